From an optimization exercise on the open Yosys and OpenROAD flow, aimed at small area, a short achievable clock period and few clock cycles; shortcuts taken in it are not production practice. The RTL was checked by simulation tests, not by an equivalence proof against the original design. The runs stand in the order in which they began. Some may have run side by side, so a run need not build on the results above it, and the first need not be the original design. Not every run is shown, and edits may drop behaviour that the tests do not exercise. Power is estimated from default activity; no workload was simulated.

**flow/run.sh**
```bash
#!/bin/bash
# synth_recipe.tcl (not shown) runs the flow's synth.tcl, then flattens the netlist and writes it again
# the make line also repeats each setting of config.mk as NAME=value (left out here)
make -C /OpenROAD-flow-scripts/flow DESIGN_CONFIG=/design/flow/config.mk WORK_HOME=/design/flow/orfs CLKGATE_MAP_FILE= SYNTH_SCRIPT=/design/flow/synth_recipe.tcl finish
```
**flow/constraint.sdc**
```tcl
create_clock -name core_clock -period 12.0 [get_ports {clk}]
set_input_delay 2.4000 -clock core_clock [delete_from_list [all_inputs] [get_ports {clk}]]
set_output_delay 2.4000 -clock core_clock [all_outputs]
set_load 0.01 [all_outputs]
```
**flow/design.v**
```verilog
module reg_file(
    input  logic        clk, reset,
    input  logic        we,
    input  logic [4:0]  waddr,
    input  logic [31:0] wdata,
    input  logic [4:0]  raddr1, raddr2,
    output logic [31:0] rdata1, rdata2
);
logic [31:0] regs [1:31];
logic [31:1] vld;
always_ff @(posedge clk) begin
    for (int k = 1; k < 32; k++)
        if (we && waddr == k) regs[k] <= wdata;
end
always_ff @(posedge clk or posedge reset) begin
    if (reset) vld <= '0;
    else for (int k = 1; k < 32; k++)
        if (we && waddr == k) vld[k] <= 1'b1;
end
always_comb begin
    rdata1 = '0;
    rdata2 = '0;
    for (int k = 1; k < 32; k++) begin
        rdata1 = rdata1 | ({32{vld[k] && raddr1 == k}} & regs[k]);
        rdata2 = rdata2 | ({32{vld[k] && raddr2 == k}} & regs[k]);
    end
end
endmodule
module Top_module(
    input  logic        clk, reset,
    output logic [31:0] imem_addr,
    input  logic [31:0] imem_rdata,
    output logic [31:0] dmem_addr,
    output logic [31:0] dmem_wdata,
    output logic        dmem_we,
    input  logic [31:0] dmem_rdata
);
localparam logic [4:0] OP_LOAD = 5'b00000, OP_IMM = 5'b00100, OP_AUIPC = 5'b00101,
                       OP_STORE = 5'b01000, OP_REG = 5'b01100, OP_LUI = 5'b01101,
                       OP_BRANCH = 5'b11000, OP_JALR = 5'b11001, OP_JAL = 5'b11011;
logic [31:2] pc_f;                   
logic        x_valid;
logic [31:2] x_inst;                 
logic [31:2] x_pc;
logic [31:0] x_rs1v, x_rs2v;         
logic        x_fwd1, x_fwd2;         
logic        m_regwe, m_load, m_store;
logic [4:0]  m_rd;
logic [31:0] m_res, m_wdata;
logic [31:0] wb_data;
assign wb_data    = m_load ? dmem_rdata : m_res;
assign dmem_addr  = m_res;
assign dmem_wdata = m_wdata;
assign dmem_we    = m_store;
logic [31:0] inst_f;
logic [4:0]  rs1_f, rs2_f, op_f;
logic        use1_f, use2_f;
logic [31:0] rf_rd1, rf_rd2, rd1_f, rd2_f;
assign imem_addr = {pc_f, 2'b00};
assign inst_f    = imem_rdata;
assign rs1_f     = inst_f[19:15];
assign rs2_f     = inst_f[24:20];
assign op_f      = inst_f[6:2];
assign use1_f    = !(op_f == OP_LUI || op_f == OP_AUIPC || op_f == OP_JAL);
assign use2_f    = (op_f == OP_REG || op_f == OP_STORE || op_f == OP_BRANCH);
reg_file u_reg_file(
    .clk(clk), .reset(reset),
    .we(m_regwe), .waddr(m_rd), .wdata(wb_data),
    .raddr1(rs1_f), .raddr2(rs2_f),
    .rdata1(rf_rd1), .rdata2(rf_rd2)
);
assign rd1_f = (m_regwe && m_rd == rs1_f) ? wb_data : rf_rd1;
assign rd2_f = (m_regwe && m_rd == rs2_f) ? wb_data : rf_rd2;
logic [4:0]  x_op, x_rd;
logic [2:0]  x_f3;
logic        is_load, is_store, is_reg, is_imm, is_lui, is_auipc, is_br, is_jal, is_jalr;
logic        x_regwe;
logic [31:0] imm_i, imm_s, imm_b, imm_u, imm_j;
assign x_op  = x_inst[6:2];
assign x_rd  = x_inst[11:7];
assign x_f3  = x_inst[14:12];
assign is_load  = x_op == OP_LOAD;
assign is_store = x_op == OP_STORE;
assign is_reg   = x_op == OP_REG;
assign is_imm   = x_op == OP_IMM;
assign is_lui   = x_op == OP_LUI;
assign is_auipc = x_op == OP_AUIPC;
assign is_br    = x_op == OP_BRANCH;
assign is_jal   = x_op == OP_JAL;
assign is_jalr  = x_op == OP_JALR;
assign x_regwe  = (x_rd != 5'd0) && (is_load || is_reg || is_imm || is_lui || is_auipc || is_jal || is_jalr);
assign imm_i = {{20{x_inst[31]}}, x_inst[31:20]};
assign imm_s = {{20{x_inst[31]}}, x_inst[31:25], x_inst[11:7]};
assign imm_b = {{19{x_inst[31]}}, x_inst[31], x_inst[7], x_inst[30:25], x_inst[11:8], 1'b0};
assign imm_u = {x_inst[31:12], 12'b0};
assign imm_j = {{11{x_inst[31]}}, x_inst[31], x_inst[19:12], x_inst[20], x_inst[30:21], 1'b0};
logic [31:0] a, b, op2, op2x, sum, sh_in, sh_out, alu_res, tgt, result;
logic [32:0] sum33;
logic [32:0] sh_ext;
logic        sub, eq, lt, ltu, cond, taken, redirect, left, fill;
logic [31:2] redirect_pc;
assign a   = x_fwd1 ? m_res : x_rs1v;
assign b   = x_fwd2 ? m_res : x_rs2v;
assign op2 = (is_reg || is_br) ? b : (is_store ? imm_s : imm_i);
assign sub   = is_br || ((is_reg || is_imm) && (x_f3 == 3'b010 || x_f3 == 3'b011))
                     || (is_reg && x_f3 == 3'b000 && x_inst[30]);
assign op2x  = sub ? ~op2 : op2;
assign sum33 = {1'b0, a} + {1'b0, op2x} + {32'b0, sub};
assign sum   = sum33[31:0];
assign ltu   = !sum33[32];
assign lt    = (a[31] != op2[31]) ? a[31] : sum[31];
assign eq    = (a == b);
function automatic logic [31:0] rev32(input logic [31:0] v);
    for (int k = 0; k < 32; k++) rev32[k] = v[31 - k];
endfunction
assign left   = (x_f3 == 3'b001);
assign fill   = x_inst[30] && a[31] && !left;
assign sh_in  = left ? rev32(a) : a;
assign sh_ext = $signed({fill, sh_in}) >>> op2[4:0];
assign sh_out = left ? rev32(sh_ext[31:0]) : sh_ext[31:0];
always_comb begin
    case (x_f3)
        3'b000: alu_res = sum;
        3'b001: alu_res = sh_out;
        3'b010: alu_res = {31'b0, lt};
        3'b011: alu_res = {31'b0, ltu};
        3'b100: alu_res = a ^ op2;
        3'b101: alu_res = sh_out;
        3'b110: alu_res = a | op2;
        default: alu_res = a & op2;
    endcase
end
assign tgt = {x_pc, 2'b00} + (is_br ? imm_b : (is_jal ? imm_j : imm_u));
always_comb begin
    case (x_f3)
        3'b000: cond = eq;
        3'b001: cond = !eq;
        3'b100: cond = lt;
        3'b101: cond = !lt;
        3'b110: cond = ltu;
        3'b111: cond = !ltu;
        default: cond = 1'b0;
    endcase
end
assign taken       = is_jal || is_jalr || (is_br && cond);
assign redirect    = x_valid && taken;
assign redirect_pc = is_jalr ? sum[31:2] : tgt[31:2];
always_comb begin
    if (is_lui)                 result = imm_u;
    else if (is_auipc)          result = tgt;
    else if (is_jal || is_jalr) result = {pc_f, 2'b00};
    else if (is_reg || is_imm)  result = alu_res;
    else                        result = sum;
end
logic stall, fwd1_n, fwd2_n;
assign fwd1_n = x_valid && x_regwe && x_rd == rs1_f;
assign fwd2_n = x_valid && x_regwe && x_rd == rs2_f;
assign stall  = is_load && ((fwd1_n && use1_f) || (fwd2_n && use2_f));
always_ff @(posedge clk or posedge reset) begin
    if (reset) begin
        pc_f    <= '0;
        x_valid <= 1'b0;
        m_regwe <= 1'b0;
        m_load  <= 1'b0;
        m_store <= 1'b0;
    end else begin
        pc_f    <= redirect ? redirect_pc : (stall ? pc_f : pc_f + 30'd1);
        x_valid <= !redirect && !stall;
        m_regwe <= x_valid && x_regwe;
        m_load  <= x_valid && is_load;
        m_store <= x_valid && is_store;
    end
end
always_ff @(posedge clk) begin
    x_inst  <= inst_f[31:2];
    x_pc    <= pc_f;
    x_rs1v  <= rd1_f;
    x_rs2v  <= rd2_f;
    x_fwd1  <= fwd1_n;
    x_fwd2  <= fwd2_n;
    m_rd    <= x_rd;
    m_res   <= result;
    m_wdata <= b;
end
endmodule
```
**flow/config.mk**
```make
export PLATFORM = sky130hd
export DESIGN_NAME = Top_module
export DESIGN_NICKNAME = Top_module
export VERILOG_FILES = /design/flow/design.v
export SDC_FILE = /design/flow/constraint.sdc
export NUM_CORES = 4
export LEC_CHECK = 0
export CAP_MARGIN = 20
export CORE_MARGIN = 2
export CORE_UTILIZATION = 35
export PLACE_DENSITY = 0.55
export SETUP_SLACK_MARGIN = 0.4
export SLEW_MARGIN = 20
```
==> results.yml, run 1 <==
floorplan:
  die_y_microns: 420
  core_sq_um: 172000
  die_area_sq_um: 176000
  rows: 152
  initial_utilization_pct: 35.3
  ios: 163
  die_width_microns: 420
final_layout:
  finalCoreUtilization_pct: 40.5
  synthToLayoutAreaGrowth_pct: 15.0
  num-nets-final: 5183
  final_area_sq_um: 69600
  fillers: 16100
  drive_gt1_share_pct: 11.9
yosys:
  synthTopCellsByCount: "992 x edfxtp_1, 460 x a221oi_1, 452 x a22o_1"
  synth-warning-count: 3
  post-synth-top-area-fraction_pct: 49.2
  post-synth-top-count-cell: "edfxtp_1"
  synth_area_leader_cell: "edfxtp_1"
  avgSynthCellArea_sq_um: 12.3
  synthCells: 4931
  yosys_register_bits: 1252
  synth_area_leaders: "edfxtp_1 49%, a221oi_1 6.7%, a22o_1 6.5%"
  yosysUniqueCellTypes: 89
  async_reset_ff_share_pct: 5.19
  synthFlopType: "edfxtp_1"
  netlist_area_sq_um: 60600
  synth_edf_count: 992
  ys_seq_area_share_pct: 58.3
sta:
  max-slew-margin-rel_pct: 10.2
  clock_skew_ns: 0.0368
  slew_violations: 0
  min_period_over_period_pct: 66.6
  worst_pin_slew_ns: 1.34
  rsz0062_at_grt: "no"
  hold_ws_ns: 0.487
  max_freq_mhz: 125
  final_hold_viol_count: 0
  fin_setup_tns_ns: 0
  finalSetupViolations: 0
  layout_min_cycle_time_ns: 8.00
detailed_routing:
  route.met2.wl_mm: 133
  wl_mm: 313
  drc: 0
  wl_per_cell_microns: 42.1
  antenna_left: 0
  dr.pass1.iters: 13
  met1_length_mm: 108
  vias: 52500
  routed_via_density: 7.08
  drt-initial-drc-count: 10800
  wl_met3_mm: 46.2
  top_layer: "met5"
hold_path:
  hold_start: "u_reg_file.vld[8]"
  hold_path.class: "register to register"
cts:
  ctsHoldBuffers: 0
  clk_path_buf_depth: 3
  clkTransAtPathRegs_ns: 0.06
  cts_resized: 0
  post_cts_buffers: 0
  cts_buffers: 136
  cts_tree: "yes"
  cts_max_level: 4
  clk_latency_ns: 0.80
  cts.sinks: 1252
  root_buffer: "clkbuf_16"
placed_design:
  hpwl_mm: 186
  port_buffers: 158
  gp_congestion: 0.998
  postPlaceCellArea_sq_um: 65100
grt:
  antenna_found_initial: 22
  grt_pass1_wl_mm: 416
  grt_max_degree: 66
  grt_pass1_vias: 49300
  gr-total-overflow: 0
  grt_use_total_pct: 34.4
critical_path:
  cp_max_fo: 50
  slowest_delay_ns: 0.79
  crit_chain: "nor3_1 > nand2_1 > o31ai_4 > buf_4 > o21ai_0 > fa_1 > nor2b_1 > o31a_1 > o31a_1 > a22oi_1 > o221a_2 > o31ai_1 > mux2i_1 > a31oi_2 > nor2_4 > buf_4 > mux2_2 > a221oi_2"
  startpoint_type: "register"
  worstSetupStartpoint: "x_inst[3]"
  r2r_start: "x_inst[3]"
  required_ns: 12.69
  slowest_stage: "nor3_1"
  crit_arrival_ns: 8.69
  critPathKind: "register to register"
  critPathCaptureType: "register"
run_status:
  status: "no timing/DRC/antenna violations"
power:
  power_density_nw_per_um2: 182
  p_leak_nw: 24.0
  ir_drop_mv: 0.106
  power_mw: 12.6
flow_run:
  cap_violations: 0
[flip-flops by register name (all words and copies together), names as in the netlist, 5 cells and up]
| signal | flops |
|---|---|
| m_rd | 5 |
| x_rs2v | 32 |
| pc_f | 30 |
| x_rs1v | 32 |
| m_wdata | 32 |
| u_reg_file.regs | 992 |
| x_inst | 30 |
| m_res | 32 |
| u_reg_file.vld | 31 |
| x_pc | 30 |
[layout make-up]
type	count	area, sq um	area share (%)
Antenna cell	9	22.5	0.0323
Clock buffer	171	3700	5.32
Clock inverter	74	752	1.08
Inverter	130	489	0.703
Multi-Input combinational cell	3146	23600	33.9
Sequential cell	1252	35300	50.7
Tap cell	2310	2890	4.15
Timing Repair Buffer	324	2830	4.06
[cell usage in the layout (no fill, tap or decap), types with 126 or more instances in the layout]
cell and count:
a21oi_1 283, a221oi_1 460, a22o_1 452, buf_4 164, clkbuf_16 141, clkdlybuf4s50_1 158, dfxtp_1 192, edfxtp_1 992
mux2i_1 128, nand2_1 151, nand4_1 155, nor2_1 189, o21ai_0 167, xnor2_1 126
[path summary, 6_finish.rpt]
check | to | slack, ns | depth (start not counted)
setup / recovery | pc_f[16] | 4.00 | 18
hold / removal | u_reg_file.vld[8] | 0.49 | 1
setup reg to reg | pc_f[16] | 4.00 | 18
hold reg to reg | u_reg_file.vld[8] | 0.49 | 1
max in group asynchronous | m_load | 9.03 | 3
min in group asynchronous | m_store | 2.23 | 3
[through the flow]
| stage | worst slack (ns) | cells |
|---|---|---|
| 6_report | 4.00 | 7416 |
| 5_1_grt | 3.64 | 7408 |
| 4_1_cts | 4.27 | 7405 |
| 3_5_place_dp | 4.30 | 7160 |
| 3_3_place_gp | 4.33 | 7160 |
| 2_1_floorplan | 6.31 | 4932 |
[critical path: cells and delay by family (launching register included)]
kind                     cells  cell delay (ns)
AND/OR/NAND/NOR              4             1.94
buffers and inverters        2             1.08
AO/OA/AOI/OAI                9             3.11
adder cells (fa/ha/maj)      1             0.51
flip-flops                   1             0.43
multiplexers                 2             0.75
[cells by family after synthesis]
kind of cell	Yosys count	synth area share, %
compound gates	1716	21.8
flops	1252	58.3
simple gates	916	7.67
buf+inv	534	3.41
mux	193	3.40
xor+xnor	192	2.78
fa+ha+maj	127	2.65
other cells	1	0.00619
[power by group]
group / switching [mW] / total [mW] / internal [mW]
logic: 1.81 / 2.68 / 0.877
registers: 0.424 / 5.72 / 5.29
clock network: 1.89 / 4.25 / 2.35
[per-layer routing]
layer  vias up  GRT usage (%)
met5         -          0.222
met4        20           22.2
met3      1391           13.5
met2      5187           51.2
met1     25800           41.1
li1      20100              -
Testbench counts, summed over its fixed seeds: cycles 113,148.
==> run 2, diff against run 1 <==
==> flow/design.v (replaced) <==
module reg_file(
    input  logic        clk, reset,
    input  logic        we,
    input  logic [4:0]  waddr,
    input  logic [31:0] wdata,
    input  logic [4:0]  raddr1, raddr2,
    output logic [31:0] rdata1, rdata2
);
logic [31:0] regs [1:31];
logic [31:1] vld;
always_ff @(posedge clk) begin
    for (int k = 1; k < 32; k++)
        if (we && waddr == k) regs[k] <= wdata;
end
always_ff @(posedge clk or posedge reset) begin
    if (reset) vld <= '0;
    else for (int k = 1; k < 32; k++)
        if (we && waddr == k) vld[k] <= 1'b1;
end
always_comb begin
    rdata1 = '0;
    rdata2 = '0;
    for (int k = 1; k < 32; k++) begin
        rdata1 = rdata1 | ({32{vld[k] && raddr1 == k}} & regs[k]);
        rdata2 = rdata2 | ({32{vld[k] && raddr2 == k}} & regs[k]);
    end
end
endmodule
module Top_module(
    input  logic        clk, reset,
    output logic [31:0] imem_addr,
    input  logic [31:0] imem_rdata,
    output logic [31:0] dmem_addr,
    output logic [31:0] dmem_wdata,
    output logic        dmem_we,
    input  logic [31:0] dmem_rdata
);
localparam logic [4:0] OP_LOAD = 5'b00000, OP_IMM = 5'b00100, OP_AUIPC = 5'b00101,
                       OP_STORE = 5'b01000, OP_REG = 5'b01100, OP_LUI = 5'b01101,
                       OP_BRANCH = 5'b11000, OP_JALR = 5'b11001, OP_JAL = 5'b11011;
logic [31:2] pc_f;                   
logic        x_valid;
logic [31:2] x_pc;
logic [31:0] x_rs1v, x_rs2v;         
logic [31:0] x_imm;                  
logic [4:0]  x_rd;
logic [2:0]  x_f3;
logic        x_i30, x_useimm, x_sub, x_regwe;
logic        x_load, x_store, x_br, x_jal, x_jalr, x_lui, x_auipc, x_alu;
logic        m_regwe, m_load, m_store;
logic [4:0]  m_rd;
logic [31:0] m_res, m_wdata;
logic [31:0] wb_data;
assign wb_data    = m_load ? dmem_rdata : m_res;
assign dmem_addr  = m_res;
assign dmem_wdata = m_wdata;
assign dmem_we    = m_store;
logic [31:0] inst_f, imm_f;
logic [4:0]  rs1_f, rs2_f, rd_f, op_f;
logic [2:0]  f3_f;
logic        use1_f, use2_f;
logic        load_f, store_f, br_f, jal_f, jalr_f, lui_f, auipc_f, reg_f, opimm_f;
logic [31:0] rf_rd1, rf_rd2, rd1_f, rd2_f;
assign imem_addr = {pc_f, 2'b00};
assign inst_f    = imem_rdata;
assign rs1_f     = inst_f[19:15];
assign rs2_f     = inst_f[24:20];
assign rd_f      = inst_f[11:7];
assign op_f      = inst_f[6:2];
assign f3_f      = inst_f[14:12];
assign load_f    = op_f == OP_LOAD;
assign store_f   = op_f == OP_STORE;
assign br_f      = op_f == OP_BRANCH;
assign jal_f     = op_f == OP_JAL;
assign jalr_f    = op_f == OP_JALR;
assign lui_f     = op_f == OP_LUI;
assign auipc_f   = op_f == OP_AUIPC;
assign reg_f     = op_f == OP_REG;
assign opimm_f   = op_f == OP_IMM;
assign use1_f    = !(lui_f || auipc_f || jal_f);
assign use2_f    = reg_f || store_f || br_f;
always_comb begin
    if (store_f)               imm_f = {{20{inst_f[31]}}, inst_f[31:25], inst_f[11:7]};
    else if (br_f)             imm_f = {{19{inst_f[31]}}, inst_f[31], inst_f[7], inst_f[30:25], inst_f[11:8], 1'b0};
    else if (lui_f || auipc_f) imm_f = {inst_f[31:12], 12'b0};
    else if (jal_f)            imm_f = {{11{inst_f[31]}}, inst_f[31], inst_f[19:12], inst_f[20], inst_f[30:21], 1'b0};
    else                       imm_f = {{20{inst_f[31]}}, inst_f[31:20]};
end
reg_file u_reg_file(
    .clk(clk), .reset(reset),
    .we(m_regwe), .waddr(m_rd), .wdata(wb_data),
    .raddr1(rs1_f), .raddr2(rs2_f),
    .rdata1(rf_rd1), .rdata2(rf_rd2)
);
assign rd1_f = (m_regwe && m_rd == rs1_f) ? wb_data : rf_rd1;
assign rd2_f = (m_regwe && m_rd == rs2_f) ? wb_data : rf_rd2;
logic [31:0] a, b, op2, op2x, sum, sh_in, sh_out, alu_res, tgt, result;
logic [32:0] sum33, diff33;
logic [32:0] sh_ext;
logic        eq, lt, ltu, blt, bltu, cond, taken, redirect, left, fill;
logic [31:2] redirect_pc;
assign a   = x_rs1v;
assign b   = x_rs2v;
assign op2 = x_useimm ? x_imm : b;
assign op2x  = x_sub ? ~op2 : op2;
assign sum33 = {1'b0, a} + {1'b0, op2x} + {32'b0, x_sub};
assign sum   = sum33[31:0];
assign ltu   = !sum33[32];
assign lt    = (a[31] != op2[31]) ? a[31] : sum[31];
assign diff33 = {1'b0, a} + {1'b0, ~b} + 33'd1;
assign bltu   = !diff33[32];
assign blt    = (a[31] != b[31]) ? a[31] : diff33[31];
assign eq     = (a == b);
function automatic logic [31:0] rev32(input logic [31:0] v);
    for (int k = 0; k < 32; k++) rev32[k] = v[31 - k];
endfunction
assign left   = !x_f3[2];
assign fill   = x_i30 && a[31] && !left;
assign sh_in  = left ? rev32(a) : a;
assign sh_ext = $signed({fill, sh_in}) >>> op2[4:0];
assign sh_out = left ? rev32(sh_ext[31:0]) : sh_ext[31:0];
always_comb begin
    case (x_f3)
        3'b000: alu_res = sum;
        3'b001: alu_res = sh_out;
        3'b010: alu_res = {31'b0, lt};
        3'b011: alu_res = {31'b0, ltu};
        3'b100: alu_res = a ^ op2;
        3'b101: alu_res = sh_out;
        3'b110: alu_res = a | op2;
        default: alu_res = a & op2;
    endcase
end
assign tgt = {x_pc, 2'b00} + x_imm;
always_comb begin
    case (x_f3)
        3'b000: cond = eq;
        3'b001: cond = !eq;
        3'b100: cond = blt;
        3'b101: cond = !blt;
        3'b110: cond = bltu;
        3'b111: cond = !bltu;
        default: cond = 1'b0;
    endcase
end
assign taken       = x_jal || x_jalr || (x_br && cond);
assign redirect    = x_valid && taken;
assign redirect_pc = x_jalr ? sum[31:2] : tgt[31:2];
always_comb begin
    if (x_lui)                result = x_imm;
    else if (x_auipc)         result = tgt;
    else if (x_jal || x_jalr) result = {pc_f, 2'b00};
    else if (x_alu)           result = alu_res;
    else                      result = sum;
end
logic stall, fwd1_n, fwd2_n;
assign fwd1_n = x_valid && x_regwe && x_rd == rs1_f;
assign fwd2_n = x_valid && x_regwe && x_rd == rs2_f;
assign stall  = x_load && ((fwd1_n && use1_f) || (fwd2_n && use2_f));
always_ff @(posedge clk or posedge reset) begin
    if (reset) begin
        pc_f    <= '0;
        x_valid <= 1'b0;
        m_regwe <= 1'b0;
        m_load  <= 1'b0;
        m_store <= 1'b0;
    end else begin
        pc_f    <= redirect ? redirect_pc : (stall ? pc_f : pc_f + 30'd1);
        x_valid <= !redirect && !stall;
        m_regwe <= x_valid && x_regwe;
        m_load  <= x_valid && x_load;
        m_store <= x_valid && x_store;
    end
end
always_ff @(posedge clk) begin
    x_pc    <= pc_f;
    x_rs1v  <= fwd1_n ? result : rd1_f;
    x_rs2v  <= fwd2_n ? result : rd2_f;
    x_imm   <= imm_f;
    x_rd    <= rd_f;
    x_f3    <= f3_f;
    x_i30   <= inst_f[30];
    x_useimm <= !(reg_f || br_f);
    x_sub   <= (reg_f && f3_f == 3'b000 && inst_f[30]) ||
               ((reg_f || opimm_f) && (f3_f == 3'b010 || f3_f == 3'b011));
    x_regwe <= (rd_f != 5'd0) && (load_f || reg_f || opimm_f || lui_f || auipc_f || jal_f || jalr_f);
    x_load  <= load_f;
    x_store <= store_f;
    x_br    <= br_f;
    x_jal   <= jal_f;
    x_jalr  <= jalr_f;
    x_lui   <= lui_f;
    x_auipc <= auipc_f;
    x_alu   <= reg_f || opimm_f;
    m_rd    <= x_rd;
    m_res   <= result;
    m_wdata <= b;
end
endmodule
==> flow/flow/run.sh (new file) <==
#!/bin/bash
set -euo pipefail
MARGIN=$(cat flow/margin.txt)
bash standard.sh SETUP_SLACK_MARGIN=$MARGIN finish > standard_finish.log 2>&1 || { tail -50 standard_finish.log; exit 1; }
tail -5 standard_finish.log
==> flow/flow/margin.txt (new file) <==
8
==> flow/standard.sh (new file) <==
#!/bin/bash
# synth_recipe.tcl (not shown) runs the flow's synth.tcl, then flattens the netlist and writes it again
# the make line also repeats each setting of config.mk as NAME=value (left out here)
make -C /OpenROAD-flow-scripts/flow DESIGN_CONFIG=/design/flow/config.mk WORK_HOME=/design/flow/orfs CLKGATE_MAP_FILE= SYNTH_SCRIPT=/design/flow/synth_recipe.tcl "${@:-finish}"
removed: flow/run.sh
==> results.yml, run 2 <==
run_status:
  status: "no timing/DRC/antenna violations"
sta:
  max-slew-margin-rel_pct: 21.9
  final_hold_viol_count: 0
  min_period_over_period_pct: 34.1
  slew_violations: 0
  worst_pin_slew_ns: 1.17
  max_freq_mhz: 245
  fin_setup_tns_ns: 0
  layout_min_cycle_time_ns: 4.09
  clock_skew_ns: 0.0659
  finalSetupViolations: 0
  rsz0062_at_grt: "yes"
detailed_routing:
  drc: 0
  wl_per_cell_microns: 43.2
  dr.pass1.iters: 10
  vias: 56700
  routed_via_density: 7.14
  wl_mm: 343
  drt-initial-drc-count: 11400
  antenna_left: 0
yosys:
  synth-warning-count: 3
  netlist_area_sq_um: 62300
  avgSynthCellArea_sq_um: 12.0
  post-synth-top-area-fraction_pct: 47.8
  yosysUniqueCellTypes: 103
  synth_area_leaders: "edfxtp_1 48%, dfxtp_1 6.9%, a22oi_1 5.2%"
  async_reset_ff_share_pct: 5.11
  ys_seq_area_share_pct: 57.3
  synthTopCellsByCount: "992 x edfxtp_1, 429 x a22oi_1, 324 x clkbuf_1"
  synth_edf_count: 992
  post-synth-top-count-cell: "edfxtp_1"
  yosys_register_bits: 1272
  synthFlopType: "edfxtp_1"
  synth_area_leader_cell: "edfxtp_1"
  synthCells: 5192
critical_path:
  startpoint_type: "input port"
  required_ns: 12.72
  critPathKind: "input port to register"
  r2r_start: "x_useimm"
  cp_max_fo: 25
  critPathCaptureType: "register"
  crit_arrival_ns: 4.81
  worstSetupStartpoint: "imem_rdata[17]"
final_layout:
  synthToLayoutAreaGrowth_pct: 25.6
  drive_gt1_share_pct: 24.8
  layout_common_cells: "992 x edfxtp_1, 394 x a22oi_1, 274 x buf_4, 244 x a22o_1, 224 x nor2_1"
  num-nets-final: 5719
  regMostFlops: "u_reg_file.regs"
  finalNonFillerCells: 7952
  final_common_cell: "edfxtp_1"
  largest_reg_flops: 992
power:
  p_sw_mw: 4.46
  sequentialPowerShare_pct: 42.0
  power_density_nw_per_um2: 173
  p_leak_nw: 27.5
  pwr-share-clk_pct: 33.6
  cell_internal_pwr_mw: 9.11
  ir_drop_mv: 0.137
  swShare_pct: 32.9
  power_frac_comb_pct: 24.4
grt:
  antenna_found_initial: 21
  gr-total-overflow: 0
  grt_use_total_pct: 36.3
  grt_pass1_wl_mm: 452
  grt_pass1_vias: 52900
  grt_max_degree: 66
floorplan:
  die_width_microns: 426
  die_y_microns: 426
  die_area_sq_um: 181000
  core_sq_um: 176000
  rows: 154
  initial_utilization_pct: 35.3
  ios: 163
cts:
  ctsHoldBuffers: 0
  clk_path_buf_depth: 3
  cts_tree: "yes"
  root_buffer: "clkbuf_16"
  cts_buffers: 140
  clkTransAtPathRegs_ns: 0.07
  cts_max_level: 4
  clk_latency_ns: 0.82
  cts.sinks: 1272
placed_design:
  gp_congestion: 0.980
  hpwl_mm: 195
  place_inst: 7435
  port_buffers: 158
hold_path:
  hold_path.class: "register to register"
  hold_start: "x_rd[2]"
flow_run:
  cap_violations: 0
## run 2: cell types whose count changed in the layout (fill, tap and decap cells not counted), moves of 65 or more
cell | previous run | this run
a22o_1 | 452 | 244
buf_4 | 164 | 274
buf_12 | 0 | 71
dlygate4sd2_1 | 0 | 93
clkdlybuf4s50_1 | 158 | 48
a22oi_1 | 5 | 394
nand3_1 | 48 | 113
a221oi_2 | 1 | 149
nand2_1 | 151 | 220
a21oi_1 | 283 | 169
a221oi_1 | 460 | 104
## run 2: repair_timing
| action | 4_1_cts | 5_1_grt |
|---|---|---|
| gates resized for setup | 648 | 245 |
| hold endpoints to repair | 0 | 0 |
| cloned | 11 | 6 |
| pin swaps | 69 | 96 |
| buffers inserted | 171 | 68 |
| endpoints found under the setup margin | 220 | 115 |
## run 2: area by class of cell
type / instances / area [sq um]
clock inverters: 83 / 1080
repair inverters: 1 / 5.00
inverters: 160 / 631
repair buffers: 561 / 6100
flip-flops and latches: 1272 / 35800
clock buffers: 172 / 3750
fillers: 16100 / 98200
diodes: 6 / 15.0
multi-input cells: 3357 / 27900
well taps: 2340 / 2930
## run 2: stage by stage
stage	worst slack (ns)	hold slack [ns]	area [sq um]	utilization [%]	total power, mW
after global placement	5.46	0.396	67800	38.4	8.60
after floorplan	7.72	0.350	64900	-	7.23
after CTS	7.99	0.409	76400	43.3	13.3
final	7.91	0.409	78300	44.3	13.6
after detailed placement	5.49	0.390	67800	38.4	8.62
after global routing	7.87	0.411	78300	44.3	13.9
## run 2: power by group through the flow
stage / combinational [mW] / sequential [mW] / clock [mW]
after global routing: 3.45 / 5.70 / 4.74
after global placement: 2.76 / 5.85 / 0
after floorplan: 1.60 / 5.63 / 0
after CTS: 3.07 / 5.68 / 4.55
after detailed placement: 2.77 / 5.85 / 0
final: 3.30 / 5.70 / 4.56
## run 2: critical path, stage by stage
cell and delay [ns]:
buf_4 0.20, nor3b_4 0.32, and3_4 0.45, buf_16 0.32, a22o_1 0.19, a221oi_1 0.05
nand4_1 0.12, nor3_1 0.06, a21oi_2 0.37, nor2_1 0.11, a21oi_1 0.15
## run 2: cell families (layout without fill, tap and decap cells)
group / Yosys count / in the layout / synth area share, %
fa+ha+maj: 160 / 160 / 3.25
xor+xnor: 128 / 128 / 1.80
other cells: 1 / 8 / 0.00602
buf+inv: 565 / 977 / 3.58
compound gates: 1683 / 1683 / 20.4
mux: 255 / 255 / 4.67
simple gates: 1128 / 1129 / 9.01
flops: 1272 / 1272 / 57.3
## run 2: layer usage
layer | vias up | global-route usage (%) | share of wire (%)
met1 | 27800 | 42.7 | 33
li1 | 21400 | - | -
met2 | 5764 | 53.3 | 42
met4 | 14 | 28.7 | 10
met5 | - | 0 | 0.068
met3 | 1761 | 13.5 | 15
## run 2: path summary, 6_finish.rpt
path,end,slack (ns),cells after the start
max reg2reg,m_res[25],7.93,16
max in group asynchronous,m_load,8.94,3
min in group asynchronous,pc_f[14],2.24,3
min reg2reg,m_rd[2],0.41,0
min,m_rd[2],0.41,0
max,x_rs1v[4],7.91,11
Testbench counts for the RTL of run 2, summed over its fixed seeds: cycles 113,148.
==> run 3, diff against run 2 <==
--- a/flow/config.mk
+++ b/flow/config.mk
@@ -8,6 +8,7 @@
 export CAP_MARGIN = 20
 export CORE_MARGIN = 2
 export CORE_UTILIZATION = 35
+export CTS_BUF_LIST = sky130_fd_sc_hd__clkbuf_8
 export PLACE_DENSITY = 0.55
 export SETUP_SLACK_MARGIN = 0.4
 export SLEW_MARGIN = 20
==> results.yml, run 3 <==
grt:
  gr-total-overflow: 0
  grt.busiest_layer: "met2"
  antenna_found_initial: 21
  grtUsageMet3_pct: 14.4
  grt_max_degree: 66
  gr-usage-met1_pct: 42.4
  grt_use_total_pct: 36.1
  grt_pass1_vias: 53200
  grt_pass1_wl_mm: 451
  met2_usage_pct: 53.0
yosys:
  post-synth-top-count-cell: "edfxtp_1"
  avgSynthCellArea_sq_um: 12.0
  netlist_area_sq_um: 62300
  yosysUniqueCellTypes: 103
  synthTopCellsByCount: "992 x edfxtp_1, 429 x a22oi_1, 324 x clkbuf_1"
  yosys_register_bits: 1272
  async_reset_ff_share_pct: 5.11
  synthFlopType: "edfxtp_1"
  synthCells: 5192
  synth-warning-count: 3
  synth_edf_count: 992
  synth_area_leaders: "edfxtp_1 48%, dfxtp_1 6.9%, a22oi_1 5.2%"
  ys_seq_area_share_pct: 57.3
  post-synth-top-area-fraction_pct: 47.8
  synth_area_leader_cell: "edfxtp_1"
power:
  power_mw: 12.9
  cell_internal_pwr_mw: 8.41
  p_sw_mw: 4.45
  ir_drop_mv: 0.102
  power_density_nw_per_um2: 168
  sequentialPowerShare_pct: 44.4
  p_leak_nw: 27.0
  swShare_pct: 34.6
  pwr-share-clk_pct: 30.0
  power_frac_comb_pct: 25.6
cts:
  clkTransAtPathRegs_ns: 0.06
  cts_buffers: 206
  cts.sinks: 1272
  clk_latency_ns: 1.03
  cts_tree: "yes"
  cts_max_level: 4
  root_buffer: "clkbuf_8"
  ctsHoldBuffers: 0
  clk_path_buf_depth: 3
placed_design:
  post-place-ws_ns: 5.49
  postPlaceCellArea_sq_um: 67800
  gp_congestion: 0.980
  place_inst: 7435
  hpwl_mm: 195
  port_buffers: 158
sta:
  fin_setup_tns_ns: 0
  worst_pin_slew_ns: 1.16
  finalSetupViolations: 0
  min_period_over_period_pct: 35.0
  clock_skew_ns: 0.114
  hold_ws_ns: 0.412
  final_hold_viol_count: 0
  slew_violations: 0
  max-slew-margin-rel_pct: 22.6
  fin_ws_ns: 7.80
  rsz0062_at_grt: "yes"
  max_freq_mhz: 238
  layout_min_cycle_time_ns: 4.20
final_layout:
  regMostFlops: "u_reg_file.regs"
  num-nets-final: 5737
  final_area_sq_um: 76500
  finalCoreUtilization_pct: 43.3
  drive_gt1_share_pct: 25.0
  synthToLayoutAreaGrowth_pct: 22.7
  finalNonFillerCells: 8034
  largest_reg_flops: 992
  final_common_cell: "edfxtp_1"
  layout_common_cells: "992 x edfxtp_1, 395 x a22oi_1, 244 x a22o_1, 240 x buf_4, 228 x nor2_1"
detailed_routing:
  dr.pass1.iters: 10
  wl_per_cell_microns: 42.2
  routed_via_density: 7.03
  drt-initial-drc-count: 11700
  vias: 56500
  drc: 0
  antenna_left: 0
  wl_mm: 339
critical_path:
  cp_max_fo: 7
  required_ns: 12.88
  crit_arrival_ns: 5.08
  critPathKind: "register to register"
  startpoint_type: "register"
  critPathCaptureType: "register"
floorplan:
  ios: 163
  rows: 154
  die_y_microns: 426
  initial_utilization_pct: 35.3
  die_width_microns: 426
  die_area_sq_um: 181000
  core_sq_um: 176000
hold_path:
  hold_path.class: "register to register"
flow_run:
  cap_violations: 0
run_status:
  status: "no timing/DRC/antenna violations"
[run 3: cell families (layout without fill, tap and decap cells)]
| kind of cell | after synthesis | count (layout) | share of synthesized area, % |
|---|---|---|---|
| flops | 1272 | 1272 | 57.3 |
| simple gates | 1128 | 1129 | 9.01 |
| buf+inv | 565 | 1056 | 3.58 |
| fa+ha+maj | 160 | 160 | 3.25 |
| mux | 255 | 255 | 4.67 |
| xor+xnor | 128 | 128 | 1.80 |
| compound gates | 1683 | 1683 | 20.4 |
| other cells | 1 | 11 | 0.00602 |
[run 3: metal layers]
metal / up-vias / part of all wire (%)
li1: 21500 / -
met1: 27600 / 33
met2: 5627 / 42
met3: 1664 / 15
met4: 24 / 9.7
met5: - / 0.10
[run 3: path summary, 6_finish.rpt]
| check | to | depth (start not counted) | slack (ns) | from |
|---|---|---|---|---|
| min | m_rd[2] | 0 | 0.41 | x_rd[2] |
| max in group asynchronous | pc_f[31] | 3 | 9.12 | reset |
| min in group asynchronous | pc_f[4] | 3 | 2.12 | reset |
| max | m_res[25] | 16 | 7.80 | x_useimm |
| max reg2reg | m_res[25] | 16 | 7.80 | x_useimm |
| min reg2reg | m_rd[2] | 0 | 0.41 | x_rd[2] |
[run 3: what timing repair did]
action | in CTS | in global routing
pin swaps | 62 | 59
setup endpoints to repair | 216 | 102
setup buffers | 142 | 55
resized for setup | 776 | 179
gates cloned | 9 | 2
[run 3: worst max-delay path: stages, from the launching register on]
cell	delay, ns
dfxtp_4	0.40
buf_6	0.15
buf_16	0.16
mux2i_4	0.40
xnor2_1	0.14
ha_2	0.41
nand4_1	0.19
nor3_2	0.35
nand3_4	0.16
a211oi_4	0.31
o211ai_1	0.18
mux2_2	0.31
o211ai_1	0.35
o211ai_1	0.16
buf_4	0.21
buf_4	0.14
inv_1	0.04
[run 3: layout make-up]
cell class	count	area [sq um]
fillers	16500	100000
flip-flops and latches	1272	35800
multi-input cells	3357	27500
repair buffers	513	5370
clock buffers	221	3040
well taps	2340	2930
clock inverters	161	1130
inverters	160	633
diodes	9	22.5
repair inverters	1	5.00
[run 3: power groups by stage]
stage / combinational, mW / clock [mW] / sequential [mW]
floorplan: 1.60 / 0 / 5.63
global placement: 2.76 / 0 / 5.85
detailed placement: 2.77 / 0 / 5.85
CTS: 3.09 / 3.87 / 5.69
global route: 3.44 / 4.06 / 5.71
finish: 3.29 / 3.87 / 5.71
==> run 4, diff against run 3 <==
--- a/flow/design.v
+++ b/flow/design.v
@@ -41,6 +41,7 @@
 logic [31:2] pc_f;                   
 logic        x_valid;
 logic [31:2] x_pc;
+logic        x_seq;                  
 logic [31:0] x_rs1v, x_rs2v;         
 logic [31:0] x_imm;                  
 logic [4:0]  x_rd;
@@ -143,7 +144,7 @@
         default: cond = 1'b0;
     endcase
 end
-assign taken       = x_jal || x_jalr || (x_br && cond);
+assign taken       = x_jalr || ((x_jal || (x_br && cond)) && !x_seq);
 assign redirect    = x_valid && taken;
 assign redirect_pc = x_jalr ? sum[31:2] : tgt[31:2];
 always_comb begin
@@ -174,6 +175,8 @@
 end
 always_ff @(posedge clk) begin
     x_pc    <= pc_f;
+    x_seq   <= (br_f  && imm_f[12:2] == 11'd1) ||
+               (jal_f && imm_f[20:2] == 19'd1);
     x_rs1v  <= fwd1_n ? result : rd1_f;
     x_rs2v  <= fwd2_n ? result : rd2_f;
     x_imm   <= imm_f;
==> results.yml, run 4 <==
yosys:
  synth_area_leader_cell: "edfxtp_1"
  async_reset_ff_share_pct: 5.11
  synth_edf_count: 992
  yosys_register_bits: 1273
  ys_seq_area_share_pct: 57.4
  synthCells: 5265
  netlist_area_sq_um: 62300
  synthFlopType: "edfxtp_1"
  synth_area_leaders: "edfxtp_1 48%, dfxtp_1 6.9%, a22oi_1 5.2%"
  yosysUniqueCellTypes: 89
  synth-warning-count: 3
  avgSynthCellArea_sq_um: 11.8
  post-synth-top-area-fraction_pct: 47.8
  synthTopCellsByCount: "992 x edfxtp_1, 435 x a22oi_1, 348 x clkbuf_1"
  post-synth-top-count-cell: "edfxtp_1"
final_layout:
  fillers: 16400
  layout_common_cells: "992 x edfxtp_1, 419 x a22oi_1, 278 x nand2_1, 239 x a22o_1, 233 x inv_1"
  largest_reg_flops: 992
  num-nets-final: 5782
  final_area_sq_um: 75900
  regMostFlops: "u_reg_file.regs"
  final_common_cell: "edfxtp_1"
  drive_gt1_share_pct: 23.6
  synthToLayoutAreaGrowth_pct: 21.8
  finalCoreUtilization_pct: 43.0
cts:
  clk_latency_ns: 1.02
  clkTransAtPathRegs_ns: 0.06
  cts_tree: "yes"
  root_buffer: "clkbuf_8"
  cts_buffers: 211
  cts.sinks: 1273
  ctsHoldBuffers: 0
  cts_max_level: 4
  clk_path_buf_depth: 3
flow_run:
  cap_violations: 0
sta:
  slew_violations: 0
  clock_skew_ns: 0.0858
  fin_ws_ns: 7.82
  fin_setup_tns_ns: 0
  layout_min_cycle_time_ns: 4.18
  min_period_over_period_pct: 34.8
  finalSetupViolations: 0
  max_freq_mhz: 239
  max-slew-margin-rel_pct: 14.9
  worst_pin_slew_ns: 1.27
  hold_ws_ns: 0.404
  final_hold_viol_count: 0
  rsz0062_at_grt: "yes"
critical_path:
  cp_top_family: "simple AND/OR/NAND/NOR gates"
  critPathBufInv: 3
  cp_max_fo: 18
  startpoint_type: "input port"
  crit_chain: "clkbuf_4 > and2_4 > and3_2 > buf_6 > buf_12 > a22o_1 > a221oi_2 > nand4_1 > nor3_1 > o22ai_1"
  critPathCaptureType: "register"
  critPathKind: "input port to register"
  slowest_stage: "nor3_1"
  crit_arrival_ns: 4.98
  required_ns: 12.80
  slowest_delay_ns: 0.71
  r2r_slack_ns: 7.99
floorplan:
  die_area_sq_um: 181000
  core_sq_um: 176000
  die_y_microns: 426
  die_width_microns: 426
  rows: 154
  initial_utilization_pct: 35.3
  ios: 163
power:
  swShare_pct: 35.1
  ir_drop_mv: 0.111
  p_leak_nw: 27.1
  cell_internal_pwr_mw: 8.41
  sequentialPowerShare_pct: 44.2
  pwr-share-clk_pct: 29.8
  power_density_nw_per_um2: 171
  p_sw_mw: 4.56
  power_frac_comb_pct: 26.1
detailed_routing:
  drc: 0
  wl_per_cell_microns: 41.8
  wl_mm: 338
  antenna_left: 0
  routed_via_density: 7.05
  vias: 57000
  drt-initial-drc-count: 11800
  dr.pass1.iters: 10
grt:
  grt_pass1_vias: 52700
  grt_max_degree: 66
  grt_use_total_pct: 35.7
  gr-total-overflow: 0
  antenna_found_initial: 16
  grt_pass1_wl_mm: 446
hold_path:
  hold_path.class: "register to register"
placed_design:
  port_buffers: 158
  post-place-ws_ns: 5.44
  postPlaceCellArea_sq_um: 67800
  gp_congestion: 1.02
  hpwl_mm: 198
run_status:
  status: "no timing/DRC/antenna violations"
==> run 4: changes by cell type in the layout (fill, tap and decap cells not counted), sizes merged, moves of 39 or more <==
cell	delta
o21ai	+48
nor2	-41
nand3	+39
nand2	+74
o211ai	+42
a21oi	-40
==> run 4: metal layers <==
| layer | wire length, microns | share of wire, % | GRT usage [%] |
|---|---|---|---|
| met1 | 113000 | 34 | 42.8 |
| met2 | 144000 | 43 | 53.1 |
| met3 | 50900 | 15 | 13.1 |
| met4 | 29700 | 8.8 | 24.7 |
| met5 | 329 | 0.097 | 0.370 |
==> run 4: metrics by stage <==
stage / total power [mW] / cells
5_1_grt: 13.3 / 8078
3_5_place_dp: 8.75 / 7493
4_1_cts: 12.7 / 7981
3_3_place_gp: 8.74 / 7492
6_report: 13.0 / 8085
2_1_floorplan: 7.30 / 5266
==> run 4: repair_timing <==
item	4_1_cts	5_1_grt
endpoints found under the setup margin	223	116
buffers inserted	86	83
gates cloned	10	11
gates resized for setup	763	193
pin swaps	45	52
==> run 4: area by class of cell <==
cell class | count | area, sq um | share of cell area [%]
Timing Repair inverter | 1 | 5.00 | 0.00659
Timing Repair Buffer | 489 | 4990 | 6.57
Clock inverter | 164 | 1030 | 1.35
Multi-Input combinational cell | 3412 | 27200 | 35.9
Clock buffer | 228 | 3140 | 4.13
Sequential cell | 1273 | 35900 | 47.3
Inverter | 168 | 652 | 0.859
Antenna cell | 10 | 25.0 | 0.0330
Tap cell | 2340 | 2930 | 3.86
==> run 4: kinds of logic (layout without fill, tap and decap cells) <==
group	after synthesis	after routing	share of synthesized area [%]
compound gates	1705	1705	20.5
flops	1273	1273	57.4
simple gates	1191	1194	9.42
buf+inv	584	1050	3.63
mux	220	220	3.99
fa+ha+maj	160	160	3.25
xor+xnor	131	131	1.84
other cells	1	12	0.00602
==> run 4: worst paths after layout <==
path	cells past startpoint	end	start
setup / recovery	10	x_rs2v[7]	imem_rdata[21]
hold / removal	0	m_rd[1]	x_rd[1]
setup reg to reg	10	x_rs1v[18]	x_rs1v[31]
hold reg to reg	0	m_rd[1]	x_rd[1]
max in group asynchronous	3	m_load	reset
min in group asynchronous	3	pc_f[22]	reset
==> run 4: worst reg2reg max path: stages (launching register included) <==
cell       delay (ns)
dfxtp_1          0.71
and3_1           0.62
mux2i_1          0.20
a2111oi_0        0.70
o21ai_0          0.19
a221oi_2         0.59
nand2_1          0.16
a21oi_1          0.35
a211oi_4         0.09
buf_12           0.19
o21ai_1          0.13
==> run 4: power groups by stage <==
stage                     Combinational (mW)  Sequential, mW  Clock, mW
after floorplan                         1.64            5.66          0
after global placement                  2.87            5.87          0
after detailed placement                2.88            5.87          0
after CTS                               3.17            5.71       3.86
after global routing                    3.52            5.72       4.05
final                                   3.38            5.72       3.86
Testbench counts for the RTL of run 4, summed over its fixed seeds: cycles 110,643.
==> run 5, diff against run 4 <==
==> flow/flow/margin.txt (replaced) <==
7.75
==> results.yml, run 5 <==
yosys:
  synth_area_leader_cell: "edfxtp_1"
  netlist_area_sq_um: 62300
  synth_area_leaders: "edfxtp_1 48%, dfxtp_1 6.9%, a22oi_1 5.2%"
  post-synth-top-area-fraction_pct: 47.8
  synth_edf_count: 992
  yosys_register_bits: 1273
  post-synth-top-count-cell: "edfxtp_1"
  synth-warning-count: 3
  ys_seq_area_share_pct: 57.4
  synthCells: 5265
  synthTopCellsByCount: "992 x edfxtp_1, 435 x a22oi_1, 348 x clkbuf_1"
  synthFlopType: "edfxtp_1"
  avgSynthCellArea_sq_um: 11.8
  async_reset_ff_share_pct: 5.11
  yosysUniqueCellTypes: 89
critical_path:
  rr_endpoint: "x_rs2v[18]"
  critPathKind: "input port to register"
  r2r_start: "x_f3[2]"
  r2r_cells: 11
  required_ns: 12.82
  cp_max_fo: 25
  r2r_slack_ns: 7.73
  crit_arrival_ns: 5.13
  startpoint_type: "input port"
  critPathCaptureType: "register"
run_status:
  status: "no timing/DRC/antenna violations"
grt:
  grt_pass1_wl_mm: 442
  grt_pass1_vias: 52800
  antenna_found_initial: 18
  gr-total-overflow: 0
  grt_max_degree: 65
  grt_use_total_pct: 35.3
placed_design:
  port_buffers: 158
  hpwl_mm: 196
  post-place-ws_ns: 5.49
  postPlaceCellArea_sq_um: 66800
  place_inst: 7498
  gp_congestion: 1.02
detailed_routing:
  dr.pass1.iters: 9
  routed_via_density: 7.06
  drt-initial-drc-count: 12300
  vias: 56500
  antenna_left: 0
  drc: 0
  wl_mm: 331
  wl_per_cell_microns: 41.4
cts:
  ctsHoldBuffers: 0
  root_buffer: "clkbuf_8"
  clk_path_buf_depth: 3
  clkTransAtPathRegs_ns: 0.07
  cts_max_level: 4
  cts_buffers: 211
  cts.sinks: 1273
  clk_latency_ns: 1.02
  cts_tree: "yes"
sta:
  max_freq_mhz: 232
  fin_ws_ns: 7.69
  fin_setup_tns_ns: 0
  layout_min_cycle_time_ns: 4.31
  slew_violations: 0
  finalSetupViolations: 0
  hold_ws_ns: 0.410
  clock_skew_ns: 0.0716
  worst_pin_slew_ns: 1.23
  min_period_over_period_pct: 35.9
  rsz0062_at_grt: "yes"
  final_hold_viol_count: 0
  max-slew-margin-rel_pct: 17.4
hold_path:
  hold_start: "x_rd[2]"
  hold_path.class: "register to register"
  min_path_cells: 0
  hold_end: "m_rd[2]"
floorplan:
  core_sq_um: 176000
  initial_utilization_pct: 35.3
  rows: 154
  die_area_sq_um: 181000
  die_y_microns: 426
  ios: 163
  die_width_microns: 426
power:
  power_density_nw_per_um2: 176
  p_leak_nw: 26.1
  power_mw: 12.9
  ir_drop_mv: 0.116
final_layout:
  finalCoreUtilization_pct: 41.6
  largest_reg_flops: 992
  num-nets-final: 5687
  synthToLayoutAreaGrowth_pct: 17.9
  fillers: 16800
  drive_gt1_share_pct: 17.6
  regMostFlops: "u_reg_file.regs"
  final_area_sq_um: 73400
  layout_common_cells: "992 x edfxtp_1, 435 x a22oi_1, 287 x nand2_1, 247 x a221oi_1, 239 x a22o_1"
  final_common_cell: "edfxtp_1"
  finalNonFillerCells: 7997
flow_run:
  cap_violations: 0
==> run 5: cell types whose count changed in the layout (fill, tap and decap cells not counted), sizes merged <==
cell	before	now
and3	86	85
buf	382	240
bufbuf	3	1
bufinv	6	11
clkbuf	241	232
clkdlybuf4s15	21	0
clkdlybuf4s18	0	2
clkdlybuf4s50	48	58
clkinv	69	96
clkinvlp	7	0
diode	10	12
dlygate4sd2	20	88
inv	251	232
nand3	160	159
==> run 5: report_power, final <==
group / switching, mW / internal (mW) / total [mW]
clock: 1.94 / 2.00 / 3.95
combinational: 2.20 / 1.02 / 3.23
sequential: 0.361 / 5.38 / 5.74
==> run 5: area by class of cell <==
cell class | instances | area, sq um | share of cell area [%]
Clock buffer | 226 | 3110 | 4.24
Tap cell | 2340 | 2930 | 3.99
Clock inverter | 171 | 1160 | 1.57
Multi-Input combinational cell | 3410 | 25900 | 35.3
Sequential cell | 1273 | 35800 | 48.8
Antenna cell | 12 | 30.0 | 0.0409
Timing Repair Buffer | 397 | 3830 | 5.21
Inverter | 168 | 637 | 0.867
==> run 5: worst max-delay path by stage <==
| stage | startpoint | to | cells past startpoint | slack, ns |
|---|---|---|---|---|
| global route | x_useimm | x_rs1v[15] | 14 | 7.69 |
| finish | imem_rdata[16] | x_rs1v[2] | 10 | 7.69 |
| floorplan | imem_rdata[16] | pc_f[10] | 11 | 7.74 |
| detailed placement | imem_rdata[15] | x_rs1v[23] | 11 | 5.49 |
| global placement | imem_rdata[15] | x_rs1v[23] | 11 | 5.50 |
| CTS | m_store | dmem_we | 1 | 7.75 |
==> run 5: timing repair <==
item                       CTS  global route
setup endpoints to repair  212           110
buffers inserted            54            30
gates cloned                 3             2
resized for setup          406           153
pin swaps                   19            30
==> run 5: cell families (layout without fill, tap and decap cells) <==
logic type	Yosys count	count (layout)	synth area share [%]
other cells	1	14	0.00602
buf+inv	584	962	3.63
flops	1273	1273	57.4
mux	220	220	3.99
fa+ha+maj	160	160	3.25
simple gates	1191	1192	9.42
compound gates	1705	1705	20.5
xor+xnor	131	131	1.84
==> run 5: routing by layer <==
| layer | vias to the layer above | track usage, % | part of all wire, % |
|---|---|---|---|
| met5 | - | 0.794 | 0.077 |
| met4 | 21 | 26.3 | 9.3 |
| li1 | 21500 | - | - |
| met1 | 27400 | 41.5 | 33 |
| met2 | 5795 | 52.7 | 43 |
| met3 | 1737 | 12.9 | 15 |
==> run 5: critical path: stages <==
cell and delay, ns:
buf_2 0.27, nor2_4 0.15, and3_2 0.41, buf_6 0.35, a222oi_1 0.47, nand3_1 0.20, nor3_4 0.46, nand2_1 0.11
o211ai_1 0.15, o21ai_1 0.09
==> run 6, diff against run 5 <==
--- a/flow/design.v
+++ b/flow/design.v
@@ -41,12 +41,12 @@
 logic [31:2] pc_f;                   
 logic        x_valid;
 logic [31:2] x_pc;
-logic        x_seq;                  
-logic [31:0] x_rs1v, x_rs2v;         
+logic [31:0] x_rs1v;                 
+logic [31:0] x_op2v;                 
 logic [31:0] x_imm;                  
 logic [4:0]  x_rd;
 logic [2:0]  x_f3;
-logic        x_i30, x_useimm, x_sub, x_regwe;
+logic        x_i30, x_sub, x_regwe, x_seq;
 logic        x_load, x_store, x_br, x_jal, x_jalr, x_lui, x_auipc, x_alu;
 logic        m_regwe, m_load, m_store;
 logic [4:0]  m_rd;
@@ -59,9 +59,10 @@
 logic [31:0] inst_f, imm_f;
 logic [4:0]  rs1_f, rs2_f, rd_f, op_f;
 logic [2:0]  f3_f;
-logic        use1_f, use2_f;
+logic        use1_f, use2_f, useimm_f, sub_f;
 logic        load_f, store_f, br_f, jal_f, jalr_f, lui_f, auipc_f, reg_f, opimm_f;
-logic [31:0] rf_rd1, rf_rd2, rd1_f, rd2_f;
+logic [31:0] rf_rd1, rf_rd2, rd1_f, rd2_f, result;
+logic        fwd1_n, fwd2_n, stall;
 assign imem_addr = {pc_f, 2'b00};
 assign inst_f    = imem_rdata;
 assign rs1_f     = inst_f[19:15];
@@ -80,6 +81,9 @@
 assign opimm_f   = op_f == OP_IMM;
 assign use1_f    = !(lui_f || auipc_f || jal_f);
 assign use2_f    = reg_f || store_f || br_f;
+assign useimm_f  = !(reg_f || br_f);
+assign sub_f     = br_f || (reg_f && f3_f == 3'b000 && inst_f[30]) ||
+                   ((reg_f || opimm_f) && (f3_f == 3'b010 || f3_f == 3'b011));
 always_comb begin
     if (store_f)               imm_f = {{20{inst_f[31]}}, inst_f[31:25], inst_f[11:7]};
     else if (br_f)             imm_f = {{19{inst_f[31]}}, inst_f[31], inst_f[7], inst_f[30:25], inst_f[11:8], 1'b0};
@@ -87,6 +91,9 @@
     else if (jal_f)            imm_f = {{11{inst_f[31]}}, inst_f[31], inst_f[19:12], inst_f[20], inst_f[30:21], 1'b0};
     else                       imm_f = {{20{inst_f[31]}}, inst_f[31:20]};
 end
+assign fwd1_n = x_valid && x_regwe && x_rd == rs1_f;
+assign fwd2_n = x_valid && x_regwe && x_rd == rs2_f;
+assign stall  = x_load && ((fwd1_n && use1_f) || (fwd2_n && use2_f));
 reg_file u_reg_file(
     .clk(clk), .reset(reset),
     .we(m_regwe), .waddr(m_rd), .wdata(wb_data),
@@ -95,23 +102,19 @@
 );
 assign rd1_f = (m_regwe && m_rd == rs1_f) ? wb_data : rf_rd1;
 assign rd2_f = (m_regwe && m_rd == rs2_f) ? wb_data : rf_rd2;
-logic [31:0] a, b, op2, op2x, sum, sh_in, sh_out, alu_res, tgt, result;
-logic [32:0] sum33, diff33;
+logic [31:0] a, op2, op2x, sum, sh_in, sh_out, alu_res, tgt;
+logic [32:0] sum33;
 logic [32:0] sh_ext;
-logic        eq, lt, ltu, blt, bltu, cond, taken, redirect, left, fill;
+logic        eq, lt, ltu, cond, taken, redirect, left, fill;
 logic [31:2] redirect_pc;
 assign a   = x_rs1v;
-assign b   = x_rs2v;
-assign op2 = x_useimm ? x_imm : b;
+assign op2 = x_op2v;
 assign op2x  = x_sub ? ~op2 : op2;
 assign sum33 = {1'b0, a} + {1'b0, op2x} + {32'b0, x_sub};
 assign sum   = sum33[31:0];
 assign ltu   = !sum33[32];
 assign lt    = (a[31] != op2[31]) ? a[31] : sum[31];
-assign diff33 = {1'b0, a} + {1'b0, ~b} + 33'd1;
-assign bltu   = !diff33[32];
-assign blt    = (a[31] != b[31]) ? a[31] : diff33[31];
-assign eq     = (a == b);
+assign eq    = (a == op2);
 function automatic logic [31:0] rev32(input logic [31:0] v);
     for (int k = 0; k < 32; k++) rev32[k] = v[31 - k];
 endfunction
@@ -137,10 +140,10 @@
     case (x_f3)
         3'b000: cond = eq;
         3'b001: cond = !eq;
-        3'b100: cond = blt;
-        3'b101: cond = !blt;
-        3'b110: cond = bltu;
-        3'b111: cond = !bltu;
+        3'b100: cond = lt;
+        3'b101: cond = !lt;
+        3'b110: cond = ltu;
+        3'b111: cond = !ltu;
         default: cond = 1'b0;
     endcase
 end
@@ -154,10 +157,6 @@
     else if (x_alu)           result = alu_res;
     else                      result = sum;
 end
-logic stall, fwd1_n, fwd2_n;
-assign fwd1_n = x_valid && x_regwe && x_rd == rs1_f;
-assign fwd2_n = x_valid && x_regwe && x_rd == rs2_f;
-assign stall  = x_load && ((fwd1_n && use1_f) || (fwd2_n && use2_f));
 always_ff @(posedge clk or posedge reset) begin
     if (reset) begin
         pc_f    <= '0;
@@ -175,17 +174,15 @@
 end
 always_ff @(posedge clk) begin
     x_pc    <= pc_f;
-    x_seq   <= (br_f  && imm_f[12:2] == 11'd1) ||
-               (jal_f && imm_f[20:2] == 19'd1);
     x_rs1v  <= fwd1_n ? result : rd1_f;
-    x_rs2v  <= fwd2_n ? result : rd2_f;
-    x_imm   <= imm_f;
+    x_op2v  <= (fwd2_n && !useimm_f) ? result : (useimm_f ? imm_f : rd2_f);
+    x_imm   <= (fwd2_n && store_f)   ? result : (store_f  ? rd2_f : imm_f);
     x_rd    <= rd_f;
     x_f3    <= f3_f;
     x_i30   <= inst_f[30];
-    x_useimm <= !(reg_f || br_f);
-    x_sub   <= (reg_f && f3_f == 3'b000 && inst_f[30]) ||
-               ((reg_f || opimm_f) && (f3_f == 3'b010 || f3_f == 3'b011));
+    x_sub   <= sub_f;
+    x_seq   <= (br_f  && imm_f[12:2] == 11'd1) ||
+               (jal_f && imm_f[20:2] == 19'd1);
     x_regwe <= (rd_f != 5'd0) && (load_f || reg_f || opimm_f || lui_f || auipc_f || jal_f || jalr_f);
     x_load  <= load_f;
     x_store <= store_f;
@@ -197,6 +194,6 @@
     x_alu   <= reg_f || opimm_f;
     m_rd    <= x_rd;
     m_res   <= result;
-    m_wdata <= b;
+    m_wdata <= x_imm;
 end
 endmodule
==> flow/flow/margin.txt (replaced) <==
8
==> results.yml, run 6 <==
final_layout:
  final_common_cell: "edfxtp_1"
  register_area_sq_um: 35800
  num-nets-final: 5645
  final_area_sq_um: 76800
  multiInputGateArea_sq_um: 27100
  synthToLayoutAreaGrowth_pct: 24.1
  regMostFlops: "u_reg_file.regs"
  largest_reg_flops: 992
  fillers: 16100
  drive_gt1_share_pct: 26.3
  finalNonFillerCells: 7983
  layout_common_cells: "992 x edfxtp_1, 381 x a22oi_1, 272 x a22o_1, 266 x buf_4, 216 x clkbuf_8"
yosys:
  synth_top_family_by_area: "compound AO/OA/AOI/OAI gates"
  synthFlopType: "edfxtp_1"
  synth-warning-count: 3
  yosys_register_bits: 1272
  synthTopCellsByCount: "992 x edfxtp_1, 397 x a22oi_1, 327 x clkbuf_1"
  synth_area_leader_cell: "edfxtp_1"
  post-synth-top-count-cell: "edfxtp_1"
  avgSynthCellArea_sq_um: 12.2
  synth_xor_area_share_pct: 1.92
  yosysUniqueCellTypes: 102
  ys_seq_area_share_pct: 57.7
  synthCells: 5083
  netlist_area_sq_um: 61900
  async_reset_ff_share_pct: 5.11
  synth_compound_area_share_pct: 20.9
  synth_adder_area_share_pct: 2.59
  synth_edf_count: 992
  synth_area_leaders: "edfxtp_1 48%, dfxtp_1 7.0%, a22oi_1 4.8%"
  post-synth-top-area-fraction_pct: 48.1
  synth-simple-area-share_pct: 9.05
  synth_mux_area_share_pct: 4.07
grt:
  grt_pass1_vias: 52600
  grt_pass1_wl_mm: 453
  grt_use_total_pct: 36.6
  gr-total-overflow: 0
  grt_max_degree: 58
  antenna_found_initial: 12
floorplan:
  die_y_microns: 425
  initial_utilization_pct: 35.2
  ios: 163
  die_width_microns: 425
  rows: 154
  core_sq_um: 176000
  die_area_sq_um: 180000
placed_design:
  hpwl_mm: 205
  place_inst: 7341
  gp_congestion: 1.01
  port_buffers: 158
  postPlaceCellArea_sq_um: 67400
critical_path:
  slowest_delay_ns: 0.42
  r2r_start: "x_f3[2]"
  crit_chain: "clkbuf_16 > and3b_2 > buf_6 > and3_4 > buf_12 > a22o_1 > a221oi_4 > nand4_1 > nor3_4 > nor3_2 > a21oi_2 > mux2i_1"
  rr_endpoint: "x_imm[6]"
  slowest_stage: "nor3_4"
  critPathCaptureType: "register"
  critPathBufInv: 3
  r2r_slack_ns: 7.94
  critPathKind: "input port to register"
  cp_top_family: "simple AND/OR/NAND/NOR gates"
  r2r_cells: 10
  startpoint_type: "input port"
  cp_max_fo: 15
  crit_arrival_ns: 5.04
  required_ns: 12.85
run_status:
  status: "no timing/DRC/antenna violations"
detailed_routing:
  antenna_left: 0
  wl_mm: 345
  vias: 56700
  dr.pass1.iters: 12
  wl_per_cell_microns: 43.3
  drt-initial-drc-count: 11400
  routed_via_density: 7.10
  drc: 0
power:
  p_leak_nw: 27.2
  sequentialPowerShare_pct: 44.6
  power_frac_comb_pct: 25.2
  pwr-share-clk_pct: 30.2
  ir_drop_mv: 0.146
  cell_internal_pwr_mw: 8.24
  power_mw: 12.6
  swShare_pct: 34.8
  p_sw_mw: 4.39
  power_density_nw_per_um2: 164
sta:
  rsz0062_at_grt: "yes"
  max-slew-margin-rel_pct: 20.9
  layout_min_cycle_time_ns: 4.19
  min_period_over_period_pct: 34.9
  finalSetupViolations: 0
  max_freq_mhz: 238
  final_hold_viol_count: 0
  slew_violations: 0
  fin_setup_tns_ns: 0
  worst_pin_slew_ns: 1.19
  hold_ws_ns: 0.401
  clock_skew_ns: 0.0896
cts:
  clk_path_buf_depth: 3
  cts_buffers: 205
  root_buffer: "clkbuf_8"
  cts_max_level: 4
  clkTransAtPathRegs_ns: 0.06
  ctsHoldBuffers: 0
  cts_tree: "yes"
  clk_latency_ns: 1.03
  cts.sinks: 1272
hold_path:
  hold_path.class: "register to register"
  hold_start: "x_rd[1]"
  min_path_cells: 0
  hold_end: "m_rd[1]"
flow_run:
  cap_violations: 0
==> run 6: cell type report <==
cell class / instances / area share [%]
Antenna cell: 10 / 0.0326
Clock buffer: 216 / 3.87
Clock inverter: 172 / 1.42
Inverter: 128 / 0.650
Multi-Input combinational cell: 3264 / 35.2
Sequential cell: 1272 / 46.7
Tap cell: 2340 / 3.81
Timing Repair Buffer: 579 / 8.31
Timing Repair inverter: 2 / 0.0130
==> run 6: per-stage QoR <==
| stage | util [%] | worst slack (ns) |
|---|---|---|
| after global routing | 43.6 | 7.85 |
| after floorplan | - | 7.54 |
| final | 43.7 | 7.81 |
| after CTS | 42.5 | 7.98 |
| after detailed placement | 38.3 | 5.06 |
| after global placement | 38.3 | 5.06 |
==> run 6: timing repair <==
item / in CTS / in global routing
buffers inserted: 130 / 91
gates resized for setup: 797 / 250
gates cloned: 11 / 11
endpoints found under the setup margin: 246 / 127
pin swaps: 54 / 105
==> run 6: worst max-delay path by stage <==
stage                    endpoint      startpoint  depth (start not counted)
global route            x_op2v[1]  imem_rdata[21]                         12
finish                  x_imm[29]  imem_rdata[20]                         12
global placement       x_op2v[15]  imem_rdata[20]                         11
floorplan                pc_f[17]   imem_rdata[6]                         10
CTS                 imem_addr[22]        pc_f[22]                          1
detailed placement     x_op2v[23]  imem_rdata[20]                         10
==> run 6: layer usage <==
layer | track usage, % | up-vias | part of all wire [%]
met3 | 14.0 | 1823 | 15
li1 | - | 21400 | -
met2 | 53.7 | 5893 | 42
met1 | 43.0 | 27500 | 33
met5 | 0.185 | - | 0.043
met4 | 28.6 | 14 | 10
==> run 6: cell families (layout without fill, tap and decap cells) <==
kind of cell	count (synthesis)	count (layout)
AO/OA/AOI/OAI	1706	1706
flip-flops	1272	1272
adder cells (fa/ha/maj)	127	127
multiplexers	188	188
buffers and inverters	551	1097
other	1	12
XOR/XNOR	136	136
AND/OR/NAND/NOR	1102	1105
==> run 6: power by group through the flow <==
| stage | registers (mW) | clock network [mW] | logic, mW |
|---|---|---|---|
| after detailed placement | 5.78 | 0 | 2.75 |
| after CTS | 5.62 | 3.80 | 2.98 |
| after floorplan | 5.62 | 0 | 1.53 |
| after global routing | 5.64 | 3.99 | 3.29 |
| final | 5.63 | 3.81 | 3.19 |
| after global placement | 5.78 | 0 | 2.73 |
==> run 6: worst reg2reg max path: stages, from the launching register on <==
cell and delay (ns):
dfxtp_4 0.54, buf_16 0.32, mux4_2 0.68, mux2i_2 0.27
nor3_1 0.15, a211o_1 0.32, a222oi_1 0.53, o221ai_1 0.28
o21bai_2 0.43, a21oi_2 0.31, o21ai_2 0.13
Testbench counts for the RTL of run 6, summed over its fixed seeds: cycles 110,643.
==> run 7, diff against run 6 <==
==> flow/design.v: back to that of run 4 <==
--- a/flow/config.mk
+++ b/flow/config.mk
@@ -7,8 +7,8 @@
 export LEC_CHECK = 0
 export CAP_MARGIN = 20
 export CORE_MARGIN = 2
-export CORE_UTILIZATION = 35
+export CORE_UTILIZATION = 45
 export CTS_BUF_LIST = sky130_fd_sc_hd__clkbuf_8
-export PLACE_DENSITY = 0.55
+export PLACE_DENSITY = 0.62
 export SETUP_SLACK_MARGIN = 0.4
 export SLEW_MARGIN = 20
==> results.yml, run 7 <==
cts:
  clk_latency_ns: 0.98
  cts.sinks: 1273
  cts_buffers: 206
  cts_max_level: 4
  clkTransAtPathRegs_ns: 0.05
  root_buffer: "clkbuf_8"
  cts_tree: "yes"
  clk_path_buf_depth: 3
sta:
  hold_ws_ns: 0.400
  min_period_over_period_pct: 34.5
  layout_min_cycle_time_ns: 4.14
  fin_setup_tns_ns: 0
  final_hold_viol_count: 0
  max_freq_mhz: 241
  worst_pin_slew_ns: 1.18
  max-slew-margin-rel_pct: 21.4
  rsz0062_at_grt: "yes"
  finalSetupViolations: 0
  slew_violations: 0
  clock_skew_ns: 0.0723
yosys:
  async_reset_ff_share_pct: 5.11
  synthTopCellsByCount: "992 x edfxtp_1, 435 x a22oi_1, 348 x clkbuf_1"
  yosys_register_bits: 1273
  ys_seq_area_share_pct: 57.4
  synth_area_leaders: "edfxtp_1 48%, dfxtp_1 6.9%, a22oi_1 5.2%"
  netlist_area_sq_um: 62300
  synth_edf_count: 992
  synthFlopType: "edfxtp_1"
  post-synth-top-area-fraction_pct: 47.8
  synth-warning-count: 3
  yosysUniqueCellTypes: 89
  post-synth-top-count-cell: "edfxtp_1"
  synthCells: 5265
  synth_area_leader_cell: "edfxtp_1"
  avgSynthCellArea_sq_um: 11.8
detailed_routing:
  antenna_left: 0
  wl_per_cell_microns: 43.0
  drc: 0
  drt-initial-drc-count: 12900
  routed_via_density: 7.62
  wl_mm: 323
  dr.pass1.iters: 17
  vias: 57400
critical_path:
  critPathBufInv: 3
  slowest_delay_ns: 0.39
  r2r_start: "x_useimm"
  cp_max_fo: 15
  r2r_cells: 15
  startpoint_type: "input port"
  rr_endpoint: "x_rs2v[21]"
  required_ns: 12.86
  cp_top_family: "simple AND/OR/NAND/NOR gates"
  critPathCaptureType: "register"
  r2r_slack_ns: 7.90
  critPathKind: "input port to register"
  crit_chain: "buf_6 > nor3_2 > and3_4 > buf_4 > buf_8 > a22oi_2 > nand4_1 > nor4_1 > nand2_1 > o211ai_1 > o21ai_1"
  slowest_stage: "and3_4"
  crit_arrival_ns: 5.00
hold_path:
  min_path_cells: 0
  hold_path.class: "register to register"
  hold_start: "x_rd[4]"
  hold_end: "m_rd[4]"
final_layout:
  num-nets-final: 5779
  largest_reg_flops: 992
  multiInputGateArea_sq_um: 27400
  fillers: 11600
  regMostFlops: "u_reg_file.regs"
  final_common_cell: "edfxtp_1"
  drive_gt1_share_pct: 23.5
  layout_common_cells: "992 x edfxtp_1, 419 x a22oi_1, 281 x nand2_1, 239 x a22o_1, 235 x buf_4"
  register_area_sq_um: 35900
  synthToLayoutAreaGrowth_pct: 20.7
flow_run:
  cap_violations: 0
floorplan:
  die_area_sq_um: 141000
  ios: 163
  core_sq_um: 137000
  rows: 136
  die_y_microns: 376
  initial_utilization_pct: 45.3
  die_width_microns: 376
power:
  power_density_nw_per_um2: 171
  p_leak_nw: 27.0
  p_sw_mw: 4.51
  pwr-share-clk_pct: 29.4
  power_frac_comb_pct: 26.4
  ir_drop_mv: 0.109
  swShare_pct: 35.0
  sequentialPowerShare_pct: 44.2
  cell_internal_pwr_mw: 8.39
placed_design:
  gp_congestion: 1.06
  port_buffers: 158
  hpwl_mm: 186
grt:
  antenna_found_initial: 18
  grt_pass1_vias: 53300
  gr-total-overflow: 0
  grt_max_degree: 66
  grt_pass1_wl_mm: 431
  grt_use_total_pct: 44.1
run_status:
  status: "no timing/DRC/antenna violations"
[run 7: worst reg2reg max path: cells and delay by family (launching register included)]
family          cells  cell delay [ns]
fa+ha+maj           1             0.36
compound gates      4             1.35
buf+inv             5             0.81
xor+xnor            2             0.30
simple gates        2             0.45
mux                 1             0.22
flops               1             0.48
[run 7: logic make-up (layout without fill, tap and decap cells)]
family,count (synthesis),count (layout),share of synthesized area (%)
muxes,220,220,3.99
AOI/OAI and AO/OA,1705,1705,20.5
DFF,1273,1273,57.4
adders and majority gates,160,160,3.25
and+or+nand+nor,1191,1191,9.42
buffers and inverters,584,1045,3.63
xor gates and xnor gates,131,131,1.84
other,1,9,0.00602
[run 7: layout make-up]
type / instances / share of cell area (%)
diodes: 7 / 0.0233
clock buffers: 220 / 4.02
clock inverters: 162 / 1.37
inverters: 168 / 0.868
multi-input cells: 3409 / 36.4
flip-flops and latches: 1273 / 47.7
well taps: 1794 / 2.98
repair buffers: 494 / 6.63
repair inverters: 1 / 0.00665
[run 7: power by group through the flow]
stage	combinational (mW)	sequential [mW]	clock, mW
2_1_floorplan	1.64	5.66	0
3_3_place_gp	2.82	5.83	0
3_5_place_dp	2.85	5.83	0
4_1_cts	3.11	5.68	3.77
5_1_grt	3.53	5.69	3.96
6_report	3.41	5.69	3.79
[run 7: how the worst max path moves through the flow]
stage,endpoint,startpoint,slack (ns),depth (start not counted)
after floorplan,pc_f[26],imem_rdata[21],7.81,11
after global placement,x_rs2v[0],imem_rdata[24],5.55,10
after detailed placement,x_rs1v[23],imem_rdata[19],5.54,11
after CTS,dmem_addr[9],m_res[9],8.00,1
after global routing,x_rs1v[28],x_useimm,7.92,18
final,x_rs1v[6],imem_rdata[19],7.86,11
[run 7: routing by layer]
| metal | GRT usage, % | vias up | part of all wire (%) |
|---|---|---|---|
| li1 | - | 21700 | - |
| met1 | 51.1 | 27400 | 32 |
| met2 | 63.9 | 6243 | 41 |
| met3 | 18.6 | 2017 | 16 |
| met4 | 35.1 | 28 | 11 |
| met5 | 0.720 | - | 0.16 |
[run 7: what timing repair did]
item | in CTS | in global routing
resized for setup | 695 | 215
setup buffers | 106 | 75
hold buffers | 0 | 0
cloned | 6 | 4
pin swaps | 54 | 74
setup endpoints to repair | 223 | 117
[run 7: through the flow]
stage                     cells  utilization (%)  cell area (sq um)  power, mW  setup slack (ns)
final                      7528             54.7              75200       12.9              7.86
after floorplan            5266                -              64800       7.30              7.81
after global placement     6946             48.8              67100       8.66              5.55
after CTS                  7441             53.5              73600       12.6              8.00
after global routing       7524             54.7              75200       13.2              7.92
after detailed placement   6947             48.8              67100       8.68              5.54
Testbench counts for the RTL of run 7, summed over its fixed seeds: cycles 110,643.
==> run 8, diff against run 7 <==
--- a/flow/config.mk
+++ b/flow/config.mk
@@ -7,8 +7,8 @@
 export LEC_CHECK = 0
 export CAP_MARGIN = 20
 export CORE_MARGIN = 2
-export CORE_UTILIZATION = 45
+export CORE_UTILIZATION = 40
 export CTS_BUF_LIST = sky130_fd_sc_hd__clkbuf_8
-export PLACE_DENSITY = 0.62
+export PLACE_DENSITY = 0.6
 export SETUP_SLACK_MARGIN = 0.4
 export SLEW_MARGIN = 20
==> results.yml, run 8 <==
critical_path:
  crit_chain: "buf_4 > nor2b_4 > and3_2 > buf_6 > buf_6 > a22o_1 > a221oi_1 > nand3_1 > nor3_1 > nand2_2 > o211ai_1 > o21ai_1"
  crit_arrival_ns: 4.93
  critPathCaptureType: "register"
  worstSetupStartpoint: "imem_rdata[21]"
  critPathKind: "input port to register"
  slowest_delay_ns: 0.32
  cp_max_fo: 17
  critPathBufInv: 3
  required_ns: 12.80
  r2r_start: "x_useimm"
  cp_top_family: "simple AND/OR/NAND/NOR gates"
  cpMostUsedCell: "buf_6"
  startpoint_type: "input port"
  slowest_stage: "nor3_1"
yosys:
  synthFlopType: "edfxtp_1"
  synthTopCellsByCount: "992 x edfxtp_1, 435 x a22oi_1, 348 x clkbuf_1"
  synth_area_leader_cell: "edfxtp_1"
  ys_seq_area_share_pct: 57.4
  async_reset_ff_share_pct: 5.11
  yosysUniqueCellTypes: 89
  avgSynthCellArea_sq_um: 11.8
  post-synth-top-area-fraction_pct: 47.8
  post-synth-top-count-cell: "edfxtp_1"
  synth_edf_count: 992
  synth_area_leaders: "edfxtp_1 48%, dfxtp_1 6.9%, a22oi_1 5.2%"
  netlist_area_sq_um: 62300
  synth-warning-count: 3
  yosys_register_bits: 1273
  synthCells: 5265
detailed_routing:
  drc: 0
  route.met2.wl_mm: 136
  routed_via_density: 7.39
  wl_mm: 333
  antenna_left: 0
  drt-initial-drc-count: 13200
  wl_per_cell_microns: 42.5
  vias: 57800
  met1_length_mm: 108
  top_layer: "met5"
  wl_met3_mm: 55.1
  dr.pass1.iters: 12
sta:
  rsz0062_at_grt: "yes"
  final_hold_viol_count: 0
  layout_min_cycle_time_ns: 4.13
  clock_skew_ns: 0.0834
  max_freq_mhz: 242
  fin_setup_tns_ns: 0
  slew_violations: 0
  finalSetupViolations: 0
  max-slew-margin-rel_pct: 19.1
  min_period_over_period_pct: 34.4
  worst_pin_slew_ns: 1.21
final_layout:
  final_common_cell: "edfxtp_1"
  drive_gt1_share_pct: 24.1
  largest_reg_flops: 992
  finalCoreUtilization_pct: 49.3
  final_area_sq_um: 76200
  regMostFlops: "u_reg_file.regs"
  synthToLayoutAreaGrowth_pct: 22.3
  num-nets-final: 5827
  fillers: 13500
  multiInputGateArea_sq_um: 27600
  register_area_sq_um: 35900
  layout_common_cells: "992 x edfxtp_1, 418 x a22oi_1, 275 x nand2_1, 262 x buf_4, 239 x a22o_1"
  finalNonFillerCells: 7821
power:
  ir_drop_mv: 0.108
  power_density_nw_per_um2: 169
  p_leak_nw: 27.3
cts:
  root_buffer: "clkbuf_8"
  cts_max_level: 4
  clkTransAtPathRegs_ns: 0.07
  clk_path_buf_depth: 3
  cts_tree: "yes"
  cts_buffers: 204
  clk_latency_ns: 0.98
  cts.sinks: 1273
grt:
  grt_pass1_wl_mm: 437
  gr-total-overflow: 0
  antenna_found_initial: 16
  grt_max_degree: 63
  grt_use_total_pct: 39.9
  grt_pass1_vias: 53000
floorplan:
  die_area_sq_um: 159000
  die_width_microns: 399
  ios: 163
  rows: 144
  core_sq_um: 154000
  initial_utilization_pct: 40.4
  die_y_microns: 399
placed_design:
  place_inst: 7195
  hpwl_mm: 190
  gp_congestion: 1.03
  port_buffers: 158
  postPlaceCellArea_sq_um: 67400
hold_path:
  hold_path.class: "register to register"
  hold_start: "x_rd[2]"
flow_run:
  cap_violations: 0
run_status:
  status: "no timing/DRC/antenna violations"
-- run 8: cells by family after synthesis --
logic type / share of synthesized area (%)
AOI/OAI and AO/OA: 20.5
DFF: 57.4
and+or+nand+nor: 9.42
buffers and inverters: 3.63
muxes: 3.99
adders and majority gates: 3.25
xor gates and xnor gates: 1.84
other: 0.00602
-- run 8: layout make-up --
class                      count  area share (%)
antenna                       14          0.0460
sequential                  1273            47.1
tap                         2044            3.36
inverter                     168           0.870
timing repair buffer         541            7.35
clock buffer                 215            3.88
timing repair inverter         1         0.00657
clock inverter               153            1.23
multi-input combinational   3412            36.2
-- run 8: what timing repair did --
item                       4_1_cts  5_1_grt
resized for setup              638      304
hold buffers                     0        0
setup endpoints to repair      223      140
gates cloned                     4       16
pin swaps                       42       76
hold endpoints to repair         0        0
buffers inserted                95      128
-- run 8: per-stage QoR --
step	hold WS [ns]	setup slack, ns	power [mW]
after global routing	0.410	7.86	13.2
after global placement	0.388	5.61	8.68
after floorplan	0.350	7.81	7.30
final	0.392	7.87	12.9
after detailed placement	0.385	5.56	8.70
after CTS	0.386	7.98	12.5
-- run 8: path summary, 6_finish.rpt --
kind / to / slack, ns / depth (start not counted)
worst min register to register: m_rd[2] / 0.39 / 0
max in group asynchronous: pc_f[4] / 8.89 / 3
min in group asynchronous: u_reg_file.vld[23] / 1.89 / 2
worst max register to register: x_rs2v[8] / 7.94 / 14
worst min-delay path: m_rd[2] / 0.39 / 0
worst max-delay path: x_rs2v[25] / 7.87 / 12
-- run 8: metal layers --
layer  vias up  GRT usage [%]
li1      21800              -
met1     27700           47.4
met2      6319           57.3
met3      1905           16.6
met4        10           30.5
met5         -          0.424
-- run 8: report_power, final --
| part | total, mW | switching, mW | internal (mW) |
|---|---|---|---|
| clock network | 3.68 | 1.87 | 1.81 |
| registers | 5.69 | 0.311 | 5.38 |
| logic | 3.51 | 2.36 | 1.15 |
| total | 12.9 | 4.54 | 8.34 |

static timing again, ports no longer ideal:
The flow's constraints put no driver on any port. The routed layouts listed below were extracted and timed again, unchanged, in two steps. Step 1 sets driving cells, clkbuf_16 on the clock port and buf_2 on the other inputs (assumed; they add their load-dependent delay and slew). Step 2 adds t to the input delays and takes it off the output delays; t is the mean of the earliest and latest rising clock arrival at the registers after step 1. Input paths then give back, and output paths get back, about the clock's delay inside the block. a / b / c = no drivers / after step 1 / after step 2; a / b = the first two.
| run | t, ns | setup WS [ns] | worst setup path after step 2 | pins driven straight from the clock port |
|---|---|---|---|---|
| run 1 | 0.861 | 4.003 / 4.003 / 4.003 | register to register | 1 |
| run 2 | 0.878 | 7.911 / 7.928 / 7.092 | input to register | 1 |
| run 3 | 1.059 | 7.797 / 7.797 / 6.911 | input to register | 1 |
| run 4 | 1.052 | 7.818 / 7.878 / 6.826 | input to register | 1 |
| run 5 | 1.063 | 7.692 / 7.702 / 6.668 | input to register | 1 |
| run 6 | 1.062 | 7.806 / 7.746 / 6.683 | input to register | 1 |
| run 7 | 1.023 | 7.857 / 7.903 / 6.881 | input to register | 1 |
| run 8 | 1.016 | 7.866 / 7.894 / 6.878 | input to register | 1 |
After both steps every run listed still meets setup and hold. The setup slack of run 6, which loses most, moves by -0.060 ns with the drivers and by -1.123 ns with both steps.
